Context: an optimization exercise on an open-source flow, tuned for small area. The choices shown serve that exercise and are no tape-out recipe.
Only simulation tests tie the RTL to the original design; equivalence was not proved.
The runs stand in the order in which they began. Some may have run side by side, so a run need not build on the results above it, and the first need not be the original design.
Some runs may be left out. An edit can pass the tests and still lose a function that they never use.
Power is estimated from default activity; no workload was simulated.

## design.v

```verilog
`timescale 1ns/1ps
module FIFO( 	i_fosk,
				i_rst_n,
				i_shr,
				i_ready,
				i_w_addr,
				i_mpcm,
				i_mpcm_addr,
				o_shr_empty_set,
				o_udr,
				o_RX8,
				o_FE,
				o_PE,
				o_RXC
				);
input 			i_fosk;					 
input 			i_rst_n;				 
input 	[10:0]	i_shr;					 
input 			i_ready;				 
input			i_w_addr;				 
input			i_mpcm;					 
input			i_mpcm_addr;			 
output			o_shr_empty_set;		 
output 	[7:0]	o_udr;					 
output			o_RX8;					 
output			o_FE;					 
output			o_PE;					 
output 			o_RXC;					 
reg 		w_addr;						 
wire 		udr1_we;					 
wire 		udr2_we;					 
reg   		rxc;						 
reg [11:0]	udr1;						 
reg [11:0]	udr2;						 
wire		v1_rst;						 
wire		v2_rst;						 
reg 		r_addr;						 
wire[11:0] 	data;						 
always@(posedge i_fosk, negedge i_rst_n) begin	
	if(!i_rst_n) 
		w_addr <= 0;	
	else
		if(udr1_we|udr2_we) 																			 
			w_addr <= ~w_addr;
end
assign 	udr1_we = !udr1[11] & !w_addr & i_ready & (!i_mpcm | (i_mpcm&i_mpcm_addr));						 
assign	udr2_we = !udr2[11] & w_addr & i_ready  & (!i_mpcm | (i_mpcm&i_mpcm_addr));						 
always@(posedge i_fosk, negedge i_rst_n) begin
	if(!i_rst_n)begin
		udr1 <= 12'h000;
		udr2 <= 12'h000;
		rxc <= 0;
	end
	else begin
			rxc <= (udr1[11] | udr2[11])&!i_w_addr;			 
		case(1'b1)											 
			udr1_we:	udr1 <= {udr1_we, i_shr};			 
			v1_rst:		udr1 <= {!v1_rst, udr1[10:0]};		 
			default:    udr1 <= udr1;
		endcase
		case(1'b1)											 
			udr2_we: 	udr2 <= {udr2_we, i_shr};			 
			v2_rst:		udr2 <= {!v2_rst, udr2[10:0]};		 
			default:    udr2 <= udr2;
		endcase
	end
end
always@(posedge i_fosk, negedge i_rst_n) begin
	if(!i_rst_n)
		r_addr <= 1;
	else
		if(i_w_addr)									 
			r_addr <= ~r_addr;
end
assign	v1_rst = i_w_addr & r_addr;						 
assign 	v2_rst = i_w_addr & !r_addr;					 
assign  data   =  r_addr ?  udr1: udr2;					 
assign 	o_udr = data[7:0];					 
assign	o_RX8 = data[8];					 
assign	o_FE  = data[9];					 
assign	o_PE  = data [10];					 
assign 	o_RXC = rxc;						 
assign o_shr_empty_set = (udr1_we|udr2_we) & i_ready;	 
endmodule 
`timescale 1ns/ 1ps
module FSM_receiver(	i_fosk,
						i_rst_n,
						i_RXEN,
						i_rxclk,
						i_ucsz,
						i_upm1,
						i_umsel,
						i_det_start,
						i_next_state,
						i_state_count,	
						i_empty,
						o_fsm_empty_rst,
						o_fsm_start,
						o_fsm_parity,
						o_fsm_stop,
						o_fsm_data,
						o_dor,
						o_sh_reg_i_r,
						o_dor_disable
					);
input 			i_fosk;				 
input			i_rst_n;			 
input 			i_RXEN;				 
input 			i_rxclk;			 
input 	[2:0]	i_ucsz;				 
input 			i_upm1;				 
input 			i_umsel;			 
input 			i_det_start;		 
input			i_next_state;		 
input 	[3:0]	i_state_count;		 
input 			i_empty;			 
output 	reg		o_fsm_empty_rst;	 
output	reg		o_fsm_start;		 
output	reg		o_fsm_parity;		 
output	reg		o_fsm_stop;			 
output	reg		o_fsm_data;			 
output	reg		o_dor;				 
output  		o_sh_reg_i_r;		 
output  reg 	o_dor_disable;		 
localparam	IDLE = 0; 
localparam	START_0 = 1;
localparam	DATA = 2;
localparam	PARITY = 3;
localparam	STOP = 4;
localparam 	START_1 = 5;
reg [3:0]	state;
reg [3:0]	next_state;
reg			fsm_start;
reg 		fsm_empty_rst;
reg			fsm_parity;
reg			fsm_stop;
reg 		fsm_data;
reg			dor;
reg			sh_reg_i_r;	
reg [3:0]	last_data;			 
reg 		b_sh_reg_i_r;		 
reg			trans;				 
reg 		trans_r;			 
always@(posedge i_fosk, negedge i_rst_n) begin
	if(!i_rst_n)begin
		state <= IDLE;
		o_fsm_empty_rst <= 1'b0;
		o_fsm_start <= 1'b0;
		o_fsm_parity <= 1'b0;
		o_fsm_stop <= 1'b0;
		o_fsm_data <= 1'b0;
		o_dor <= 1'b0;
		b_sh_reg_i_r <= 1;
		o_dor_disable <= 1;
		trans_r <= 1;
	end
	else begin
		b_sh_reg_i_r <= sh_reg_i_r;																 
		trans_r <= trans;
		if(state == IDLE & i_RXEN) 																 
			state <= next_state;
		else
			if((i_next_state&!i_umsel)|(i_rxclk&i_umsel)) begin									 
					o_fsm_empty_rst <= fsm_empty_rst;
					state <= next_state;
					o_fsm_start <= fsm_start;
					o_fsm_parity <= fsm_parity;
					o_fsm_stop <= fsm_stop;
					o_fsm_data <= fsm_data;
					o_dor <= dor;
					if(state == START_1)														
						o_dor_disable <= ~dor;
			end
	end
end
assign 		o_sh_reg_i_r = b_sh_reg_i_r & !sh_reg_i_r;											 
always@* begin
	next_state 	= 	state;
	last_data = 4'd0;
	fsm_empty_rst = 1'b0;
	fsm_start = 1'b0;
	fsm_parity = 1'b0;
	fsm_stop = 1'b0;
	fsm_data = 1'b0;
	dor = 1'b0;
	sh_reg_i_r = 0;
	trans = trans_r;
	if(i_RXEN)begin																			 
		case(state)
			IDLE:	if(i_RXEN)begin
						next_state = START_0;
						fsm_start = 1'b1;	
					end
			START_0:if(i_det_start & i_empty) begin
							next_state = DATA;
							fsm_data = 1'b1;
					end
					else begin
						next_state = START_0;
						fsm_start = 1'b1;	
					end
			DATA:	begin
						case(i_ucsz)														 
							3'b000:	last_data = 6;											 
							3'b001: last_data = 7;											 
							3'b010:	last_data = 8;											 
							3'b011:	last_data = 9;											 
							3'b111:	last_data = 10;											 
							default: last_data = 0;											 
						endcase
						if(i_state_count == last_data)										
							if(i_upm1)begin
								next_state = PARITY;
								fsm_parity = i_upm1;
							end
							else begin
								next_state = STOP;
								fsm_stop = 1;
							end
						else begin
							next_state = DATA;
							fsm_data = 1'b1;
							trans = 1;
						end	
					end
			PARITY:	begin
						begin
							next_state = STOP;
							fsm_stop = 1;
						end
					end
			STOP:	begin
						next_state = START_1;
						fsm_start = 1;
						if(!i_umsel)	 begin												 
							fsm_empty_rst = o_dor_disable;
							trans = 0;
						end
						sh_reg_i_r = 1;
					end
			START_1:begin
						sh_reg_i_r = 0;
						if(i_umsel&trans_r)														 
							fsm_empty_rst = o_dor_disable;
						if(i_det_start)
							if(i_empty) begin
								next_state = DATA;
								fsm_data = 1'b1;
							end
							else begin
								next_state = DATA;
								fsm_data = 1'b1;
								dor = i_det_start;
							end
						else begin
							fsm_start = 1;
						end	
					end
			default:next_state = IDLE;
		endcase
	end
	else 																				 
		next_state = IDLE;
end
endmodule
`timescale 1ns / 1ps
module FSM_transmitter(	i_fosk,
						i_rst_n,
						i_TXEN,
						i_txclk,
						i_udre,
						i_ucsz,
						i_usbs,
						i_upm1,
						o_fsm_we,
						o_fsm_ps,
						o_fsm_ad,
						o_fsm_pi,
						o_fsm_dp,
						o_txc
						);
input			i_fosk;				 
input			i_rst_n;			 
input 			i_TXEN;				 
input			i_txclk;			 
input			i_udre;				 
input	[2:0]	i_ucsz;				 
input			i_usbs;				 
input			i_upm1;				 
output	reg		o_fsm_we;			 
output	reg		o_fsm_ps;			 
output	reg		o_fsm_ad;			 
output	reg		o_fsm_pi;			 
output	reg		o_fsm_dp;			 
output	reg		o_txc;				 
localparam	IDLE = 0;
localparam	START = 1;
localparam	DATA_0 = 2;
localparam	DATA_1 = 3;
localparam	DATA_2 = 4;
localparam	DATA_3 = 5;
localparam	DATA_4 = 6;
localparam	DATA_5 = 7;
localparam	DATA_6 = 8;
localparam	DATA_7 = 9;
localparam	DATA_8 = 10;
localparam	PARITY = 11;
localparam	STOP_1 = 12;
localparam	STOP_2 = 13;
reg [3:0]	state;
reg [3:0]	next_state;
reg			fsm_we;
reg			fsm_ps;
reg			fsm_ad;
reg			fsm_pi;
reg			fsm_dp;
reg			fsm_txc;
always@(posedge i_fosk, negedge i_rst_n) begin
	if(!i_rst_n)begin
		state <= IDLE;
		o_fsm_we <= 1'b0;
		o_fsm_ps <= 1'b1;
		o_fsm_ad <= 1'b0;
		o_fsm_pi <= 1'b0;
		o_fsm_dp <= 1'b0;
		o_txc <=1'b0;
	end
	else if(i_txclk) begin
		state <= next_state;
		o_fsm_we <= fsm_we;
		o_fsm_ps <= fsm_ps;
		o_fsm_ad <= fsm_ad;
		o_fsm_pi <= fsm_pi;
		o_fsm_dp <= fsm_dp;
		o_txc <= fsm_txc;
	end
end
always@* begin
	next_state 	= 	state;
	fsm_we		=	1'b0;
	fsm_ps		=	1'b1;
	fsm_ad 		=	1'b0;
	fsm_pi 		=	1'b0;
	fsm_dp 		=	1'b0;
	fsm_txc		= 	1'b0;
	case(state)
		IDLE:	if( (i_udre == 0) & (i_TXEN == 1)) begin		
					next_state  = START;					
					fsm_we = 1'b1;
					fsm_ps = 1'b0;
					fsm_pi = 1'b1;
				end
		START:  begin
					if(	(i_ucsz[2:0] == 3'b100)|
						(i_ucsz[2:0] == 3'b101)|
						(i_ucsz[2:0] == 3'b110)) begin
						if (i_upm1 == 1'b1) begin			 
							next_state = PARITY;
							fsm_ps = 1'b0;
							fsm_ad = 1'b1;
							fsm_dp = 1'b1;
						end
						else begin							 
							next_state = STOP_1;
						end
					end	
					else begin									
						next_state = DATA_0;
						fsm_ad = 1'b1;
					end
				end
		DATA_0: begin	
					next_state = DATA_1;
					fsm_ad = 1'b1;
				end
		DATA_1: begin	
					next_state = DATA_2;
					fsm_ad = 1'b1;
				end
		DATA_2: begin	
					next_state = DATA_3;
					fsm_ad = 1'b1;
				end
		DATA_3: begin	
					next_state = DATA_4;
					fsm_ad = 1'b1;
				end
		DATA_4: begin	
					if(i_ucsz[2:0] == 3'b000)				 
						if (i_upm1 == 1'b1) begin			 
							next_state = PARITY;
							fsm_ps = 1'b0;
							fsm_ad = 1'b1;
							fsm_dp = 1'b1;
						end
						else begin							 
							next_state = STOP_1;
						end
					else begin
						next_state = DATA_5;				 
						fsm_ad = 1'b1;
					end
					end
		DATA_5: begin	
					if(i_ucsz[2:0] == 3'b001)				 
						if (i_upm1 == 1'b1) begin			 
							next_state = PARITY;
							fsm_ps = 1'b0;
							fsm_ad = 1'b1;
							fsm_dp = 1'b1;
						end
						else begin							 
							next_state = STOP_1;
						end
					else begin								 
						next_state = DATA_6;
						fsm_ad = 1'b1;
					end
					end
		DATA_6: begin	
					if(i_ucsz[2:0] == 3'b010)				 
						if (i_upm1 == 1'b1) begin			 
							next_state = PARITY;
							fsm_ps = 1'b0;
							fsm_ad = 1'b1;
							fsm_dp = 1'b1;
						end	
						else begin							 
							next_state = STOP_1;
						end
					else begin
						next_state = DATA_7;				 
						fsm_ad = 1'b1;
					end
					end
		DATA_7: begin	
					if(i_ucsz[2:0] == 3'b011)				 
						if (i_upm1 == 1'b1) begin			 
							next_state = PARITY;
							fsm_ps = 1'b0;
							fsm_ad = 1'b1;
							fsm_dp = 1'b1;
						end
						else begin							 
							next_state = STOP_1;
						end
					else begin								 
						next_state = DATA_8;
						fsm_ad = 1'b1;
					end
					end
		DATA_8: begin		
					if (i_upm1 == 1'b1) begin				 
						next_state = PARITY;
						fsm_ps = 1'b0;
						fsm_ad = 1'b1;
						fsm_dp = 1'b1;
					end
					else begin								 
						next_state = STOP_1;
					end
				end
		PARITY: next_state = STOP_1;
		STOP_1: begin 
					if(i_usbs == 1'b1)						 
						next_state = STOP_2;
					else begin								 
						if(i_udre == 1)	begin				 
							next_state = IDLE;	
							fsm_txc  = 1'b1;
						end
						else begin							 
							next_state = START;
							fsm_we = 1'b1;
							fsm_ps = 1'b0;
							fsm_pi = 1'b1;
						end
					end
				end
		STOP_2: begin 
					if(i_udre == 1)	begin					 
						next_state = IDLE;
						fsm_txc  = 1'b1;
					end	
					else begin
						next_state = START;					 
						fsm_we = 1'b1;
						fsm_ps = 1'b0;
						fsm_pi = 1'b1;
					end
				end
	default:	next_state = IDLE;							 
	endcase
 end
endmodule 
`timescale 1ns / 1ps
module clock_generator (	i_fosk,	
							i_rst_n,		
							i_clk,
							i_UBRR,
							i_UCPOL,
							i_U2X,
							i_DDR_XCK,
							i_UMSEL,
							i_we_ubrrh,
							i_we_ubrrl,
							i_data,
							o_txclk,
							o_rxclk,
							o_clk
						);
input 			i_fosk;			 
input 			i_rst_n;		 
input 			i_clk;			 
input [11:0]	i_UBRR;			 
input			i_UCPOL;		 
input 			i_U2X;			 
input 			i_DDR_XCK;		 
input 			i_UMSEL;
input			i_we_ubrrh;		 
input			i_we_ubrrl;		 
input [7:0]		i_data;
output 			o_txclk;		 
output			o_rxclk;		 
output			o_clk;			 
reg 	[11:0] 	counter;								 
wire 			f_div;									 
reg 			first_flop;						
reg 			second_flop;
reg 			edge_flop;								 
reg 			f_slave;								 
wire			f_master;								 
wire			mode_8;									 
wire			mode_16;								 
reg		[3:0]	mode_counter;							 
wire 			f_txclk;								 
wire            f_rxclk;								 
reg 			txclk;									 
reg 			rxclk;									 
wire 			f_syn;									 
always @( posedge i_fosk, negedge i_rst_n) begin
	if( !i_rst_n ) 
		counter <= 12'h000;
	else 
		case(1'b1)													 
			i_we_ubrrl:	counter <= 	{4'h0,i_data};					 
			i_we_ubrrh:	counter <= 	{i_data[3:0], 8'h00};			 
			~(|counter):counter <=	i_UBRR;
		default: counter <=	counter - 1'b1;
		endcase 	
end
assign f_div = ~(|counter);
always@(posedge i_fosk, negedge i_rst_n) begin
	if(!i_rst_n) 
		mode_counter <= 4'h0;
	else if(f_div)
		mode_counter <= mode_counter - 1;
end
assign	f_master = mode_counter[0];				 
assign	mode_8 = mode_counter[2];				 
assign	mode_16 = mode_counter[3];				 
always@(posedge i_fosk, negedge i_rst_n) begin
	if(!i_rst_n) begin
		first_flop <= 1'b0;
		second_flop<= 1'b0;
	end
	else begin
		first_flop <= i_clk;
		second_flop<= first_flop;
	end
end
always@(posedge i_fosk, negedge i_rst_n) begin
	if(!i_rst_n) begin
		edge_flop <= 1'b0;
	end
	else begin
		edge_flop <= i_UCPOL ? 	( second_flop & ~first_flop) : 	 
								(~second_flop &  first_flop);	 
	end
end
always@(posedge i_fosk, negedge i_rst_n) begin
	if(!i_rst_n) 
		f_slave <= 1'b0;
	else if(edge_flop)
		f_slave <= edge_flop;
	else
		f_slave <= 1'b0;	 
end
assign f_syn = i_DDR_XCK ? f_master : f_slave;										 
assign f_txclk = (i_UMSEL ? f_syn : (i_U2X ? mode_8 : mode_16));
assign f_rxclk = (i_UMSEL ? f_syn : f_div);	
always@(posedge i_fosk, negedge i_rst_n) begin
	if(!i_rst_n) begin
		txclk 	<= 1'b0;
		rxclk 	<= 1'b0;
	end
	else begin
		txclk 	<= f_txclk;			 
		rxclk  	<= f_rxclk;			 
	end
end
assign o_txclk =  	~txclk & f_txclk;	
assign o_rxclk = 	~rxclk & f_rxclk;
assign o_clk   = 	f_master;
endmodule
`timescale 1ns/ 1ps
module data_path_receiver(	i_fosk,
							i_rst_n,
							i_RxD,
							i_rxclk,
							i_umsel,
							i_upm0,
							i_u2x,
							i_ucsz,
							i_shr_empty_set,
							i_fsm_empty_rst,
							i_fsm_start,
							i_fsm_parity,
							i_fsm_stop,
							i_fsm_data,
							i_dor_disable,
							i_sh_reg_i_r,
							o_det_start,
							o_next_state,
							o_state_count,
							o_empty,
							o_shr_data,
							o_mpcm_addr
							);
input 			i_fosk;					 
input 			i_rst_n;				 
input 			i_RxD;					 
input 			i_rxclk;				 
input 			i_umsel;				 
input 			i_upm0;					 
input 			i_u2x;					 
input	[2:0]	i_ucsz;					 
input 			i_shr_empty_set;		 
input 			i_fsm_empty_rst;		 
input 			i_fsm_start;			 
input 			i_fsm_parity;			 
input 			i_fsm_stop;				 
input 			i_fsm_data;				 
input			i_dor_disable;			 
input			i_sh_reg_i_r;			 
output			o_mpcm_addr;			 
output			o_next_state;			 
output			o_det_start;			 
output	[3:0]	o_state_count;			 
output 			o_empty;				 
output	[10:0]	o_shr_data;				 
reg 			fsm_empty_rst;			 
reg 			empty;					 
reg				det_start;	
reg				mpcm_addr;			
reg 	[9:0] 	sh_reg_i;				 
wire 			data_in_s;				 
wire			data_in_a;				 
wire 			data_in;				 
reg 	[7:0]	counter;				 
reg				next_state;				 
wire    [3:0]   state_count;			 
reg 			parity_r;				 
reg 			shr_count_we;			 
reg 	[10:0]	sh_reg_r;				 
reg 			help;					 
always@(posedge i_fosk, negedge i_rst_n) begin
	if(!i_rst_n) begin
		empty <= 1'b1;
		fsm_empty_rst<= 0;
	end
	else begin
		fsm_empty_rst <= i_fsm_empty_rst;
		empty <= ~(i_fsm_empty_rst &(!fsm_empty_rst)) & (i_shr_empty_set | empty );				 
	end
end
always@(posedge i_fosk, negedge i_rst_n) begin
	if(!i_rst_n) 
		sh_reg_i <= 10'h3FF;
	else 
		if(i_umsel)begin												 
			sh_reg_i <= {i_RxD, sh_reg_i[9:1]};		
		end
		else begin														 
			if(i_sh_reg_i_r)											 
					sh_reg_i <= 10'h3FF;
			else if(i_rxclk) 											 
					sh_reg_i <= {i_RxD, sh_reg_i[9:1]};	
		end																			
end
assign 	data_in_a = ((sh_reg_i[9]&sh_reg_i[8]) | (sh_reg_i[9]&sh_reg_i[7])  | (sh_reg_i[8]&sh_reg_i[7])) ;	 
assign  data_in_s =  sh_reg_i[2];																			 
assign  data_in = i_umsel ?  data_in_s : data_in_a;															 
always@(posedge i_fosk, negedge i_rst_n)begin
	if(!i_rst_n) 
		det_start <= 0;
	else begin
		det_start <=  ~(i_umsel ?  data_in_s : ( data_in_a | (i_u2x ? sh_reg_i[4]: sh_reg_i[0] )));			 
	end
end
always@(posedge i_fosk, negedge i_rst_n) begin
	if(!i_rst_n) 
			counter <= 7'b0000000;
	else begin
		if(!i_umsel)																											 
			if(((!det_start)&(~(i_umsel ?  data_in_s : ( data_in_a | (i_u2x ? sh_reg_i[4]: sh_reg_i[0] ) )))) & i_fsm_start) 	 
				counter <= i_u2x ? 7'b0000111 : 7'b0001011; 																	 
			else if(i_rxclk) 
				counter <= counter + 1'b1;																						
		if(i_umsel)																												 
			if(i_fsm_start & det_start)																							 
				counter <= 7'h02;									
			else if(i_rxclk) 
				counter <= counter + 1'b1;
		end	
end
assign state_count = i_umsel? counter [3:0]: (i_u2x ? counter[6:3] : counter [7:4]) ;											 
always@(posedge i_fosk, negedge i_rst_n) begin																		
	if(!i_rst_n) 
		next_state <= 0;
	else
		next_state <= state_count;	
end
always@* begin
	if(i_umsel)																			 
		shr_count_we = !i_umsel;
	else																				 
		if(i_u2x)																		 
			shr_count_we = (!counter[0]) & counter[1] & counter [2] ;
		else																			 
			shr_count_we = (!counter[0]) & counter[1] & (!counter [2]) & counter[3];			
end
always@(posedge i_fosk, negedge i_rst_n) begin
	if(!i_rst_n)
		parity_r <= 0;
	else 
		if(i_rxclk )
			if(i_fsm_start)																 
				parity_r <= i_upm0;
			else if(shr_count_we| i_umsel)												 
				parity_r <=  parity_r ^ data_in;
end
always@(posedge i_fosk, negedge i_rst_n) begin
	if(!i_rst_n) begin
		sh_reg_r <= 11'h000;
		mpcm_addr <= 0;
		help <= 0;
	end
	else
		if(i_rxclk) begin
			if(i_fsm_start) begin
				help <= 1;
			end
			if((shr_count_we | i_umsel) & i_fsm_data &i_dor_disable) begin					 
				if(help)
					sh_reg_r<= 0;
				help <= 0;
				sh_reg_r[7:0] <= sh_reg_r[8:1];												 
				case(i_ucsz)
					3'b000: sh_reg_r[4] <= data_in;											 
					3'b001:	sh_reg_r[5] <= data_in;											 
					3'b010:	sh_reg_r[6] <= data_in;											 
					3'b011:	sh_reg_r[7] <= data_in;											 
					3'b111:	sh_reg_r[8] <= data_in;											 
					default:sh_reg_r <= 10'h000;											 
				endcase	
				mpcm_addr <= data_in;														 
			end
			if(i_fsm_stop & (shr_count_we|i_umsel)&i_dor_disable)							 
				sh_reg_r[9]  <=	!data_in;	
			if(i_fsm_parity&i_dor_disable)	
				sh_reg_r[10] <= (parity_r&!i_umsel)|(i_umsel& (parity_r ^ data_in));												 
		end
end
assign 	o_det_start = det_start;
assign 	o_empty = empty;
assign  o_next_state = next_state ^ state_count;
assign	o_state_count = state_count;
assign	o_shr_data = sh_reg_r;
assign 	o_mpcm_addr = mpcm_addr;
endmodule
`timescale 1ns / 1ps
module data_path_transmitter(	i_fosk,
								i_rst_n,
								i_txclk,
								i_we_udr_tr,
								i_tx,
								i_tx8,
								i_UPM0,
								i_fsm_we,
								i_fsm_ps,
								i_fsm_ad,
								i_fsm_pi,
								i_fsm_dp,
								o_TxD,
								o_udre
								);
input 			i_fosk;			 
input 			i_rst_n;		 
input 			i_txclk;		 
input 			i_we_udr_tr;	 
input	[7:0]	i_tx;			 
input			i_tx8;			 
input 			i_UPM0;			 
input			i_fsm_we;		 
input			i_fsm_ps;		 
input			i_fsm_ad;		 
input			i_fsm_pi;		 
input			i_fsm_dp;		 
output			o_TxD;			 
output 			o_udre;			 
reg udre; 						 
reg udre_o;						 
reg [8:0]		tx_data;		 
wire			frame_bit;		 
reg 			parity_bit;		
reg 			TxD;			 
always@(posedge i_fosk, negedge i_rst_n) begin
	if(!i_rst_n) begin
		udre <= 1'b1;
		udre_o <= 1'b1;
	end
	else begin 
		if(udre_o == 1)
			udre_o <= (~i_we_udr_tr);	 
		else if(i_txclk)
			udre_o <= i_fsm_we;		 
	end
end
always@(posedge i_fosk, negedge i_rst_n) begin
	if(!i_rst_n) 
		tx_data <= 1'b0;	
	else 
		if(i_txclk) begin
			if(i_fsm_we) 
				tx_data <= {i_tx8,i_tx};
			else
				tx_data <= {1'b0,tx_data[8:1]};
		end
end
assign  frame_bit = i_fsm_ad ? tx_data[0] : i_fsm_ps; 						 
always@(posedge i_fosk, negedge i_rst_n) begin
	if(!i_rst_n) begin
		parity_bit <= 0;
		TxD <= 1;
	end
	else 
		if(i_txclk) begin
			parity_bit <= i_fsm_pi ? i_UPM0 : (parity_bit ^ frame_bit);		 
			TxD <= i_fsm_dp ? parity_bit : frame_bit;						 
		end
end
assign o_TxD = TxD;
assign o_udre = udre_o;
endmodule 
`timescale 1ns/1ps
module receiver(		i_fosk,
						i_rst_n,
						i_RXEN,
						i_RxD,
						i_rxclk,
						i_ucsz,
						i_upm,
						i_umsel,
						i_u2x,
						i_w_addr,
						i_mpcm,
						o_dor,
						o_udr,
						o_RX8,
						o_FE,
						o_PE,
						o_RXC
						);
input 			i_fosk;						 
input 			i_rst_n;					 
input 			i_RXEN;						 
input			i_RxD;						 
input 			i_rxclk;					 
input [2:0]		i_ucsz;						 
input [1:0]		i_upm;						 
input 			i_umsel;					 
input			i_u2x;						 
input			i_w_addr;					 
input			i_mpcm;						 
output 	reg		o_dor;						 
output 	[7:0]	o_udr;						 
output			o_RX8;						 
output			o_FE;						 
output			o_PE;						 
output 			o_RXC;						 
wire		det_start;						 
wire		next_state;						 
wire[3:0]	state_count;					 
wire		empty;							 
wire		fsm_empty_rst;					 
wire		fsm_start;						 
wire		fsm_parity;						 
wire		fsm_stop;						 
wire		fsm_data;						 
wire		shr_empty_set;					 
wire [10:0]	shr_data;						 
wire		mpcm_addr;						 
wire		dor;							 
wire		dor_disable;					 
wire        sh_reg_i_r;						 
FSM_receiver FSM_receiver_inst1(	.i_fosk(i_fosk),
									.i_rst_n(i_rst_n),
									.i_RXEN(i_RXEN),
									.i_rxclk(i_rxclk),
									.i_ucsz(i_ucsz),
									.i_upm1(i_upm[1]),
									.i_umsel(i_umsel),
									.i_det_start(det_start),
									.i_next_state(next_state),
									.i_state_count(state_count),	
									.i_empty(empty),
									.o_fsm_empty_rst(fsm_empty_rst),
									.o_fsm_start(fsm_start),
									.o_fsm_parity(fsm_parity),
									.o_fsm_stop(fsm_stop),
									.o_fsm_data(fsm_data),
									.o_dor(dor),
									.o_sh_reg_i_r(sh_reg_i_r),
									.o_dor_disable(dor_disable)
								);
data_path_receiver data_path_receiver_inst1(	.i_fosk(i_fosk),
												.i_rst_n(i_rst_n),
												.i_RxD(i_RxD),
												.i_rxclk(i_rxclk),
												.i_umsel(i_umsel),
												.i_upm0(i_upm[0]),
												.i_u2x(i_u2x),
												.i_ucsz(i_ucsz),
												.i_shr_empty_set(shr_empty_set),
												.i_fsm_empty_rst(fsm_empty_rst),
												.i_fsm_start(fsm_start),
												.i_fsm_parity(fsm_parity),
												.i_fsm_stop(fsm_stop),
												.i_fsm_data(fsm_data),
												.i_dor_disable(dor_disable),
												.i_sh_reg_i_r(sh_reg_i_r),
												.o_mpcm_addr(mpcm_addr),
												.o_det_start(det_start),
												.o_next_state(next_state),
												.o_state_count(state_count),
												.o_empty(empty),
												.o_shr_data(shr_data)
												);
FIFO FIFO_inst1( 	.i_fosk(i_fosk),
					.i_rst_n(i_rst_n),
					.i_shr(shr_data),
					.i_ready(!empty),
					.i_w_addr(i_w_addr),
					.i_mpcm(i_mpcm),
					.i_mpcm_addr(mpcm_addr),
					.o_shr_empty_set(shr_empty_set),
					.o_udr(o_udr),
					.o_RX8(o_RX8),
					.o_FE(o_FE),
					.o_PE(o_PE),
					.o_RXC(o_RXC)
					);
always@(posedge i_fosk, negedge i_rst_n) begin
	if(!i_rst_n)
		o_dor <= 0;
	else
		o_dor <= ~shr_empty_set & (o_dor | dor);			 
end
endmodule
`timescale 1ns / 1ps
module	registers(	i_fosk,											
					i_rst_n,										
					i_addr,
					i_word,
					i_we,
					i_udre,
					i_dor,
					i_udr_rc,
					i_rx8,
					i_fe,
					i_pe,
					i_rxc,
					i_txc,
					o_word,
					o_ubrr,
					o_ucpol,
					o_u2x,
					o_umsel,
					o_we_ubrrh,
					o_we_ubrrl,
					o_txen,
					o_ucsz,
					o_usbs,
					o_upm,
					o_we_udr_tr,
					o_udr_tr,
					o_tx8,
					o_rxen,
					o_we_udr_rc,
					o_mpcm
					);
input			i_fosk;											
input			i_rst_n;										
input	[7:0]	i_addr;
input	[7:0]	i_word;
input			i_we;
input			i_udre;
input			i_dor;
input	[7:0]	i_udr_rc;
input			i_rx8;
input			i_fe;
input			i_pe;
input			i_rxc;
input			i_txc;
output	reg	[7:0]	o_word;
output		[11:0]	o_ubrr;
output				o_ucpol;
output				o_u2x;
output				o_umsel;
output				o_we_ubrrh;
output				o_we_ubrrl;
output				o_txen;
output		[2:0]	o_ucsz;
output				o_usbs;
output		[1:0]	o_upm;
output				o_we_udr_tr;
output		[7:0]	o_udr_tr;
output				o_tx8;
output				o_rxen;
output				o_we_udr_rc;
output				o_mpcm;
reg sel;					 
reg	txc_r;					 
reg we_udr_tr;		 
reg we_ucsra;		 
reg we_ucsrb;		 
reg we_ucsrc;		 
reg we_ubrrh;		 
reg we_ubrrl;		 
wire txc_f;			 
wire we_txc_rxc;	 
reg 	[7:0]	udr_tr;
reg 			txc;
reg 			u2x;
reg 			mpcm;
reg				rxcie;
reg				txcie;
reg 			udrie;
reg 			rxen;
reg				txen;
reg 			ucsz2;
reg 			tx8;
reg				ursel1;
reg 			umsel;
reg 	[1:0]	upm;
reg				usbs;
reg		[1:0]	ucsz;
reg 			ucpol;
reg				ursel2;	
reg		[3:0]	ubrrh;
reg		[7:0]	ubrrl;
always@* begin
	we_udr_tr 	= 0;		
 	we_ucsra	= 0;		
	we_ucsrb	= 0;		
 	we_ucsrc	= 0;		
	we_ubrrh	= 0;		
	we_ubrrl	= 0;	
	case(i_addr)								
			8'h00:	we_udr_tr	= i_udre & txen;					 
			8'h01:	we_ucsra 	= 1'b1;						 
			8'h02:	we_ucsrb 	= 1'b1;						 
			8'h03:	if(i_word[7])
						we_ucsrc 	 = 1'b1;					 
					else
						we_ubrrh	= 1'b1;							 
			8'h04:	we_ubrrl = 1'b1;								 
	endcase	
end
always@(posedge i_fosk, negedge i_rst_n) begin
	if(!i_rst_n) 
		txc_r <= 0;
	else
		txc_r <= i_txc;											
end
assign	txc_f = !txc_r & i_txc;							 
always@(posedge i_fosk, negedge i_rst_n) begin
	if(!i_rst_n) begin
		udr_tr <= 0;
		txc <= 0;
		u2x <= 0;
		mpcm <= 0;
		rxcie <= 0;
		txcie <= 0;
		udrie <= 0;
		rxen <= 0;
		txen <= 0;
		ucsz2 <= 0;
		tx8 <= 0;
		ursel1 <= 0;
		umsel <= 0;
		upm <= 0;
		usbs <= 0;
		ucsz <= 0;
		ucpol <= 0;
		ursel2 <= 0;	
		ubrrh <= 0;
		ubrrl <= 0;
	end 
	else begin
		txc <= (txc_f | txc)&i_udre;					 
		if(i_we)begin
			case(1'b1)	
				we_udr_tr:	udr_tr <= i_word;											 
				we_ucsra:	begin														 
								txc <= i_word[6];															
								u2x	<= i_word[1];
								mpcm <= i_word[0];
							end		
				we_ucsrb:	begin														 
								rxcie <= i_word[7];
								txcie <= i_word[6];
								udrie <= i_word[5];
								rxen  <= i_word[4];
								txen  <= i_word[3];
								ucsz2 <= i_word[2];
								tx8  <= i_word[0];
							end
				we_ucsrc:	begin														 
								ursel1 <= i_word[7]; 
								umsel <= i_word[6];
								upm <= i_word[5:4];
								usbs <= i_word[3];
								ucsz <= i_word[2:1];
								ucpol <=i_word[0];
							end	
				we_ubrrh:	{ ursel2, ubrrh }  <= { i_word[7], i_word[3:0] };			 
				we_ubrrl:	ubrrl  <= i_word;											 
			endcase
		end
	end
end
always@(posedge i_fosk, negedge i_rst_n) begin
	if(!i_rst_n) 
		sel <= 1'b0;
	else 
		if(i_addr == 8'h04)
			sel <= ~sel;
		else
			sel <= 1'b0;
end
always@* begin
	case(i_addr)								
		8'h00:  o_word = i_udr_rc;							 
		8'h01:	begin										 
					o_word[7] = i_rxc;
					o_word[6] = txc;
					o_word[5] = i_udre;
					o_word[4] = i_fe;
					o_word[3] = i_dor;
					o_word[2] = i_pe;
					o_word[1] = u2x;
					o_word[0] = mpcm;
				end
		8'h02:	begin										 
					o_word[7] = rxcie;
					o_word[6] = txcie;
					o_word[5] = udrie;
					o_word[4] = rxen;
					o_word[3] = txen;
					o_word[2] = ucsz2;
					o_word[1] = i_rx8;
					o_word[0] = tx8;
				end
		8'h03:	begin										 
					if(sel)begin							 
						o_word[7] = ursel1;
						o_word[6] = umsel;
						o_word[5:4] = upm;
						o_word[3] = usbs;
						o_word[2:1] = ucsz;
						o_word[0] = ucpol;
					end
					else begin
						o_word[7] = ursel2;					 
						o_word[6:4] = 3'b000;
						o_word[3:0] = ubrrh;
					end
				end
		8'h04:	o_word = ubrrl;								 
		default: o_word = 8'h00;
	endcase
end
assign	o_ubrr = {ubrrh, ubrrl};
assign	o_ucpol = ucpol;
assign	o_u2x = u2x;
assign	o_umsel = umsel;
assign	o_we_ubrrh = we_ubrrh;
assign	o_we_ubrrl = we_ubrrl;
assign	o_txen = txen;
assign	o_ucsz = {ucsz2, ucsz};
assign	o_usbs = usbs;
assign	o_upm = upm;
assign	o_we_udr_tr = we_udr_tr &i_we;
assign	o_udr_tr = udr_tr;
assign	o_tx8 = tx8;
assign	o_rxen = rxen;
assign	o_we_udr_rc = (!i_addr & !i_we);
assign	o_mpcm = mpcm;
endmodule
`timescale 1ns / 1ps
module transmitter(	i_fosk,
					i_rst_n,
					i_TXEN,
					i_txclk,
					i_ucsz,
					i_usbs,
					i_upm,
					i_we_udr_tr,
					i_udr,
					i_tx8,
					o_TxD,
					o_udre,
					o_txc
					);
input 		i_fosk;				 
input 		i_rst_n;			 
input 		i_TXEN;				 
input 		i_txclk;			 
input [2:0]	i_ucsz;				 
input 		i_usbs;				 
input [1:0]	i_upm;				 
input 		i_we_udr_tr;		 
input [7:0]	i_udr;				 
input 		i_tx8;				 
output		o_TxD;				 
output		o_udre;				 
output 		o_txc;				 
wire fsm_we;					 
wire fsm_ps;					 
wire fsm_ad;					 
wire fsm_pi;					 
wire fsm_dp;					 
wire udre;						 
wire TxD;						 
wire txc;						 
FSM_transmitter FSM_transmitter_inst1(	.i_fosk(i_fosk),
										.i_rst_n(i_rst_n),
										.i_TXEN(i_TXEN),
										.i_txclk(i_txclk),
										.i_udre(udre),
										.i_ucsz(i_ucsz),
										.i_usbs(i_usbs),
										.i_upm1(i_upm[1]),
										.o_fsm_we(fsm_we),
										.o_fsm_ps(fsm_ps),
										.o_fsm_ad(fsm_ad),
										.o_fsm_pi(fsm_pi),
										.o_fsm_dp(fsm_dp),
										.o_txc(txc)
										);
data_path_transmitter data_path_transmitter_inst1(	.i_fosk(i_fosk),
													.i_rst_n(i_rst_n),
													.i_txclk(i_txclk),
													.i_we_udr_tr(i_we_udr_tr),
													.i_tx(i_udr),
													.i_tx8(i_tx8),
													.i_UPM0(i_upm[0]),
													.i_fsm_we(fsm_we),
													.i_fsm_ps(fsm_ps),
													.i_fsm_ad(fsm_ad),
													.i_fsm_pi(fsm_pi),
													.i_fsm_dp(fsm_dp),
													.o_TxD(TxD),
													.o_udre(udre)
													);
 assign o_udre = udre;
 assign o_TxD = TxD;
 assign o_txc = txc;
endmodule
`timescale 1ns / 1ps
module usart_top(	i_fosk,
					i_rst_n,
					i_clk,
					i_rxd,
					i_addr,
					i_word,
					i_we,
					i_DDR_XCL,
					o_word,
					o_clk,
					o_txd
				);
input			i_fosk;
input			i_rst_n;
input			i_clk;
input			i_rxd;
input	[7:0]	i_addr;
input	[7:0]	i_word;
input			i_we;
input			i_DDR_XCL;
output	[7:0]	o_word;
output			o_clk;
output			o_txd;
wire 			udre;
wire			dor;
wire	[7:0]	udr_rc;
wire	 		rx8;
wire 			fe;
wire			pe;
wire 			rxc;
wire			txc;
wire 	[11:0]	ubrr;
wire			ucpol;
wire			u2x;
wire			we_ubrrh;
wire			we_ubrrl;
wire			txen;
wire	[2:0]	ucsz;
wire			usbs;
wire	[1:0]	upm;
wire			we_udr_tr;
wire	[7:0]	udr_tr;
wire			tx8;
wire			rxen;
wire			we_udr_rc;
wire			mpcm;
wire			umsel;
wire 			txclk;
wire			rxclk;
registers	registers_inst1(	.i_fosk(i_fosk),											
								.i_rst_n(i_rst_n),										
								.i_addr(i_addr),
								.i_word(i_word),
								.i_we(i_we),
								.i_udre(udre),
								.i_dor(dor),
								.i_udr_rc(udr_rc),
								.i_rx8(rx8),
								.i_fe(fe),
								.i_pe(pe),
								.i_rxc(rxc),
								.i_txc(txc),
								.o_word(o_word),
								.o_ubrr(ubrr),
								.o_ucpol(ucpol),
								.o_u2x(u2x),
								.o_umsel(umsel),
								.o_we_ubrrh(we_ubrrh),
								.o_we_ubrrl(we_ubrrl),
								.o_txen(txen),
								.o_ucsz(ucsz),
								.o_usbs(usbs),
								.o_upm(upm),
								.o_we_udr_tr(we_udr_tr),
								.o_udr_tr(udr_tr),
								.o_tx8(tx8),
								.o_rxen(rxen),
								.o_we_udr_rc(we_udr_rc),
								.o_mpcm(mpcm)
								);
clock_generator clock_generator_inst1 (	.i_fosk(i_fosk),	
										.i_rst_n(i_rst_n),		
										.i_clk(i_clk),
										.i_UBRR(ubrr),
										.i_UCPOL(ucpol),
										.i_U2X(u2x),
										.i_DDR_XCK(i_DDR_XCL),
										.i_UMSEL(umsel),
										.i_we_ubrrh(we_ubrrh),
										.i_we_ubrrl(we_ubrrl),
										.i_data(i_word),
										.o_txclk(txclk),
										.o_rxclk(rxclk),
										.o_clk(o_clk)
									);
transmitter transmitter_inst1(	.i_fosk(i_fosk),
								.i_rst_n(i_rst_n),
								.i_TXEN(txen),
								.i_txclk(txclk),
								.i_ucsz(ucsz),
								.i_usbs(usbs),
								.i_upm(upm),
								.i_we_udr_tr(we_udr_tr),
								.i_udr(udr_tr),
								.i_tx8(tx8),
								.o_TxD(o_txd),
								.o_udre(udre),
								.o_txc(txc)
								);
receiver receiver_inst1(			.i_fosk(i_fosk),
									.i_rst_n(i_rst_n),
									.i_RXEN(rxen),
									.i_RxD(i_rxd),
									.i_rxclk(rxclk),
									.i_ucsz(ucsz),
									.i_upm(upm),
									.i_umsel(umsel),
									.i_u2x(u2x),
									.i_w_addr(we_udr_rc),
									.i_mpcm(mpcm),
									.o_dor(dor),
									.o_udr(udr_rc),
									.o_RX8(rx8),
									.o_FE(fe),
									.o_PE(pe),
									.o_RXC(rxc)
									);
endmodule
```

## constraint.sdc

```tcl
create_clock -name core_clock -period 8.0 [get_ports {i_fosk}]
set_input_delay 1.6000 -clock core_clock [delete_from_list [all_inputs] [get_ports {i_fosk}]]
set_output_delay 1.6000 -clock core_clock [all_outputs]
set_load 0.01 [all_outputs]
```

## run.sh

```bash
#!/bin/bash
# synth_recipe.tcl (not shown) runs the flow's synth.tcl, then flattens the netlist and writes it again
# the make line also repeats each setting of config.mk as NAME=value (left out here)
make -C /OpenROAD-flow-scripts/flow DESIGN_CONFIG=/design/flow/config.mk WORK_HOME=/design/flow/orfs CLKGATE_MAP_FILE= SYNTH_SCRIPT=/design/flow/synth_recipe.tcl finish
```

## config.mk

```make
export PLATFORM = sky130hd
export DESIGN_NAME = usart_top
export DESIGN_NICKNAME = usart_top
export VERILOG_FILES = /design/flow/design.v
export SDC_FILE = /design/flow/constraint.sdc
export NUM_CORES = 4
export LEC_CHECK = 0
export CAP_MARGIN = 20
export CORE_MARGIN = 2
export CORE_UTILIZATION = 40
export PLACE_DENSITY = 0.6
export SLEW_MARGIN = 20
```

==> reports/summary.log, run 1 <==
[yosys] dominant combinational cell family by area after synthesis simple AND/OR/NAND/NOR gates
[grt] via count of the first global-routing pass 6071
[timing] Final Cycle Share 74.72%
[yosys] library cell with the highest instance count after synthesis dfrtp_1
[worst_setup_path] CP bufs+invs 3
[run_status] run status complete, no violations
[worst_setup_path] CP top delay family simple AND/OR/NAND/NOR gates
[flow_run] MaxCap Viol Count 0
[timing] RSZ-0062 raised after global routing no
[die] number of placed I/O pins 32
[hold_path] number of cells on the worst hold path 0
[yosys] Synth top cells by count dfrtp_1 (142), nand2_1 (105), o21ai_0 (69)
[route] router iterations before antenna repair 6
[route] routed via count divided by cell count 5.559
[worst_setup_path] Critical R2R Launch clock_generator_inst1.counter[4]
[route] detailed router's first-iteration violation count 485
[grt] pin count of the biggest net entering global routing 86
[worst_setup_path] Worst Path Required 6.40 ns
[grt] initial antenna violation count 0
[yosys] cells after synthesis 845
[worst_setup_path] start-to-end type of the worst setup path primary input to output port
[timing] setup_tns 0 ns
[route] Antenna Violating Nets Remaining 0
[power_and_ir_drop] PnR Total Power 2304 uW
[timing] Least-Margin Pin Slew 0.9660 ns
[yosys] Synth area leader dfrtp_1
[yosys] share of cell area taken by muxes after synthesis 12.27%
[layout] Post-Route Utilization 45.44%
[timing] headroom to the max-slew limit 35.60%
[clock_tree] Clock Sinks 160
[power_and_ir_drop] leakage power figure 0.004011 uW
[hold_path] source of the worst hold timing path clock_generator_inst1.edge_flop
[worst_setup_path] endpoint kind of the worst setup timing path output port
[clock_tree] clock root buffer clkbuf_16
[yosys] count of flip-flops with a built-in enable after synthesis 0
[timing] final setup violation count 0
[timing] count of endpoints failing hold in the final timing report 0
[timing] post-layout min period 5.977 ns
[yosys] area share of the largest cell type after synthesis 42.31%
[yosys] sequential-to-total area share from yosys stat 47.94%
[grt] total global-route track usage 19.57%
[hold_path] Worst Hold Class flip-flop to flip-flop
[placed_design] post-placement worst setup slack 2.064 ns
[power_and_ir_drop] Max rail drop VDD 0.0001758 V
[placed_design] IO Port Bufs 31
[yosys] xor-xnor portion of the synthesized cell area 2.294%
[placed_design] final RePlAce weighted congestion 0.9032
[clock_tree] clock buffers created by TritonCTS 17
[clock_tree] post_cts resized 0
[clock_tree] Worst-path clk slew 0.07 ns
[yosys] Synth Cell Area 8399 um2
[yosys] Compound-Gate Fraction of Synth Area 15.86%
[yosys] count of warnings emitted by yosys 8
[route] total wirelength of the detailed-routed design 20.69 mm
[power_and_ir_drop] power density of the placed cells 243.6 nW/um2
[yosys] most instantiated flip-flop cell in the synthesis netlist dfrtp_1
[die] num rows 53
[yosys] Simple-Gate Fraction of Synth Area 16.82%
[worst_setup_path] cell-by-cell trace of the critical path clkdlybuf4s50_1, or4_1, nor2_1, and3_1, a222oi_1, inv_1, clkdlybuf4s50_1
[yosys] Adder-Cell Fraction of Synth Area 0.8640%
[grt] Remaining Overflow, GRT 0
[clock_tree] hold bufs inserted after CTS 0
[clock_tree] clock latency of the later-clocked register in the worst-skew pair 0.43 ns
[layout] ant diodes 0
[worst_setup_path] worst r2r path cells 6
[die] horizontal extent of the die 148.9 um
[worst_setup_path] Worst R2R Setup Slack 4.35 ns
[die] y dimension of the die 148.9 um
[yosys] Netlist cell types 81
[route] DRC viols 0
[yosys] Async S/R FF share, synth 100.0%
[route] wire length per cell after detailed routing 18.23 um
[clock_tree] number of buffers on the longest clock path 2
[timing] total count of max-transition violations in the final report 0
[route] via count 6309
[worst_setup_path] cell with the most instances on the worst path clkdlybuf4s50_1
[timing] Post-Route Hold Slack 0.3997 ns
[yosys] flip-flop and latch count after synthesis 160
[hold_path] hold-critical path endpoint clock_generator_inst1.f_slave
[timing] worst-case clock skew 0.01032 ns
[die] die area 22170 um2
[worst_setup_path] maximum single-stage delay on the critical path 0.64 ns
[die] Core Region 20820 um2
[yosys] synth top area cells dfrtp_1 (42%), mux2_2 (7.9%), dfstp_2 (5.6%), nand2_1 (4.7%), o21ai_0 (4.1%)
[worst_setup_path] critical-path cell with the highest stage delay and3_1
[clock_tree] CTS tree built
[die] starting utilization of the core area 40.34%
[worst_setup_path] Max Fanout on Critical Path 18
[yosys] Syn Area/Cell 9.940 um2
[grt] first-pass GRT wire length 33.67 mm
[layout] layout overhead on the synthesized area 12.65%
[clock_tree] setup fix buffers added after clock tree synthesis 0
[worst_setup_path] Data arrival, critical path 4.38 ns
[clock_tree] depth of the CTS H-tree 4
[layout] fraction of layout cells with a size suffix above 1 15.00%
[timing] achievable clock frequency 167.3 MHz
[worst_setup_path] startpoint kind of the worst setup timing path primary input
[placed_design] post-detailed-placement half-perimeter wirelength 14.18 mm
[timing] worst setup margin 2.023 ns
[layout] number of nets in the final layout 874
[worst_setup_path] Crit. Startpoint i_addr[3]
logic make-up (layout without fill, tap and decap cells):
kind of cell,after synthesis,in the layout
buf+inv,82,97
flops,160,160
compound gates,199,199
simple gates,282,282
fa+ha+maj,6,6
mux,94,94
xor+xnor,22,22
metal layers:
layer / track usage [%] / wire (um) / share of wire (%)
met1: 28.63 / 10340 / 50
met2: 29.56 / 9286 / 45
met3: 3.823 / 731 / 3.5
met4: 5.619 / 331 / 1.6
met5: 0 / 0 / 0
worst reg2reg max path, stage by stage, from the launching register on:
cell and delay, ns:
dfrtp_1 0.43, or4_4 0.60, nor4_4 0.47, nand2_2 0.48, o21ai_1 0.84, a21oi_1 0.37
a221o_1 0.38
layout make-up:
cell class                      count  area (um2)
Clock inverter                     11       132.6
Timing Repair Buffer               35       341.6
Multi-Input combinational cell    603        4064
Fill cell                        1999       11360
Inverter                           30       112.6
Tap cell                          275       344.1
Clock buffer                       21       440.4
Sequential cell                   160        4026
registers in the layout, summed over array words and instances, names as in the netlist, 3 cells and up:
name	cells
clock_generator_inst1.counter	12
clock_generator_inst1.mode_counter	4
receiver_inst1.FIFO_inst1.udr1	12
receiver_inst1.FIFO_inst1.udr2	12
receiver_inst1.FSM_receiver_inst1.state	3
receiver_inst1.data_path_receiver_inst1.counter	8
receiver_inst1.data_path_receiver_inst1.sh_reg_i	10
receiver_inst1.data_path_receiver_inst1.sh_reg_r	11
registers_inst1.ubrrh	4
registers_inst1.ubrrl	8
registers_inst1.udr_tr	8
transmitter_inst1.FSM_transmitter_inst1.state	4
transmitter_inst1.data_path_transmitter_inst1.tx_data	9
worst max-delay path by stage:
stage                      to  depth (start not counted)
floorplan           o_word[6]                          7
global placement    o_word[2]                          7
detailed placement  o_word[3]                          7
CTS                 o_word[3]                          7
global route        o_word[3]                          7
finish              o_word[3]                          7
metrics by stage:
stage,instances,cell area [um2]
after global placement,1103,8876
after floorplan,845,8399
after detailed placement,1103,8882
after CTS,1135,9455
final,1135,9462
after global routing,1135,9462
where the power goes:
group	switching [uW]	internal [uW]
clock	341	463
combinational	244	215
sequential	136	905
cell usage in the layout (no fill, tap or decap), types with 5 or more instances in the layout:
cell,instances
a211oi_1,6
o211ai_1,5
nor2_1,50
nor3_1,14
or4_1,5
mux2_2,59
and2_1,10
dfstp_2,18
nand2_1,105
inv_1,28
xor2_1,5
ha_1,5
clkdlybuf4s50_1,30
dfrtp_1,142
nand3b_1,6
xnor2_1,17
o22ai_1,11
nand3_1,21
a222oi_1,5
a21oi_1,35
nor4_1,6
nand4_1,9
and3_1,8
mux2i_1,33
clkbuf_16,17
nand2b_1,10
nor2b_1,13
o21ai_0,69
a221o_1,13
==> run 2: changes to the inputs <==
==> design.v (replaced) <==
`timescale 1ns/1ps
module FIFO(i_fosk, i_rst_n, i_shr, i_ready, i_w_addr, i_mpcm, i_mpcm_addr,
            o_shr_empty_set, o_udr, o_RX8, o_FE, o_PE, o_RXC);
input         i_fosk;
input         i_rst_n;
input  [10:0] i_shr;
input         i_ready;
input         i_w_addr;      
input         i_mpcm;
input         i_mpcm_addr;
output        o_shr_empty_set;
output [7:0]  o_udr;
output        o_RX8;
output        o_FE;
output        o_PE;
output        o_RXC;
reg        w_addr, r_addr, rxc;
reg        v1, v2;
reg [10:0] udr1, udr2;
wire accept  = i_ready & (~i_mpcm | i_mpcm_addr);
wire udr1_we = ~v1 & ~w_addr & accept;
wire udr2_we = ~v2 &  w_addr & accept;
always @(posedge i_fosk, negedge i_rst_n)
    if (!i_rst_n) begin
        w_addr <= 1'b0;
        r_addr <= 1'b1;
        rxc <= 1'b0;
        v1 <= 1'b0; v2 <= 1'b0;
        udr1 <= 11'h000; udr2 <= 11'h000;
    end else begin
        if (udr1_we | udr2_we)
            w_addr <= ~w_addr;
        if (i_w_addr)
            r_addr <= ~r_addr;
        rxc <= (v1 | v2) & ~i_w_addr;
        if (udr1_we) begin
            udr1 <= i_shr; v1 <= 1'b1;
        end else if (i_w_addr & r_addr)
            v1 <= 1'b0;
        if (udr2_we) begin
            udr2 <= i_shr; v2 <= 1'b1;
        end else if (i_w_addr & ~r_addr)
            v2 <= 1'b0;
    end
wire [10:0] data = r_addr ? udr1 : udr2;
assign o_udr  = data[7:0];
assign o_RX8  = data[8];
assign o_FE   = data[9];
assign o_PE   = data[10];
assign o_RXC  = rxc;
assign o_shr_empty_set = udr1_we | udr2_we;
endmodule
`timescale 1ns/1ps
module FSM_receiver(i_fosk, i_rst_n, i_RXEN, i_rxclk, i_ucsz, i_upm1, i_umsel, i_det_start,
                    i_next_state, i_state_count, i_empty, o_fsm_empty_rst, o_fsm_start,
                    o_fsm_parity, o_fsm_stop, o_fsm_data, o_dor, o_sh_reg_i_r,
                    o_dor_disable);
input        i_fosk;
input        i_rst_n;
input        i_RXEN;
input        i_rxclk;
input  [2:0] i_ucsz;
input        i_upm1;
input        i_umsel;
input        i_det_start;
input        i_next_state;
input  [3:0] i_state_count;
input        i_empty;
output reg   o_fsm_empty_rst;
output       o_fsm_start;
output       o_fsm_parity;
output       o_fsm_stop;
output       o_fsm_data;
output       o_dor;
output       o_sh_reg_i_r;
output reg   o_dor_disable;
localparam IDLE = 3'd0, START_0Z = 3'd1, START_0 = 3'd2, DATA = 3'd3, DATA_DOR = 3'd4,
           PARITY = 3'd5, STOP = 3'd6, START_1 = 3'd7;
reg [2:0] state, next_state;
reg       empty_rst;
reg       b_sh_reg_i_r, trans_r;
reg [3:0] last_data;
wire en       = i_umsel ? i_rxclk : i_next_state;
wire in_data  = (state == DATA) | (state == DATA_DOR);
wire in_stop  = i_RXEN & (state == STOP);
always @* begin
    case (i_ucsz)
        3'b000:  last_data = 4'd6;
        3'b001:  last_data = 4'd7;
        3'b010:  last_data = 4'd8;
        3'b011:  last_data = 4'd9;
        3'b111:  last_data = 4'd10;
        default: last_data = 4'd0;
    endcase
end
always @* begin
    next_state = state;
    empty_rst = 1'b0;
    if (!i_RXEN)
        next_state = IDLE;
    else case (state)
        IDLE:     next_state = START_0Z;
        START_0Z,
        START_0:  next_state = (i_det_start & i_empty) ? DATA : START_0;
        DATA,
        DATA_DOR: next_state = (i_state_count == last_data) ? (i_upm1 ? PARITY : STOP) : DATA;
        PARITY:   next_state = STOP;
        STOP:     begin next_state = START_1; empty_rst = ~i_umsel & o_dor_disable; end
        START_1:  begin
                      empty_rst = i_umsel & trans_r & o_dor_disable;
                      if (i_det_start) next_state = i_empty ? DATA : DATA_DOR;
                  end
    endcase
end
always @(posedge i_fosk, negedge i_rst_n)
    if (!i_rst_n) begin
        state <= IDLE;
        o_fsm_empty_rst <= 1'b0;
        o_dor_disable <= 1'b1;
        b_sh_reg_i_r <= 1'b1;
        trans_r <= 1'b1;
    end else begin
        b_sh_reg_i_r <= in_stop;
        if (i_RXEN & in_data & (i_state_count != last_data))
            trans_r <= 1'b1;
        else if (in_stop & ~i_umsel)
            trans_r <= 1'b0;
        if ((state == IDLE & i_RXEN) | en)
            state <= next_state;
        if (en)
            o_fsm_empty_rst <= empty_rst;
        if (en & (state == START_1))
            o_dor_disable <= ~(i_RXEN & i_det_start & ~i_empty);
    end
assign o_sh_reg_i_r = b_sh_reg_i_r & ~in_stop;
assign o_fsm_start  = (state == START_0) | (state == START_1);
assign o_fsm_data   = in_data;
assign o_fsm_parity = (state == PARITY);
assign o_fsm_stop   = (state == STOP);
assign o_dor        = (state == DATA_DOR);
endmodule
`timescale 1ns / 1ps
module FSM_transmitter(i_fosk, i_rst_n, i_TXEN, i_txclk, i_udre, i_ucsz, i_usbs, i_upm1,
                       o_start, o_data, o_parity, o_txc_p);
input        i_fosk;
input        i_rst_n;
input        i_TXEN;
input        i_txclk;
input        i_udre;
input  [2:0] i_ucsz;
input        i_usbs;
input        i_upm1;
output       o_start;
output       o_data;
output       o_parity;
output reg   o_txc_p;      
localparam IDLE = 4'd0, START = 4'd1, DATA_0 = 4'd2, DATA_1 = 4'd3, DATA_2 = 4'd4,
           DATA_3 = 4'd5, DATA_4 = 4'd6, DATA_5 = 4'd7, DATA_6 = 4'd8, DATA_7 = 4'd9,
           DATA_8 = 4'd10, PARITY = 4'd11, STOP_1 = 4'd12, STOP_2 = 4'd13;
reg [3:0] state, next_state;
reg       done;
wire [3:0] end_data = i_upm1 ? PARITY : STOP_1;
always @* begin
    next_state = state;
    done = 1'b0;
    case (state)
        IDLE:   if (!i_udre & i_TXEN) next_state = START;
        START:  next_state = (i_ucsz == 3'd4 || i_ucsz == 3'd5 || i_ucsz == 3'd6) ? end_data : DATA_0;
        DATA_0: next_state = DATA_1;
        DATA_1: next_state = DATA_2;
        DATA_2: next_state = DATA_3;
        DATA_3: next_state = DATA_4;
        DATA_4: next_state = (i_ucsz == 3'd0) ? end_data : DATA_5;
        DATA_5: next_state = (i_ucsz == 3'd1) ? end_data : DATA_6;
        DATA_6: next_state = (i_ucsz == 3'd2) ? end_data : DATA_7;
        DATA_7: next_state = (i_ucsz == 3'd3) ? end_data : DATA_8;
        DATA_8: next_state = end_data;
        PARITY: next_state = STOP_1;
        STOP_1: if (i_usbs) next_state = STOP_2;
                else begin next_state = i_udre ? IDLE : START; done = i_udre; end
        STOP_2: begin next_state = i_udre ? IDLE : START; done = i_udre; end
        default: next_state = IDLE;
    endcase
end
always @(posedge i_fosk, negedge i_rst_n)
    if (!i_rst_n) begin
        state <= IDLE;
        o_txc_p <= 1'b0;
    end else begin
        if (i_txclk)
            state <= next_state;
        o_txc_p <= i_txclk & done;
    end
assign o_start  = (state == START);
assign o_data   = (state >= DATA_0) && (state <= DATA_8);
assign o_parity = (state == PARITY);
endmodule
`timescale 1ns / 1ps
module clock_generator(i_fosk, i_rst_n, i_clk, i_UBRR, i_UCPOL, i_U2X, i_DDR_XCK, i_UMSEL,
                       i_ld_ubrrh, i_ld_ubrrl, i_data, o_txclk, o_rxclk, o_clk);
input         i_fosk;
input         i_rst_n;
input         i_clk;
input  [11:0] i_UBRR;
input         i_UCPOL;
input         i_U2X;
input         i_DDR_XCK;
input         i_UMSEL;
input         i_ld_ubrrh;
input         i_ld_ubrrl;
input  [7:0]  i_data;
output        o_txclk;
output        o_rxclk;
output        o_clk;
reg [11:0] counter;
reg [3:0]  mode_counter;
reg        first_flop, second_flop, edge_flop, f_slave;
reg        txclk, rxclk;
wire f_div = ~|counter;
always @(posedge i_fosk, negedge i_rst_n)
    if (!i_rst_n)
        counter <= 12'h000;
    else if (i_ld_ubrrl)
        counter <= {4'h0, i_data};
    else if (i_ld_ubrrh)
        counter <= {i_data[3:0], 8'h00};
    else if (f_div)
        counter <= i_UBRR;
    else
        counter <= counter - 1'b1;
always @(posedge i_fosk, negedge i_rst_n)
    if (!i_rst_n)
        mode_counter <= 4'h0;
    else if (f_div)
        mode_counter <= mode_counter - 1'b1;
always @(posedge i_fosk, negedge i_rst_n)
    if (!i_rst_n) begin
        first_flop <= 1'b0; second_flop <= 1'b0; edge_flop <= 1'b0; f_slave <= 1'b0;
    end else begin
        first_flop  <= i_clk;
        second_flop <= first_flop;
        edge_flop   <= i_UCPOL ? (second_flop & ~first_flop) : (~second_flop & first_flop);
        f_slave     <= edge_flop;
    end
wire f_master = mode_counter[0];
wire f_syn    = i_DDR_XCK ? f_master : f_slave;
wire f_txclk  = i_UMSEL ? f_syn : (i_U2X ? mode_counter[2] : mode_counter[3]);
wire f_rxclk  = i_UMSEL ? f_syn : f_div;
always @(posedge i_fosk, negedge i_rst_n)
    if (!i_rst_n) begin
        txclk <= 1'b0; rxclk <= 1'b0;
    end else begin
        txclk <= f_txclk; rxclk <= f_rxclk;
    end
assign o_txclk = ~txclk & f_txclk;
assign o_rxclk = ~rxclk & f_rxclk;
assign o_clk   = f_master;
endmodule
`timescale 1ns/1ps
module data_path_receiver(i_fosk, i_rst_n, i_RxD, i_rxclk, i_umsel, i_upm0, i_u2x, i_ucsz,
                          i_shr_empty_set, i_fsm_empty_rst, i_fsm_start, i_fsm_parity,
                          i_fsm_stop, i_fsm_data, i_dor_disable, i_sh_reg_i_r,
                          o_det_start, o_next_state, o_state_count, o_empty, o_shr_data,
                          o_mpcm_addr);
input         i_fosk;
input         i_rst_n;
input         i_RxD;
input         i_rxclk;
input         i_umsel;
input         i_upm0;
input         i_u2x;
input  [2:0]  i_ucsz;
input         i_shr_empty_set;
input         i_fsm_empty_rst;
input         i_fsm_start;
input         i_fsm_parity;
input         i_fsm_stop;
input         i_fsm_data;
input         i_dor_disable;
input         i_sh_reg_i_r;
output        o_det_start;
output        o_next_state;
output [3:0]  o_state_count;
output        o_empty;
output [10:0] o_shr_data;
output        o_mpcm_addr;
reg        fsm_empty_rst, empty, det_start, mpcm_addr;
reg [9:0]  sh_reg_i;
reg [7:0]  counter;
reg        next_state;
reg        parity_r;
reg [10:0] sh_reg_r;
reg        help;
always @(posedge i_fosk, negedge i_rst_n)
    if (!i_rst_n) begin
        empty <= 1'b1;
        fsm_empty_rst <= 1'b0;
    end else begin
        fsm_empty_rst <= i_fsm_empty_rst;
        empty <= ~(i_fsm_empty_rst & ~fsm_empty_rst) & (i_shr_empty_set | empty);
    end
always @(posedge i_fosk, negedge i_rst_n)
    if (!i_rst_n)
        sh_reg_i <= 10'h3FF;
    else if (~i_umsel & i_sh_reg_i_r)
        sh_reg_i <= 10'h3FF;
    else if (i_umsel | i_rxclk)
        sh_reg_i <= {i_RxD, sh_reg_i[9:1]};
wire data_in_a = (sh_reg_i[9] & sh_reg_i[8]) | (sh_reg_i[9] & sh_reg_i[7]) | (sh_reg_i[8] & sh_reg_i[7]);
wire data_in   = i_umsel ? sh_reg_i[2] : data_in_a;
wire det_start_d = ~(i_umsel ? sh_reg_i[2] : (data_in_a | (i_u2x ? sh_reg_i[4] : sh_reg_i[0])));
always @(posedge i_fosk, negedge i_rst_n)
    if (!i_rst_n)
        det_start <= 1'b0;
    else
        det_start <= det_start_d;
always @(posedge i_fosk, negedge i_rst_n)
    if (!i_rst_n)
        counter <= 8'h00;
    else if (~i_umsel & ~det_start & det_start_d & i_fsm_start)
        counter <= i_u2x ? 8'd7 : 8'd11;
    else if (i_umsel & i_fsm_start & det_start)
        counter <= 8'd2;
    else if (i_rxclk)
        counter <= counter + 1'b1;
wire [3:0] state_count = i_umsel ? counter[3:0] : (i_u2x ? counter[6:3] : counter[7:4]);
always @(posedge i_fosk, negedge i_rst_n)
    if (!i_rst_n)
        next_state <= 1'b0;
    else
        next_state <= state_count[0];
wire shr_count_we = i_umsel | (i_u2x ? (counter[2:0] == 3'd6) : (counter[3:0] == 4'd10));
always @(posedge i_fosk, negedge i_rst_n)
    if (!i_rst_n)
        parity_r <= 1'b0;
    else if (i_rxclk) begin
        if (i_fsm_start)
            parity_r <= i_upm0;
        else if (shr_count_we)
            parity_r <= parity_r ^ data_in;
    end
wire shift = i_rxclk & shr_count_we & i_fsm_data & i_dor_disable;
always @(posedge i_fosk, negedge i_rst_n)
    if (!i_rst_n) begin
        sh_reg_r <= 11'h000;
        mpcm_addr <= 1'b0;
        help <= 1'b0;
    end else begin
        if (shift) begin
            if (help)
                sh_reg_r[10:8] <= 3'b000;
            help <= 1'b0;
            sh_reg_r[7:0] <= sh_reg_r[8:1];
            case (i_ucsz)
                3'b000: sh_reg_r[4] <= data_in;
                3'b001: sh_reg_r[5] <= data_in;
                3'b010: sh_reg_r[6] <= data_in;
                3'b011: sh_reg_r[7] <= data_in;
                3'b111: sh_reg_r[8] <= data_in;
                default: sh_reg_r <= 11'h000;
            endcase
            mpcm_addr <= data_in;
        end else if (i_rxclk & i_fsm_start)
            help <= 1'b1;
        if (i_rxclk & i_fsm_stop & shr_count_we & i_dor_disable)
            sh_reg_r[9] <= ~data_in;
        if (i_rxclk & i_fsm_parity & i_dor_disable)
            sh_reg_r[10] <= i_umsel ? (parity_r ^ data_in) : parity_r;
    end
assign o_det_start   = det_start;
assign o_empty       = empty;
assign o_next_state  = next_state ^ state_count[0];
assign o_state_count = state_count;
assign o_shr_data    = sh_reg_r;
assign o_mpcm_addr   = mpcm_addr;
endmodule
`timescale 1ns / 1ps
module data_path_transmitter(i_fosk, i_rst_n, i_txclk, i_we_udr_tr, i_tx, i_tx8, i_UPM0,
                             i_start, i_data, i_parity, o_TxD, o_udre);
input       i_fosk;
input       i_rst_n;
input       i_txclk;
input       i_we_udr_tr;
input [7:0] i_tx;
input       i_tx8;
input       i_UPM0;
input       i_start;      
input       i_data;       
input       i_parity;     
output reg  o_TxD;
output reg  o_udre;
reg [8:0] tx_data;
reg       parity_bit;
always @(posedge i_fosk, negedge i_rst_n)
    if (!i_rst_n)
        o_udre <= 1'b1;
    else if (o_udre)
        o_udre <= ~i_we_udr_tr;
    else if (i_txclk)
        o_udre <= i_start;
always @(posedge i_fosk)
    if (i_txclk) begin
        tx_data    <= i_start ? {i_tx8, i_tx} : {1'b0, tx_data[8:1]};
        parity_bit <= i_start ? i_UPM0 : (parity_bit ^ tx_data[0]);
    end
always @(posedge i_fosk, negedge i_rst_n)
    if (!i_rst_n)
        o_TxD <= 1'b1;
    else if (i_txclk)
        o_TxD <= i_parity ? parity_bit : (i_data ? tx_data[0] : ~i_start);
endmodule
`timescale 1ns/1ps
module receiver(i_fosk, i_rst_n, i_RXEN, i_RxD, i_rxclk, i_ucsz, i_upm, i_umsel, i_u2x,
                i_rd, i_mpcm, o_dor, o_udr, o_RX8, o_FE, o_PE, o_RXC);
input        i_fosk;
input        i_rst_n;
input        i_RXEN;
input        i_RxD;
input        i_rxclk;
input  [2:0] i_ucsz;
input  [1:0] i_upm;
input        i_umsel;
input        i_u2x;
input        i_rd;         
input        i_mpcm;
output reg   o_dor;
output [7:0] o_udr;
output       o_RX8;
output       o_FE;
output       o_PE;
output       o_RXC;
wire        det_start, next_state, empty, shr_empty_set, mpcm_addr;
wire [3:0]  state_count;
wire [10:0] shr_data;
wire        fsm_empty_rst, fsm_start, fsm_parity, fsm_stop, fsm_data, fsm_dor;
wire        dor_disable, sh_reg_i_r;
FSM_receiver u_fsm(.i_fosk(i_fosk), .i_rst_n(i_rst_n), .i_RXEN(i_RXEN), .i_rxclk(i_rxclk),
    .i_ucsz(i_ucsz), .i_upm1(i_upm[1]), .i_umsel(i_umsel), .i_det_start(det_start),
    .i_next_state(next_state), .i_state_count(state_count), .i_empty(empty),
    .o_fsm_empty_rst(fsm_empty_rst), .o_fsm_start(fsm_start), .o_fsm_parity(fsm_parity),
    .o_fsm_stop(fsm_stop), .o_fsm_data(fsm_data), .o_dor(fsm_dor),
    .o_sh_reg_i_r(sh_reg_i_r), .o_dor_disable(dor_disable));
data_path_receiver u_dp(.i_fosk(i_fosk), .i_rst_n(i_rst_n), .i_RxD(i_RxD), .i_rxclk(i_rxclk),
    .i_umsel(i_umsel), .i_upm0(i_upm[0]), .i_u2x(i_u2x), .i_ucsz(i_ucsz),
    .i_shr_empty_set(shr_empty_set), .i_fsm_empty_rst(fsm_empty_rst),
    .i_fsm_start(fsm_start), .i_fsm_parity(fsm_parity), .i_fsm_stop(fsm_stop),
    .i_fsm_data(fsm_data), .i_dor_disable(dor_disable), .i_sh_reg_i_r(sh_reg_i_r),
    .o_det_start(det_start), .o_next_state(next_state), .o_state_count(state_count),
    .o_empty(empty), .o_shr_data(shr_data), .o_mpcm_addr(mpcm_addr));
FIFO u_fifo(.i_fosk(i_fosk), .i_rst_n(i_rst_n), .i_shr(shr_data), .i_ready(~empty),
    .i_w_addr(i_rd), .i_mpcm(i_mpcm), .i_mpcm_addr(mpcm_addr),
    .o_shr_empty_set(shr_empty_set), .o_udr(o_udr), .o_RX8(o_RX8), .o_FE(o_FE),
    .o_PE(o_PE), .o_RXC(o_RXC));
always @(posedge i_fosk, negedge i_rst_n)
    if (!i_rst_n)
        o_dor <= 1'b0;
    else
        o_dor <= ~shr_empty_set & (o_dor | fsm_dor);
endmodule
`timescale 1ns / 1ps
module registers(i_fosk, i_rst_n, i_addr, i_word, i_we, i_udre, i_dor, i_udr_rc, i_rx8,
                 i_fe, i_pe, i_rxc, i_txc_p, o_word, o_ubrr, o_ucpol, o_u2x, o_umsel,
                 o_ld_ubrrh, o_ld_ubrrl, o_txen, o_ucsz, o_usbs, o_upm, o_we_udr_tr,
                 o_udr_tr, o_tx8, o_rxen, o_rd_udr, o_mpcm);
input         i_fosk;
input         i_rst_n;
input  [7:0]  i_addr;
input  [7:0]  i_word;
input         i_we;
input         i_udre;
input         i_dor;
input  [7:0]  i_udr_rc;
input         i_rx8;
input         i_fe;
input         i_pe;
input         i_rxc;
input         i_txc_p;       
output reg [7:0] o_word;
output [11:0] o_ubrr;
output        o_ucpol;
output        o_u2x;
output        o_umsel;
output        o_ld_ubrrh;    
output        o_ld_ubrrl;    
output        o_txen;
output [2:0]  o_ucsz;
output        o_usbs;
output [1:0]  o_upm;
output        o_we_udr_tr;
output [7:0]  o_udr_tr;
output        o_tx8;
output        o_rxen;
output        o_rd_udr;
output        o_mpcm;
wire hi0 = ~|i_addr[7:3];
wire a0 = hi0 & (i_addr[2:0] == 3'd0);
wire a1 = hi0 & (i_addr[2:0] == 3'd1);
wire a2 = hi0 & (i_addr[2:0] == 3'd2);
wire a3 = hi0 & (i_addr[2:0] == 3'd3);
wire a4 = hi0 & (i_addr[2:0] == 3'd4);
reg       sel;
reg [7:0] udr_tr;
reg       txc, u2x, mpcm;
reg       rxcie, txcie, udrie, rxen, txen, ucsz2, tx8;
reg       ursel, umsel, usbs, ucpol;
reg [1:0] upm, ucsz;
reg [3:0] ubrrh;
reg [7:0] ubrrl;
assign o_we_udr_tr = a0 & i_we & i_udre & txen;
always @(posedge i_fosk)
    if (o_we_udr_tr)
        udr_tr <= i_word;
always @(posedge i_fosk, negedge i_rst_n) begin
    if (!i_rst_n) begin
        txc <= 1'b0; u2x <= 1'b0; mpcm <= 1'b0;
        rxcie <= 1'b0; txcie <= 1'b0; udrie <= 1'b0; rxen <= 1'b0; txen <= 1'b0;
        ucsz2 <= 1'b0; tx8 <= 1'b0;
        ursel <= 1'b0; umsel <= 1'b0; upm <= 2'b00; usbs <= 1'b0; ucsz <= 2'b00;
        ucpol <= 1'b0;
        ubrrh <= 4'h0; ubrrl <= 8'h00;
    end else begin
        if (a1 & i_we) begin
            txc <= i_word[6]; u2x <= i_word[1]; mpcm <= i_word[0];
        end else
            txc <= (i_txc_p | txc) & i_udre;
        if (a2 & i_we) begin
            rxcie <= i_word[7]; txcie <= i_word[6]; udrie <= i_word[5];
            rxen <= i_word[4]; txen <= i_word[3]; ucsz2 <= i_word[2]; tx8 <= i_word[0];
        end
        if (a3 & i_we & i_word[7]) begin
            ursel <= 1'b1; umsel <= i_word[6]; upm <= i_word[5:4]; usbs <= i_word[3];
            ucsz <= i_word[2:1]; ucpol <= i_word[0];
        end
        if (a3 & i_we & ~i_word[7])
            ubrrh <= i_word[3:0];
        if (a4 & i_we)
            ubrrl <= i_word;
    end
end
always @(posedge i_fosk, negedge i_rst_n)
    if (!i_rst_n)
        sel <= 1'b0;
    else
        sel <= a4 & ~sel;
always @* begin
    o_word = 8'h00;
    if (a0) o_word = i_udr_rc;
    if (a1) o_word = {i_rxc, txc, i_udre, i_fe, i_dor, i_pe, u2x, mpcm};
    if (a2) o_word = {rxcie, txcie, udrie, rxen, txen, ucsz2, i_rx8, tx8};
    if (a3) o_word = sel ? {ursel, umsel, upm, usbs, ucsz, ucpol} : {4'h0, ubrrh};
    if (a4) o_word = ubrrl;
end
assign o_ubrr     = {ubrrh, ubrrl};
assign o_ucpol    = ucpol;
assign o_u2x      = u2x;
assign o_umsel    = umsel;
assign o_ld_ubrrh = a3 & ~i_word[7];
assign o_ld_ubrrl = a4;
assign o_txen     = txen;
assign o_ucsz     = {ucsz2, ucsz};
assign o_usbs     = usbs;
assign o_upm      = upm;
assign o_udr_tr   = udr_tr;
assign o_tx8      = tx8;
assign o_rxen     = rxen;
assign o_rd_udr   = a0 & ~i_we;
assign o_mpcm     = mpcm;
endmodule
`timescale 1ns / 1ps
module transmitter(i_fosk, i_rst_n, i_TXEN, i_txclk, i_ucsz, i_usbs, i_upm, i_we_udr_tr,
                   i_udr, i_tx8, o_TxD, o_udre, o_txc_p);
input        i_fosk;
input        i_rst_n;
input        i_TXEN;
input        i_txclk;
input  [2:0] i_ucsz;
input        i_usbs;
input  [1:0] i_upm;
input        i_we_udr_tr;
input  [7:0] i_udr;
input        i_tx8;
output       o_TxD;
output       o_udre;
output       o_txc_p;
wire st_start, st_data, st_parity;
FSM_transmitter u_fsm(.i_fosk(i_fosk), .i_rst_n(i_rst_n), .i_TXEN(i_TXEN),
    .i_txclk(i_txclk), .i_udre(o_udre), .i_ucsz(i_ucsz), .i_usbs(i_usbs),
    .i_upm1(i_upm[1]), .o_start(st_start), .o_data(st_data), .o_parity(st_parity),
    .o_txc_p(o_txc_p));
data_path_transmitter u_dp(.i_fosk(i_fosk), .i_rst_n(i_rst_n), .i_txclk(i_txclk),
    .i_we_udr_tr(i_we_udr_tr), .i_tx(i_udr), .i_tx8(i_tx8), .i_UPM0(i_upm[0]),
    .i_start(st_start), .i_data(st_data), .i_parity(st_parity),
    .o_TxD(o_TxD), .o_udre(o_udre));
endmodule
`timescale 1ns / 1ps
module usart_top(i_fosk, i_rst_n, i_clk, i_rxd, i_addr, i_word, i_we, i_DDR_XCL,
                 o_word, o_clk, o_txd);
input         i_fosk;
input         i_rst_n;
input         i_clk;
input         i_rxd;
input  [7:0]  i_addr;
input  [7:0]  i_word;
input         i_we;
input         i_DDR_XCL;
output [7:0]  o_word;
output        o_clk;
output        o_txd;
wire        udre, dor, rx8, fe, pe, rxc, txc_p;
wire [7:0]  udr_rc;
wire [11:0] ubrr;
wire        ucpol, u2x, umsel, ld_ubrrh, ld_ubrrl, txen, usbs, rxen, mpcm, tx8;
wire [2:0]  ucsz;
wire [1:0]  upm;
wire        we_udr_tr, rd_udr;
wire [7:0]  udr_tr;
wire        txclk, rxclk;
registers u_regs(.i_fosk(i_fosk), .i_rst_n(i_rst_n), .i_addr(i_addr), .i_word(i_word),
    .i_we(i_we), .i_udre(udre), .i_dor(dor), .i_udr_rc(udr_rc), .i_rx8(rx8), .i_fe(fe),
    .i_pe(pe), .i_rxc(rxc), .i_txc_p(txc_p), .o_word(o_word), .o_ubrr(ubrr),
    .o_ucpol(ucpol), .o_u2x(u2x), .o_umsel(umsel), .o_ld_ubrrh(ld_ubrrh),
    .o_ld_ubrrl(ld_ubrrl), .o_txen(txen), .o_ucsz(ucsz), .o_usbs(usbs), .o_upm(upm),
    .o_we_udr_tr(we_udr_tr), .o_udr_tr(udr_tr), .o_tx8(tx8), .o_rxen(rxen),
    .o_rd_udr(rd_udr), .o_mpcm(mpcm));
clock_generator u_clk(.i_fosk(i_fosk), .i_rst_n(i_rst_n), .i_clk(i_clk), .i_UBRR(ubrr),
    .i_UCPOL(ucpol), .i_U2X(u2x), .i_DDR_XCK(i_DDR_XCL), .i_UMSEL(umsel),
    .i_ld_ubrrh(ld_ubrrh), .i_ld_ubrrl(ld_ubrrl), .i_data(i_word),
    .o_txclk(txclk), .o_rxclk(rxclk), .o_clk(o_clk));
transmitter u_tx(.i_fosk(i_fosk), .i_rst_n(i_rst_n), .i_TXEN(txen), .i_txclk(txclk),
    .i_ucsz(ucsz), .i_usbs(usbs), .i_upm(upm), .i_we_udr_tr(we_udr_tr), .i_udr(udr_tr),
    .i_tx8(tx8), .o_TxD(o_txd), .o_udre(udre), .o_txc_p(txc_p));
receiver u_rx(.i_fosk(i_fosk), .i_rst_n(i_rst_n), .i_RXEN(rxen), .i_RxD(i_rxd),
    .i_rxclk(rxclk), .i_ucsz(ucsz), .i_upm(upm), .i_umsel(umsel), .i_u2x(u2x),
    .i_rd(rd_udr), .i_mpcm(mpcm), .o_dor(dor), .o_udr(udr_rc), .o_RX8(rx8),
    .o_FE(fe), .o_PE(pe), .o_RXC(rxc));
endmodule
==> run 2 against run 1 <==
Final area fell by 8.5%. Maximum frequency rose by 1.4%. Cell count fell by 13%. Non-clock buffer count fell by 1. Hold slack got worse by 0.057 ns. Combinational power fell by 3%. Critical endpoint is now o_word[6]. Largest cell class is now flip-flops and latches. Largest power group unchanged. Highest routed layer unchanged.
==> reports/summary.log, run 2 <==
[run_status] run status complete, no violations [unchanged]
[die] number of placed I/O pins 32 [unchanged]
[clock_tree] depth of the CTS H-tree 4 [unchanged]
[grt] pin count of the biggest net entering global routing 76 [was 86]
[worst_setup_path] cell with the most instances on the worst path clkdlybuf4s50_1 [unchanged]
[power_and_ir_drop] power density of the placed cells 263.0 nW/um2 [was 243.6 nW/um2]
[worst_setup_path] cell-by-cell trace of the critical path clkdlybuf4s50_1, or4_4, or3_1, nor3_1, a22oi_1, o21ai_0, clkdlybuf4s50_1 [was clkdlybuf4s50_1, or4_1, nor2_1, and3_1, a222oi_1, inv_1, clkdlybuf4s50_1]
[yosys] synth top area cells dfrtp_1 (38%), mux2_2 (8.5%), edfxtp_1 (7.1%), dfstp_2 (5.9%), o21ai_0 (4.0%) [was dfrtp_1 (42%), mux2_2 (7.9%), dfstp_2 (5.6%), nand2_1 (4.7%), o21ai_0 (4.1%)]
[worst_setup_path] Data arrival, critical path 4.29 ns [was 4.38 ns]
[yosys] Synth Cell Area 7579 um2 [was 8399 um2]
[timing] final setup violation count 0 [unchanged]
[clock_tree] Worst-path clk slew 0.06 ns [was 0.07 ns]
[layout] layout overhead on the synthesized area 14.30% [was 12.65%]
[timing] Final Cycle Share 73.67% [was 74.72%]
[worst_setup_path] worst r2r path cells 9 [was 6]
[yosys] Syn Area/Cell 10.44 um2 [was 9.940 um2]
[clock_tree] setup fix buffers added after clock tree synthesis 0 [unchanged]
[timing] post-layout min period 5.893 ns [was 5.977 ns]
[clock_tree] hold bufs inserted after CTS 0 [unchanged]
[worst_setup_path] CP top delay family simple AND/OR/NAND/NOR gates [unchanged]
[worst_setup_path] endpoint kind of the worst setup timing path output port [unchanged]
[route] Antenna Violating Nets Remaining 0 [unchanged]
[power_and_ir_drop] Max rail drop VDD 0.0001763 V [was 0.0001758 V]
[clock_tree] clock latency of the later-clocked register in the worst-skew pair 0.42 ns [was 0.43 ns]
[placed_design] IO Port Bufs 31 [unchanged]
[grt] Remaining Overflow, GRT 0 [unchanged]
[timing] worst-case clock skew 0.009544 ns [was 0.01032 ns]
[power_and_ir_drop] leakage power figure 0.003616 uW [was 0.004011 uW]
[placed_design] final RePlAce weighted congestion 0.8449 [was 0.9032]
[timing] count of endpoints failing hold in the final timing report 0 [unchanged]
[worst_setup_path] maximum single-stage delay on the critical path 0.56 ns [was 0.64 ns]
[yosys] most instantiated flip-flop cell in the synthesis netlist dfrtp_1 [unchanged]
[route] via count 5598 [was 6309]
[grt] first-pass GRT wire length 30.05 mm [was 33.67 mm]
[yosys] cells after synthesis 726 [was 845]
[layout] most common cell after layout, fill and taps aside dfrtp_1 [unchanged]
[route] routed metal-1 wire length 8.730 mm [was 10.34 mm]
[worst_setup_path] start-to-end type of the worst setup path primary input to output port [unchanged]
[worst_setup_path] CP bufs+invs 2 [was 3]
[yosys] sequential-to-total area share from yosys stat 50.67% [was 47.94%]
[worst_setup_path] Worst Path Required 6.40 ns [about the same]
[grt] via count of the first global-routing pass 5616 [was 6071]
[timing] RSZ-0062 raised after global routing no [unchanged]
[yosys] area share of the largest cell type after synthesis 37.64% [was 42.31%]
[placed_design] post-detailed-placement half-perimeter wirelength 12.68 mm [was 14.18 mm]
[timing] achievable clock frequency 169.7 MHz [was 167.3 MHz]
[die] Core Region 18640 um2 [was 20820 um2]
[die] num rows 50 [was 53]
[route] wire length per cell after detailed routing 18.66 um [was 18.23 um]
[grt] total global-route track usage 19.25% [was 19.57%]
[yosys] count of flip-flops with a built-in enable after synthesis 18 [was 0]
[yosys] library cell with the highest instance count after synthesis dfrtp_1 [unchanged]
[route] router iterations before antenna repair 5 [was 6]
[yosys] count of warnings emitted by yosys 8 [unchanged]
[yosys] Async S/R FF share, synth 87.92% [was 100.0%]
[clock_tree] post_cts resized 0 [unchanged]
[worst_setup_path] startpoint kind of the worst setup timing path primary input [unchanged]
[route] DRC viols 0 [unchanged]
[layout] number of nets in the final layout 764 [was 874]
[timing] Least-Margin Pin Slew 0.9743 ns [was 0.9660 ns]
[clock_tree] CTS tree built [unchanged]
[grt] initial antenna violation count 0 [unchanged]
[timing] setup_tns 0 ns [unchanged]
[timing] headroom to the max-slew limit 34.84% [was 35.60%]
[route] met2 wire length 8.591 mm [was 9.286 mm]
[worst_setup_path] Max Fanout on Critical Path 10 [was 18]
[layout] fraction of layout cells with a size suffix above 1 17.31% [was 15.00%]
[layout] number of flip-flops under the largest register name 12
[layout] register name with the most flops u_clk.counter
[hold_path] number of cells on the worst hold path 0 [unchanged]
[clock_tree] number of buffers on the longest clock path 2 [unchanged]
[clock_tree] Clock Sinks 149 [was 160]
[layout] Post-Route Utilization 46.46% [was 45.44%]
[route] routed via count divided by cell count 5.683 [was 5.559]
[flow_run] MaxCap Viol Count 0 [unchanged]
[hold_path] Worst Hold Class flip-flop to flip-flop [unchanged]
[route] detailed router's first-iteration violation count 415 [was 485]
[layout] leading cell types in the layout, fill and taps excluded dfrtp_1 (114), nand2_1 (67), o21ai_0 (61) [was dfrtp_1 (142), nand2_1 (105), o21ai_0 (69)]
[die] starting utilization of the core area 40.65% [was 40.34%]
[layout] number of inserted filler cells in the final layout 1726 [was 1999]
[yosys] Netlist cell types 71 [was 81]
[die] horizontal extent of the die 141.6 um [was 148.9 um]
[route] uppermost routed layer met4 [unchanged]
[clock_tree] clock root buffer clkbuf_16 [unchanged]
[route] total wirelength of the detailed-routed design 18.38 mm [was 20.69 mm]
[die] y dimension of the die 141.6 um [was 148.9 um]
[layout] ant diodes 0 [unchanged]
[yosys] flip-flop and latch count after synthesis 149 [was 160]
[yosys] Synth area leader dfrtp_1 [unchanged]
[worst_setup_path] number of gates on the worst path with buffers counted 7 [unchanged]
[worst_setup_path] critical-path cell with the highest stage delay clkdlybuf4s50_1 [was and3_1]
[route] met3 WL 643 um [was 731 um]
[yosys] Synth top cells by count dfrtp_1 (114), nand2_1 (67), o21ai_0 (61) [was dfrtp_1 (142), nand2_1 (105), o21ai_0 (69)]
[timing] total count of max-transition violations in the final report 0 [unchanged]
[die] die area 20060 um2 [was 22170 um2]
[clock_tree] clock buffers created by TritonCTS 17 [unchanged]
[run 2: report_power, final]
part / leakage, uW / switching, uW / total (uW) / internal [uW]
Combinational: 0.00148 / 234 / 447 / 212
Clock: 0.000293 / 332 / 813 / 481
Sequential: 0.00184 / 143 / 1020 / 876
Total: 0.00362 / 710 / 2280 / 1570
[run 2: final timing paths]
check,slack (ns),to,start
max in group asynchronous,5.52,u_clk.mode_counter[0],i_rst_n
min in group asynchronous,1.13,u_rx.u_dp.parity_r,i_rst_n
min,0.34,u_clk.f_slave,u_clk.edge_flop
max,2.11,o_word[6],i_addr[4]
max reg2reg,4.34,u_rx.u_dp.sh_reg_r[8],u_clk.counter[0]
min reg2reg,0.34,u_clk.f_slave,u_clk.edge_flop
[run 2: stage by stage]
step,worst slack (ns),hold slack [ns],power (uW),instances,cell area (um2)
CTS,2.115,0.3463,2294,985,8650
finish,2.107,0.3426,2278,985,8662
floorplan,3.243,0.3312,1343,726,7579
global placement,2.177,0.3390,1461,953,8049
detailed placement,2.116,0.3347,1477,953,8049
global route,1.928,0.3660,2402,985,8662
[run 2: kinds of logic after synthesis]
| logic type | synth area share [%] |
|---|---|
| DFF | 50.67 |
| muxes | 11.97 |
| and+or+nand+nor | 15.01 |
| AOI/OAI and AO/OA | 15.97 |
| xor gates and xnor gates | 2.543 |
| adders and majority gates | 0.6604 |
| buffers and inverters | 3.186 |
[run 2: area by class of cell]
cell class,count,area [um2],area share (%)
Sequential cell,149,3840,44.33
Clock buffer,18,450.4,5.200
Inverter,20,75.07,0.8667
Clock inverter,14,150.1,1.733
Multi-Input combinational cell,516,3520,40.63
Tap cell,234,292.8,3.380
Timing Repair Buffer,34,334.1,3.857
[run 2: per-layer routing]
metal,track usage (%),vias to the layer above
met2,30.35,111
met1,26.32,2774
met5,0,-
met4,7.368,0
li1,-,2683
met3,3.881,30
[run 2: worst register-to-register path: stages, from the launching register on]
cell and delay, ns:
dfrtp_1 0.41, inv_1 0.08, ha_1 0.21, nor4b_1 0.46
nand3_1 0.13, buf_4 0.25, o31ai_4 0.67, nand4_1 0.79
o21ai_0 0.37, o21ai_0 0.13
==> run 3: changes to the inputs <==
--- a/config.mk
+++ b/config.mk
@@ -8,5 +8,8 @@
 export CAP_MARGIN = 20
 export CORE_MARGIN = 2
-export CORE_UTILIZATION = 40
-export PLACE_DENSITY = 0.6
+export CORE_UTILIZATION = 60
+export CTS_BUF_LIST = sky130_fd_sc_hd__clkbuf_4 sky130_fd_sc_hd__clkbuf_8
+export CTS_CLUSTER_DIAMETER = 100
+export CTS_CLUSTER_SIZE = 40
+export PLACE_DENSITY = 0.7
 export SLEW_MARGIN = 20
==> run 3 against run 2 <==
Setup slack lost 0.42 ns. Cell count shrank 6.3%. Via count grew 0.48%. Critical path depth is the same. Power shrank 12%. Global-route usage grew 8.4 points. Routed wire length shrank 4.0%. Synthesized cell count is the same. Critical path type unchanged. Largest power group unchanged.
==> reports/summary.log, run 3 <==
[timing] post-layout min period 6.318 ns [was 5.893 ns]
[layout] most common cell after layout, fill and taps aside dfrtp_1 [unchanged]
[timing] final setup violation count 0 [unchanged]
[yosys] Syn Area/Cell 10.44 um2 [unchanged]
[run_status] run status complete, no violations [unchanged]
[grt] via count of the first global-routing pass 5580 [was 5616]
[yosys] library cell with the highest instance count after synthesis dfrtp_1 [unchanged]
[die] y dimension of the die 116.4 um [was 141.6 um]
[route] routed via count divided by cell count 6.094 [was 5.683]
[timing] total count of max-transition violations in the final report 0 [unchanged]
[clock_tree] number of buffers on the longest clock path 2 [unchanged]
[route] detailed router's first-iteration violation count 343 [was 415]
[worst_setup_path] startpoint kind of the worst setup timing path primary input [unchanged]
[power_and_ir_drop] share of total power in the clock network 27.3% [was 35.7%]
[placed_design] IO Port Bufs 31 [unchanged]
[flow_run] MaxCap Viol Count 0 [unchanged]
[layout] Post-Route Utilization 67.08% [was 46.46%]
[clock_tree] depth of the CTS H-tree 4 [unchanged]
[route] wire length per cell after detailed routing 19.11 um [was 18.66 um]
[timing] setup_tns 0 ns [unchanged]
[power_and_ir_drop] sequential share of power 50.5% [was 44.7%]
[placed_design] final RePlAce weighted congestion 0.8376 [was 0.8449]
[power_and_ir_drop] leakage power figure 0.003512 uW [was 0.003616 uW]
[worst_setup_path] Data arrival, critical path 4.72 ns [was 4.29 ns]
[yosys] flip-flop and latch count after synthesis 149 [unchanged]
[power_and_ir_drop] net switching power of the design 660.5 uW [was 709.6 uW]
[power_and_ir_drop] share of total power in combinational logic 22.2% [was 19.6%]
[layout] leading cell types in the layout, fill and taps excluded dfrtp_1 (114), nand2_1 (67), o21ai_0 (61) [unchanged]
[worst_setup_path] Max Fanout on Critical Path 29 [was 10]
[clock_tree] post_cts resized 0 [unchanged]
[die] Core Region 12470 um2 [was 18640 um2]
[power_and_ir_drop] proportion of total power due to net switching 32.81% [was 31.15%]
[layout] register name with the most flops u_clk.counter [unchanged]
[die] horizontal extent of the die 116.4 um [was 141.6 um]
[clock_tree] setup fix buffers added after clock tree synthesis 0 [unchanged]
[layout] number of inserted filler cells in the final layout 991 [was 1726]
[yosys] sequential-to-total area share from yosys stat 50.67% [unchanged]
[clock_tree] clock latency of the later-clocked register in the worst-skew pair 0.45 ns [was 0.42 ns]
[grt] total global-route track usage 27.61% [was 19.25%]
[timing] Final Cycle Share 78.98% [was 73.67%]
[die] num rows 41 [was 50]
[yosys] xor-xnor portion of the synthesized cell area 2.543% [unchanged]
[layout] fraction of layout cells with a size suffix above 1 17.31% [unchanged]
[yosys] count of warnings emitted by yosys 8 [unchanged]
[layout] layout overhead on the synthesized area 10.34% [was 14.30%]
[timing] Least-Margin Pin Slew 0.9612 ns [was 0.9743 ns]
[clock_tree] Worst-path clk slew 0.08 ns [was 0.06 ns]
[route] via count 5625 [was 5598]
[worst_setup_path] start-to-end type of the worst setup path primary input to output port [unchanged]
[timing] RSZ-0062 raised after global routing no [unchanged]
[grt] Remaining Overflow, GRT 0 [unchanged]
[layout] number of nets in the final layout 764 [unchanged]
[clock_tree] Clock Sinks 149 [unchanged]
[yosys] Adder-Cell Fraction of Synth Area 0.6604% [unchanged]
[clock_tree] hold bufs inserted after CTS 0 [unchanged]
[route] total wirelength of the detailed-routed design 17.64 mm [was 18.38 mm]
[layout] number of flip-flops under the largest register name 12 [unchanged]
[yosys] most instantiated flip-flop cell in the synthesis netlist dfrtp_1 [unchanged]
[yosys] dominant combinational cell family by area after synthesis compound AO/OA/AOI/OAI gates [unchanged]
[timing] worst-case clock skew 0.01382 ns [was 0.009544 ns]
[layout] ant diodes 0 [unchanged]
[yosys] synth top area cells dfrtp_1 (38%), mux2_2 (8.5%), edfxtp_1 (7.1%), dfstp_2 (5.9%), o21ai_0 (4.0%) [unchanged]
[worst_setup_path] endpoint kind of the worst setup timing path output port [unchanged]
[die] die area 13550 um2 [was 20060 um2]
[layout] non-filler cells, final 923 [was 985]
[power_and_ir_drop] PnR Total Power 2013 uW [was 2278 uW]
[yosys] cells after synthesis 726 [unchanged]
[grt] pin count of the biggest net entering global routing 84 [was 76]
[hold_path] Worst Hold Class flip-flop to flip-flop [unchanged]
[placed_design] post-detailed-placement half-perimeter wirelength 12.31 mm [was 12.68 mm]
[yosys] Synth Cell Area 7579 um2 [unchanged]
[timing] headroom to the max-slew limit 35.57% [was 34.84%]
[power_and_ir_drop] Internal Pwr Total 1352 uW [was 1569 uW]
[timing] achievable clock frequency 158.3 MHz [was 169.7 MHz]
[route] router iterations before antenna repair 5 [unchanged]
[worst_setup_path] Worst R2R Setup Slack 4.34 ns [about the same]
[yosys] count of flip-flops with a built-in enable after synthesis 18 [unchanged]
[clock_tree] clock root buffer clkbuf_8 [was clkbuf_16]
[power_and_ir_drop] Max rail drop VDD 0.0001509 V [was 0.0001763 V]
[yosys] Compound-Gate Fraction of Synth Area 15.96% [unchanged]
[yosys] Async S/R FF share, synth 87.92% [unchanged]
[yosys] Simple-Gate Fraction of Synth Area 15.01% [unchanged]
[route] DRC viols 0 [unchanged]
[die] number of placed I/O pins 32 [unchanged]
[route] Antenna Violating Nets Remaining 0 [unchanged]
[grt] initial antenna violation count 0 [unchanged]
[yosys] area share of the largest cell type after synthesis 37.64% [unchanged]
[yosys] Synth top cells by count dfrtp_1 (114), nand2_1 (67), o21ai_0 (61) [unchanged]
[worst_setup_path] Worst Path Required 6.40 ns [about the same]
[placed_design] instance count after placement with tap cells included 891 [was 953]
[clock_tree] clock buffers created by TritonCTS 17 [unchanged]
[power_and_ir_drop] power density of the placed cells 240.7 nW/um2 [was 263.0 nW/um2]
[yosys] share of cell area taken by muxes after synthesis 11.97% [unchanged]
[die] starting utilization of the core area 60.79% [was 40.65%]
[grt] first-pass GRT wire length 28.50 mm [was 30.05 mm]
[yosys] Netlist cell types 71 [unchanged]
[clock_tree] CTS tree built [unchanged]
[yosys] Synth area leader dfrtp_1 [unchanged]
[timing] count of endpoints failing hold in the final timing report 0 [unchanged]
## run 3: cell counts after synthesis
Identical to the previous run, type by type.
## run 3: per-layer routing
layer | GRT usage, % | vias to the layer above | routed length, um
met1 | 36.16 | 2792 | 7754
met4 | 11.83 | 0 | 439
li1 | - | 2665 | -
met3 | 4.878 | 32 | 700
met2 | 45.58 | 136 | 8746
met5 | 0 | - | 0
## run 3: area by class of cell
class / count / area, um2 / share of cell area [%]
Multi-Input combinational cell: 516 / 3520 / 42.09
Inverter: 20 / 75.07 / 0.8978
Tap cell: 172 / 215.2 / 2.574
Clock buffer: 21 / 270.3 / 3.232
Clock inverter: 11 / 107.6 / 1.287
Sequential cell: 149 / 3840 / 45.92
Timing Repair Buffer: 34 / 334.1 / 3.995
## run 3: cells by family (layout without fill, tap and decap cells)
family	after synthesis	count (layout)
AND/OR/NAND/NOR	225	225
AO/OA/AOI/OAI	186	186
flip-flops	149	149
XOR/XNOR	22	22
buffers and inverters	61	86
adder cells (fa/ha/maj)	4	4
multiplexers	79	79
## run 3: critical path, cell delays in order
cell and delay [ns]:
clkdlybuf4s50_1 0.90, nor2_1 0.40, nand2_1 0.10, nor3_2 0.73, a22oi_1 0.21, o21ai_0 0.18
clkdlybuf4s50_1 0.60
## run 3: power by group through the flow
stage / Combinational (uW) / Clock (uW) / Sequential, uW
after floorplan: 393 / 0 / 951
after global placement: 429 / 0 / 1020
after detailed placement: 444 / 0 / 1030
after CTS: 447 / 560 / 1010
after global routing: 505 / 592 / 1030
final: 447 / 550 / 1020
## run 3: worst paths after layout
path	from	to	cells past startpoint
max in group asynchronous	i_rst_n	u_rx.u_fsm.state[1]	2
worst min register to register	u_clk.edge_flop	u_clk.f_slave	0
worst max-delay path	i_addr[0]	o_word[7]	7
worst min-delay path	u_clk.edge_flop	u_clk.f_slave	0
min in group asynchronous	i_rst_n	u_clk.txclk	1
worst max register to register	u_clk.counter[0]	u_rx.u_dp.sh_reg_r[9]	9
## run 3: through the flow
step           instance area, um2  worst slack [ns]  hold slack (ns)
5_1_grt                      8362             1.436           0.3821
2_1_floorplan                7579             3.243           0.3312
4_1_cts                      8346             1.705           0.3647
3_5_place_dp                 7968             1.707           0.3379
3_3_place_gp                 7968             1.882           0.3458
6_report                     8362             1.682           0.3590
==> run 4: changes to the inputs <==
==> flow/run.sh (new file) <==
#!/bin/bash
# Own layout flow: the standard flow (unchanged synthesis) with three
# layout-only changes, set in an extra config file that includes the standard flow's:
#  - remove the buffers ABC inserted, at floorplan (ORFS REMOVE_ABC_BUFFERS)
#  - buffer every port with the smallest buffer, sky130_fd_sc_hd__buf_1
#  - clock tree from clkbuf_8 clusters without dummy loads
set -euo pipefail
W=$(pwd)
{
  echo "include $W/config.mk"
  cat "$W/flow/extra.mk"
} > "$W/own_config.mk"
sed "s#DESIGN_CONFIG=[^ ]*#DESIGN_CONFIG=$W/own_config.mk#" "$W/standard.sh" > "$W/own_standard.sh"
bash "$W/own_standard.sh" > "$W/flow.log" 2>&1
==> flow/extra.mk (new file) <==
export REMOVE_ABC_BUFFERS = 1
export BUFFER_PORTS_ARGS = -buffer_cell sky130_fd_sc_hd__buf_1
export CTS_ARGS = -sink_clustering_enable -repair_clock_nets -dont_use_dummy_load -buf_list sky130_fd_sc_hd__clkbuf_8 -root_buf sky130_fd_sc_hd__clkbuf_8 -sink_clustering_size 30 -sink_clustering_max_diameter 80
==> standard.sh (new file) <==
#!/bin/bash
# synth_recipe.tcl (not shown) runs the flow's synth.tcl, then flattens the netlist and writes it again
# the make line also repeats each setting of config.mk as NAME=value (left out here)
make -C /OpenROAD-flow-scripts/flow DESIGN_CONFIG=/design/flow/config.mk WORK_HOME=/design/flow/orfs CLKGATE_MAP_FILE= SYNTH_SCRIPT=/design/flow/synth_recipe.tcl "${@:-finish}"
--- a/config.mk
+++ b/config.mk
@@ -9,7 +9,4 @@
 export CORE_MARGIN = 2
 export CORE_UTILIZATION = 60
-export CTS_BUF_LIST = sky130_fd_sc_hd__clkbuf_4 sky130_fd_sc_hd__clkbuf_8
-export CTS_CLUSTER_DIAMETER = 100
-export CTS_CLUSTER_SIZE = 40
 export PLACE_DENSITY = 0.7
 export SLEW_MARGIN = 20
removed: run.sh
==> run 4 against run 3 <==
Non-clock buffer count grew 1. Sequential power hardly changed. Synthesized cell count did not move. Maximum frequency grew 22%.
==> reports/summary.log, run 4 <==
[layout] fraction of layout cells with a size suffix above 1 15.74% [was 17.31%]
[die] number of placed I/O pins 32 [unchanged]
[clock_tree] Worst-path clk slew 0.07 ns [was 0.08 ns]
[hold_path] Worst Hold Class flip-flop to flip-flop [unchanged]
[clock_tree] setup fix buffers added after clock tree synthesis 0 [unchanged]
[route] Antenna Violating Nets Remaining 0 [unchanged]
[route] DRC viols 0 [unchanged]
[layout] register name with the most flops u_clk.counter [unchanged]
[timing] total count of max-transition violations in the final report 0 [unchanged]
[die] num rows 41 [unchanged]
[clock_tree] depth of the CTS H-tree 4 [unchanged]
[power_and_ir_drop] Internal Pwr Total 1264 uW [was 1352 uW]
[route] via count 5628 [was 5625]
[flow_run] MaxCap Viol Count 0 [unchanged]
[yosys] most instantiated flip-flop cell in the synthesis netlist dfrtp_1 [unchanged]
[timing] Final Cycle Share 64.95% [was 78.98%]
[grt] busiest layer in global routing met2 [unchanged]
[timing] post-layout min period 5.196 ns [was 6.318 ns]
[grt] global routing usage on met2 42.60% [was 45.58%]
[timing] worst-case clock skew 0.02510 ns [was 0.01382 ns]
[yosys] Async S/R FF share, synth 87.92% [unchanged]
[grt] first-pass GRT wire length 27.14 mm [was 28.50 mm]
[timing] RSZ-0062 raised after global routing no [unchanged]
[clock_tree] Clock Sinks 149 [unchanged]
[worst_setup_path] start-to-end type of the worst setup path primary input to output port [unchanged]
[die] y dimension of the die 116.4 um [unchanged]
[yosys] xor-xnor portion of the synthesized cell area 2.543% [unchanged]
[power_and_ir_drop] leakage power figure 0.003372 uW [was 0.003512 uW]
[run_status] run status complete, no violations [unchanged]
[timing] headroom to the max-slew limit 41.15% [was 35.57%]
[route] total wirelength of the detailed-routed design 16.92 mm [was 17.64 mm]
[yosys] sequential-to-total area share from yosys stat 50.67% [unchanged]
[clock_tree] clock latency of the later-clocked register in the worst-skew pair 0.45 ns [about the same]
[grt] routing usage on met3 5.086% [was 4.878%]
[route] wire length per cell after detailed routing 18.61 um [was 19.11 um]
[worst_setup_path] Max Fanout on Critical Path 10 [was 29]
[layout] leading cell types in the layout, fill and taps excluded dfrtp_1 (114), nand2_1 (67), o21ai_0 (61) [unchanged]
[layout] most common cell after layout, fill and taps aside dfrtp_1 [unchanged]
[power_and_ir_drop] power density of the placed cells 232.8 nW/um2 [was 240.7 nW/um2]
[yosys] cells after synthesis 726 [unchanged]
[power_and_ir_drop] share of total power in the clock network 22.6% [was 27.3%]
[yosys] area share of the largest cell type after synthesis 37.64% [unchanged]
[power_and_ir_drop] sequential share of power 54.2% [was 50.5%]
[layout] Post-Route Utilization 64.48% [was 67.08%]
[yosys] count of flip-flops with a built-in enable after synthesis 18 [unchanged]
[clock_tree] hold bufs inserted after CTS 0 [unchanged]
[power_and_ir_drop] share of total power in combinational logic 23.2% [was 22.2%]
[power_and_ir_drop] net switching power of the design 607.7 uW [was 660.5 uW]
[placed_design] final RePlAce weighted congestion 0.8511 [was 0.8376]
[layout] layout overhead on the synthesized area 6.059% [was 10.34%]
[yosys] share of cell area taken by muxes after synthesis 11.97% [unchanged]
[layout] number of flip-flops under the largest register name 12 [unchanged]
[timing] Least-Margin Pin Slew 0.8827 ns [was 0.9612 ns]
[power_and_ir_drop] proportion of total power due to net switching 32.47% [was 32.81%]
[yosys] Synth top cells by count dfrtp_1 (114), nand2_1 (67), o21ai_0 (61) [unchanged]
[worst_setup_path] endpoint kind of the worst setup timing path output port [unchanged]
[yosys] Adder-Cell Fraction of Synth Area 0.6604% [unchanged]
[worst_setup_path] Data arrival, critical path 3.60 ns [was 4.72 ns]
[placed_design] instance count after placement with tap cells included 892 [was 891]
[grt] total global-route track usage 26.45% [was 27.61%]
[yosys] Netlist cell types 71 [unchanged]
[timing] count of endpoints failing hold in the final timing report 0 [unchanged]
[die] Core Region 12470 um2 [unchanged]
[timing] achievable clock frequency 192.5 MHz [was 158.3 MHz]
[clock_tree] number of buffers on the longest clock path 2 [unchanged]
[yosys] Syn Area/Cell 10.44 um2 [unchanged]
[layout] non-filler cells, final 909 [was 923]
[yosys] count of warnings emitted by yosys 8 [unchanged]
[placed_design] post-detailed-placement half-perimeter wirelength 11.89 mm [was 12.31 mm]
[yosys] Synth Cell Area 7579 um2 [unchanged]
[yosys] Compound-Gate Fraction of Synth Area 15.96% [unchanged]
[grt] Remaining Overflow, GRT 0 [unchanged]
[die] starting utilization of the core area 60.79% [unchanged]
[yosys] dominant combinational cell family by area after synthesis compound AO/OA/AOI/OAI gates [unchanged]
[yosys] library cell with the highest instance count after synthesis dfrtp_1 [unchanged]
[die] die area 13550 um2 [unchanged]
[route] router iterations before antenna repair 4 [was 5]
[timing] final setup violation count 0 [unchanged]
[clock_tree] clock buffers created by TritonCTS 17 [unchanged]
[placed_design] IO Port Bufs 31 [unchanged]
[clock_tree] CTS tree built [unchanged]
[yosys] flip-flop and latch count after synthesis 149 [unchanged]
[route] routed via count divided by cell count 6.191 [was 6.094]
[clock_tree] post_cts resized 0 [unchanged]
[clock_tree] clock root buffer clkbuf_8 [unchanged]
[yosys] Simple-Gate Fraction of Synth Area 15.01% [unchanged]
[route] detailed router's first-iteration violation count 364 [was 343]
[grt] via count of the first global-routing pass 5328 [was 5580]
[yosys] Synth area leader dfrtp_1 [unchanged]
[power_and_ir_drop] Max rail drop VDD 0.0001587 V [was 0.0001509 V]
[timing] setup_tns 0 ns [unchanged]
[die] horizontal extent of the die 116.4 um [unchanged]
[grt] M1 GR Usage 35.94% [was 36.16%]
[grt] pin count of the biggest net entering global routing 85 [was 84]
[worst_setup_path] Worst Path Required 6.40 ns [about the same]
[layout] number of nets in the final layout 765 [was 764]
[worst_setup_path] startpoint kind of the worst setup timing path primary input [unchanged]
[grt] initial antenna violation count 0 [unchanged]
[layout] ant diodes 0 [unchanged]
[yosys] synth top area cells dfrtp_1 (38%), mux2_2 (8.5%), edfxtp_1 (7.1%), dfstp_2 (5.9%), o21ai_0 (4.0%) [unchanged]
[run 4: final timing paths]
check / cells after the start / slack, ns / endpoint / startpoint
worst max-delay path: 7 / 2.80 / o_word[6] / i_addr[4]
worst min-delay path: 0 / 0.35 / u_clk.f_slave / u_clk.edge_flop
worst max register to register: 9 / 4.49 / u_rx.u_dp.sh_reg_r[9] / u_clk.counter[0]
worst min register to register: 0 / 0.35 / u_clk.f_slave / u_clk.edge_flop
max in group asynchronous: 2 / 5.59 / u_rx.u_fifo.v1 / i_rst_n
min in group asynchronous: 1 / 1.23 / u_clk.counter[2] / i_rst_n
[run 4: power groups by stage]
stage	clock, uW	sequential [uW]	combinational [uW]
detailed placement	0	1030	432
finish	423	1020	434
CTS	435	1010	436
floorplan	0	990	333
global placement	0	1020	417
global route	464	1030	492
[run 4: area by class of cell]
class	count	area, um2
well taps	172	215.2
flip-flops and latches	149	3840
fillers	1052	4428
inverters	20	75.07
repair buffers	35	153.9
clock buffers	17	234.0
multi-input cells	516	3520
[run 4: worst max-delay path: stages]
cell and delay [ns]:
buf_1 0.07, or4_4 0.54, or3_1 0.50, nor3_1 0.44, a22oi_1 0.11, o21ai_0 0.16
buf_1 0.19
[run 4: through the flow]
step,power [uW],setup WS (ns),area (um2),hold slack [ns]
final,1872,2.804,8038,0.3488
after global routing,1990,2.679,8038,0.3579
after CTS,1883,2.810,8021,0.3510
after detailed placement,1458,2.810,7787,0.3394
after global placement,1437,2.888,7787,0.3325
after floorplan,1323,3.076,7412,0.3312
[run 4: cells by family after synthesis]
| family | Yosys count |
|---|---|
| simple gates | 225 |
| compound gates | 186 |
| flops | 149 |
| mux | 79 |
| buf+inv | 61 |
| xor+xnor | 22 |
| fa+ha+maj | 4 |
[run 4: routing by layer]
metal | part of all wire [%] | vias to the layer above
met2 | 49 | 154
met4 | 2.1 | 0
met5 | 0 | -
met1 | 44 | 2799
li1 | - | 2650
met3 | 4.3 | 25

==> what the ideal ports hide <==
In the flow no input, the clock included, has a driving cell. The finished layouts below were timed again as built, in two steps.
Step 1 assumes that a clkbuf_16 drives the clock port and a buf_2 every other input.
Step 2 times the ports against the registers' clock, not the clock port: input delays grow and output delays shrink by t, the midpoint of the rising clock arrivals with the driver on.
a / b / c = ideal / step 1 / step 2; a / b = the first two.
run	t, ns	setup WS [ns]	worst setup path after step 2	pins driven straight from the clock port
run 1	0.471	2.023 / 2.002 / 2.002	input to output	1
run 2	0.466	2.107 / 2.072 / 2.072	input to output	1
run 3	0.478	1.682 / 1.660 / 1.660	input to output	1
run 4	0.476	2.804 / 2.781 / 2.781	input to output	1
After both steps every run listed still meets setup and hold. For run 2, which loses most, drivers alone change the setup slack by -0.035 ns; drivers and shift together by -0.035 ns.
